This design comes from an exercise in tuning for small area and a short achievable clock period on the open sky130 flow, not from production work. At most, simulation tests tie the RTL to the original design; equivalence was not proved. The runs stand in the order in which they began. Some may have run side by side, so a run need not build on the results above it, and the first need not be the original design. The series may have gaps, and a smaller design here may also do less where the tests do not look. The RTL of runs 2 and 3 was laid out without a check of its function. Power is estimated from default activity; no workload was simulated.

<file path="run.sh">
#!/bin/bash
# synth_recipe.tcl (not shown) runs the flow's synth.tcl, then flattens the netlist and writes it again
# the make line also repeats each setting of config.mk as NAME=value (left out here)
make -C /OpenROAD-flow-scripts/flow DESIGN_CONFIG=/design/flow/config.mk WORK_HOME=/design/flow/orfs CLKGATE_MAP_FILE= SYNTH_SCRIPT=/design/flow/synth_recipe.tcl finish
</file>
<file path="constraint.sdc">
create_clock -name core_clock -period 9.0 [get_ports {clk}]
set_input_delay 1.8000 -clock core_clock [delete_from_list [all_inputs] [get_ports {clk}]]
set_output_delay 1.8000 -clock core_clock [all_outputs]
set_load 0.01 [all_outputs]
</file>
<file path="design.v">
module P_MUL(
	clk,
    rst_n,
    in_1,
    in_2,
    in_3,
    in_4,
    in_valid,
	out_valid,
	out
);
input clk, rst_n, in_valid;
input [46:0] in_1, in_2, in_3, in_4;
output logic out_valid;
output logic [95:0] out;
logic [95:0] next_out;
logic next_out_valid;
logic [47:0] sum_A, sum_B;
logic [47:0] next_sum_A, next_sum_B;
logic stage1_valid, next_stage1_valid; 
logic [31:0] mul_A, mul_B, mul_C, mul_D, mul_E, mul_F, mul_G, mul_H, mul_I;
logic [31:0] next_mul_A, next_mul_B, next_mul_C, next_mul_D, next_mul_E, next_mul_F, next_mul_G, next_mul_H, next_mul_I;
logic stage2_valid, next_stage2_valid;
logic [95:0] sum_C, next_sum_C;
logic stage3_valid, next_stage3_valid;
always_ff @(posedge clk or negedge rst_n) begin
    if(!rst_n) begin
        sum_A        <= 48'd0;
        sum_B        <= 48'd0;
        stage1_valid <= 1'b0;
    end
    else begin
        sum_A        <= next_sum_A;
        sum_B        <= next_sum_B;
        stage1_valid <= next_stage1_valid;
    end
end
always_comb begin
    if(in_valid) begin
        next_sum_A        = in_1 + in_2;
        next_sum_B        = in_3 + in_4;
        next_stage1_valid = 1'b1;
    end
    else begin
        next_sum_A        = 48'd0;
        next_sum_B        = 48'd0;
        next_stage1_valid = 1'b0;
    end
end
always_ff @(posedge clk or negedge rst_n) begin
    if(!rst_n) begin
        mul_A        <= 32'd0;
        mul_B        <= 32'd0;
        mul_C        <= 32'd0;
        mul_D        <= 32'd0;
        mul_E        <= 32'd0;
        mul_F        <= 32'd0;
        mul_G        <= 32'd0;
        mul_H        <= 32'd0;
        mul_I        <= 32'd0;
        stage2_valid <= 1'b0;
    end
    else begin
        mul_A        <= next_mul_A;
        mul_B        <= next_mul_B;
        mul_C        <= next_mul_C;
        mul_D        <= next_mul_D;
        mul_E        <= next_mul_E;
        mul_F        <= next_mul_F;
        mul_G        <= next_mul_G;
        mul_H        <= next_mul_H;
        mul_I        <= next_mul_I;
        stage2_valid <= next_stage2_valid;
    end
end
always_comb begin
    if(stage1_valid) begin
        next_mul_A = sum_A[15:0]  * sum_B[15:0];
        next_mul_B = sum_A[31:16] * sum_B[15:0];
        next_mul_C = sum_A[47:32] * sum_B[15:0];
        next_mul_D = sum_A[15:0]  * sum_B[31:16];
        next_mul_E = sum_A[31:16] * sum_B[31:16];
        next_mul_F = sum_A[47:32] * sum_B[31:16];      
        next_mul_G = sum_A[15:0]  * sum_B[47:32];
        next_mul_H = sum_A[31:16] * sum_B[47:32];
        next_mul_I = sum_A[47:32] * sum_B[47:32];
        next_stage2_valid = 1'b1;
    end
    else begin
        next_mul_A = 32'd0;
        next_mul_B = 32'd0;
        next_mul_C = 32'd0;
        next_mul_D = 32'd0;
        next_mul_E = 32'd0;
        next_mul_F = 32'd0;      
        next_mul_G = 32'd0;
        next_mul_H = 32'd0;
        next_mul_I = 32'd0;
        next_stage2_valid = 1'b0;
    end
end
always_ff @(posedge clk or negedge rst_n) begin
    if(!rst_n) begin
        sum_C        <= 96'd0;
        stage3_valid <= 1'b0;
    end
    else begin
        sum_C        <= next_sum_C;
        stage3_valid <= next_stage3_valid;
    end
end
always_comb begin
    if(stage2_valid) begin
        next_sum_C        = {mul_C, 32'b0} + {mul_B, 16'b0} + mul_A + {mul_F, 48'b0} + {mul_E, 32'b0} + {mul_D, 16'b0} + {mul_I, 64'b0} + {mul_H, 48'b0} + {mul_G, 32'b0};
        next_stage3_valid = 1'b1;
    end
    else begin
        next_sum_C        = 96'd0;
        next_stage3_valid = 1'b0;
    end
end
always_ff @(posedge clk or negedge rst_n) begin
    if(!rst_n) begin
        out       <= 96'd0;
        out_valid <= 1'b0;
    end
    else begin
        out       <= next_out;
        out_valid <= next_out_valid;
    end
end
always_comb begin
    if(stage3_valid) begin
        next_out       = sum_C;
        next_out_valid = 1'b1;
    end
    else begin
        next_out       = 96'd0;
        next_out_valid = 1'b0;
    end
end
endmodule
</file>
<file path="config.mk">
export PLATFORM = sky130hd
export DESIGN_NAME = P_MUL
export DESIGN_NICKNAME = P_MUL
export VERILOG_FILES = /design/flow/design.v
export SDC_FILE = /design/flow/constraint.sdc
export NUM_CORES = 4
export LEC_CHECK = 0
export CAP_MARGIN = 20
export CORE_MARGIN = 2
export CORE_UTILIZATION = 40
export SLEW_MARGIN = 20
</file>
==> impl_metrics.toml, run 1 <==
[setup_path]
crit_path_max_fanout = 22
cp-start-kind = "register"
cp.arrival_ps = 8410
critPathRequiredTime_ps = 9580
worstSetupPathType = "reg -> reg"
end_kind = "register"

[logic_synthesis]
syn_area_sq_mm = 0.105
yosys_register_bits = 580
syn_avg_cell_area_sq_um = 9.15
ys_async_sr_fraction_pct = 100
synth_common_cells = "inv_1 (2,146), fa_1 (1,877), nand2_1 (1,469)"
synth_fp_nets = 14700
synthMostInstantiatedCell = "inv_1"
synth.largest_area_cell = "fa_1"
synth-seq-area-share_pct = 13.8
yosys-top-cells-area = "fa_1 (36%), dfrtp_1 (14%), ha_1 (14%)"
synth_top_area_share_pct = 35.8
synth_cells = 11500
synth_warnings = 1
ys.flop_type = "dfrtp_1"
ys_types = 83
synth-edff-count = 0

[run_status]
status = "complete, no violations"

[cts]
root_buffer = "clkbuf_16"
cts_max_level = 3
hold_buffers = 0
cts_buffers = 77
worstSkewPairLatency_ps = 750
clock-sinks = 580
clk_pin_slew_ps = 70
postCtsSetupRepairBufs = 0
postCtsResizedCells = 0
cts.path.max_buffers = 3
cts_tree = "built"

[detailed_routing]
drtAntennaViolNets = 0
vias_per_cell = 5.24
vias = 78900
routed_wl_um = 326000
wl_per_cell_um = 21.6
drc = 0
drt-initial-drc-count = 6085
drt-pass1-iter-count = 6

[timing]
rsz0062_at_grt = "false"
slew_viol_final = 0
hold_violations = 0
tns_ps = 0
skew_ps = 41.5
post-route-period-util_pct = 87.0
fmax_ghz = 0.128
relSlewSlack_pct = 18.4
finalCriticalPeriod_ps = 7830
worst_pin_slew_ps = 1220
final-setup-viol-count = 0
fin_ws_ps = 1170

[cells_and_area]
fin_util_pct = 43.8
syn2layout_area_growth_pct = 9.11
layout-drive-gt1-share_pct = 3.77
finish.instance_area_sq_mm = 0.115
final_nets = 14700

[pwr]
ir_drop_v = 0.000236
power_density_mw_per_mm2 = 267
cellLeakagePower_nw = 58.7
p_clk_share_pct = 11.2
switchingPower_mw = 16.8
pwr-share-comb_pct = 75.2
pwr-share-seq_pct = 13.6
switching_share_pct = 55.0
intPower_mw = 13.7

[floorplanning]
ios = 288
die_area_sq_mm = 0.267
rows = 188
die_w_um = 516
core_sq_mm = 0.262
initial_core_util_pct = 40.1
die_h_um = 516

[placement]
gp_congestion = 0.944
place_area_sq_mm = 0.112
preCtsSetupSlack_ps = 1290
place.port_buffers = 287
dpl.hpwl_um = 257000

[grt]
grt_max_degree = 134
grt_pass1_wl_um = 507000
gr-total-overflow = 0
antenna_found_initial = 28
grt_util_all_layers_pct = 24.8
grt_pass1_vias = 84800

[flow_run]
drv_cap = 0

[hold_path]
hold_path.class = "reg -> reg"
==> cell usage in the layout, fill, tap and decap left out, types with 47 or more instances in the layout <==
master / count
o21ai_0: 217
nor2b_1: 63
and3_1: 48
nand3_1: 84
a21o_1: 192
and2_1: 1220
fa_1: 1877
xnor2_1: 184
buf_4: 186
xor2_1: 148
a211oi_1: 47
inv_1: 2145
clkbuf_16: 77
o21bai_1: 63
nor3_1: 77
dfrtp_2: 56
nand2b_1: 73
clkdlybuf4s50_1: 285
dfrtp_1: 524
nor2_1: 486
a21oi_1: 339
a31oi_1: 48
nand2_1: 1469
ha_1: 1158
==> state kept, by name (all words and copies together) (netlist names), 32 cells and up <==
signal	flops
sum_A	48
mul_D	32
mul_A	32
mul_B	32
out	96
mul_I	32
sum_C	96
mul_G	32
sum_B	48
mul_H	32
mul_C	32
mul_F	32
mul_E	32
==> power by group through the flow <==
stage	registers, mW	clock network (mW)	logic (mW)
3_5_place_dp	4.19	0	22.5
3_3_place_gp	4.18	0	22.2
2_1_floorplan	3.62	0	15.3
6_report	4.16	3.41	23.0
4_1_cts	4.15	3.52	22.7
5_1_grt	4.22	3.61	25.7
==> stage by stage <==
step | power (mW) | instances | hold slack [ps]
4_1_cts | 30.4 | 15000 | 450
2_1_floorplan | 18.9 | 11500 | 352
3_5_place_dp | 26.7 | 14900 | 441
5_1_grt | 33.5 | 15000 | 458
3_3_place_gp | 26.4 | 14900 | 436
6_report | 30.5 | 15000 | 443
==> cells by family after synthesis <==
kind of cell	after synthesis	synth area share [%]
buf+inv	2729	9.76
xor+xnor	332	2.77
simple gates	3638	16.9
mux	10	0.0953
flops	580	13.8
fa+ha+maj	3035	49.6
compound gates	1149	7.11
==> path summary, 6_finish.rpt <==
path,startpoint,to,slack [ps],cells after the start
hold reg to reg,sum_C[50]$_DFF_PN0_,out[50]$_DFF_PN0_,440,1
min in group asynchronous,rst_n,out[81]$_DFF_PN0_,1070,1
setup reg to reg,sum_A[36]$_DFF_PN0_,mul_F[25]$_DFF_PN0_,1170,23
setup / recovery,sum_A[36]$_DFF_PN0_,mul_F[25]$_DFF_PN0_,1170,23
max in group asynchronous,rst_n,sum_A[0]$_DFF_PN0_,6450,2
hold / removal,sum_C[50]$_DFF_PN0_,out[50]$_DFF_PN0_,440,1
==> worst max-delay path, cell delays in order (launching register included) <==
cell       delay [ps]
dfrtp_1           850
buf_4             390
buf_4             380
nand2_1           120
fa_1              500
inv_1              60
fa_1              550
fa_1              430
fa_1              480
fa_1              500
inv_1              60
fa_1              550
inv_1              60
ha_1              330
and3_1            270
nand3_1           120
a211oi_1          470
o2111ai_1         270
a31oi_1           310
o21ai_0           220
a21oi_1           260
a21oi_1           110
xor2_1            280
nor2_1             80
==> metal layers <==
| layer | track usage [%] | vias up | part of all wire [%] |
|---|---|---|---|
| met5 | 0 | - | 0.0040 |
| met4 | 5.56 | 2 | 2.3 |
| met3 | 5.09 | 433 | 8.8 |
| met2 | 37.5 | 3107 | 43 |
| met1 | 36.5 | 40300 | 46 |
| li1 | - | 35000 | - |
==> cell type report <==
type                       count  area, sq um
sequential                   580        14600
clock buffer                  99         2080
inverter                    2148         8070
fill                       25300       147000
tap                         3515         4400
timing repair buffer         484         4490
clock inverter                43          702
antenna                        7         17.5
multi-input combinational   8164        80300
==> run 2: too many edits to list; what changed since run 1 <==
design.v: 142 -> 7604 lines; modules unchanged: 0
  P_MUL: edited, 142 -> 7579 lines, shown in part
  pm_fa: new, 4 lines
  pm_ha: new, 4 lines
  pm_pgn: new, 4 lines
  pm_pgp: new, 4 lines
  pm_gn: new, 3 lines
  pm_gp: new, 3 lines
  pm_inv: new, 3 lines
==> module P_MUL, changes in run 2, first 98 of 7705 lines <==
@@ -1,4 +1,4 @@
 module P_MUL(
-	clk,
+    clk,
     rst_n,
     in_1,
@@ -7,6 +7,6 @@
     in_4,
     in_valid,
-	out_valid,
-	out
+    out_valid,
+    out
 );
 input clk, rst_n, in_valid;
@@ -14,129 +14,7566 @@
 output logic out_valid;
 output logic [95:0] out;
-logic [95:0] next_out;
-logic next_out_valid;
-logic [47:0] sum_A, sum_B;
-logic [47:0] next_sum_A, next_sum_B;
-logic stage1_valid, next_stage1_valid; 
-logic [31:0] mul_A, mul_B, mul_C, mul_D, mul_E, mul_F, mul_G, mul_H, mul_I;
-logic [31:0] next_mul_A, next_mul_B, next_mul_C, next_mul_D, next_mul_E, next_mul_F, next_mul_G, next_mul_H, next_mul_I;
-logic stage2_valid, next_stage2_valid;
-logic [95:0] sum_C, next_sum_C;
-logic stage3_valid, next_stage3_valid;
+logic [47:0] sa;
+logic [23:0] one;
+logic [23:0] two;
+logic [23:0] neg;
+logic b47;
+logic [257:0] r1;
+logic [47:0] sa_d;
+logic [47:0] sb_d;
+logic pa_p1;
+logic pa_g2;
+logic pa_p3;
+logic pa_g4;
+logic pa_p5;
+logic pa_g6;
+logic pa_p7;
+logic pa_g8;
+logic pa_p9;
+logic pa_g10;
+logic pa_p11;
+logic pa_g12;
+logic pa_p13;
+logic pa_g14;
+logic pa_p15;
+logic pa_g16;
+logic pa_p17;
+logic pa_g18;
+logic pa_p19;
+logic pa_g20;
+logic pa_p21;
+logic pa_g22;
+logic pa_p23;
+logic pa_g24;
+logic pa_p25;
+logic pa_g26;
+logic pa_p27;
+logic pa_g28;
+logic pa_p29;
+logic pa_g30;
+logic pa_p31;
+logic pa_g32;
+logic pa_p33;
+logic pa_g34;
+logic pa_p35;
+logic pa_g36;
+logic pa_p37;
+logic pa_g38;
+logic pa_p39;
+logic pa_g40;
+logic pa_p41;
+logic pa_g42;
+logic pa_p43;
+logic pa_g44;
+logic pa_p45;
+logic pa_g46;
+logic pa_p47;
+logic pa_g48;
+logic pa_p49;
+logic pa_g50;
+logic pa_p51;
+logic pa_g52;
+logic pa_p53;
+logic pa_g54;
+logic pa_p55;
+logic pa_g56;
+logic pa_p57;
+logic pa_g58;
+logic pa_p59;
+logic pa_g60;
+logic pa_p61;
+logic pa_g62;
==> module pm_fa as of run 2 <==
module pm_fa(input a, input b, input c, output s, output co);
assign s = a ^ b ^ c;
assign co = (a & b) | (a & c) | (b & c);
endmodule
==> module pm_ha as of run 2 <==
module pm_ha(input a, input b, output s, output co);
assign s = a ^ b;
assign co = a & b;
endmodule
==> module pm_pgn as of run 2 <==
module pm_pgn(input gh, input ph, input gl, input pl, output gn, output pn);
assign gn = ~(gh | (ph & gl));
assign pn = ~(ph & pl);
endmodule
==> module pm_pgp as of run 2 <==
module pm_pgp(input ghn, input phn, input gln, input pln, output g, output p);
assign g = ~(ghn & (phn | gln));
assign p = ~(phn | pln);
endmodule
==> module pm_gn as of run 2 <==
module pm_gn(input gh, input ph, input gl, output gn);
assign gn = ~(gh | (ph & gl));
endmodule
==> module pm_gp as of run 2 <==
module pm_gp(input ghn, input phn, input gln, output g);
assign g = ~(ghn & (phn | gln));
endmodule
==> module pm_inv as of run 2 <==
module pm_inv(input a, output y);
assign y = ~a;
endmodule
removed: run.sh
==> flow/run.sh (new file) <==
#!/bin/bash
# Own layout flow: the standard layout (standard.sh: the standard synthesis
# and ORFS steps, unchanged) with two settings passed through the environment:
#  - the port buffers inserted before global placement are buf_2 cells
#    (every input and output port still gets its own buffer);
set -euo pipefail
export BUFFER_PORTS_ARGS="-buffer_cell sky130_fd_sc_hd__buf_2"
export SETUP_SLACK_MARGIN=5.5
bash standard.sh finish > standard.log 2>&1
==> standard.sh (new file) <==
#!/bin/bash
# synth_recipe.tcl (not shown) runs the flow's synth.tcl, then flattens the netlist and writes it again
# the make line also repeats each setting of config.mk as NAME=value (left out here)
make -C /OpenROAD-flow-scripts/flow DESIGN_CONFIG=/design/flow/config.mk WORK_HOME=/design/flow/orfs CLKGATE_MAP_FILE= SYNTH_SCRIPT=/design/flow/synth_recipe.tcl "${@:-finish}"
--- a/config.mk
+++ b/config.mk
@@ -10,2 +10,3 @@
 export CORE_UTILIZATION = 40
 export SLEW_MARGIN = 20
+export SYNTH_HIERARCHICAL = 1
==> impl_metrics.toml, run 2 <==
[logic_synthesis]
yosys_register_bits = 477
ys_types = 28
synth_fp_nets = 7800
yosys-top-cells-area = "fa_1 (32%), xnor2_1 (17%), dfxtp_1 (14%)"
synth.largest_area_cell = "fa_1"
synth-seq-area-share_pct = 14.2
synth_cells = 6251
syn_avg_cell_area_sq_um = 10.8
synth_warnings = 7
synthMostInstantiatedCell = "xnor2_1"
synth_top_area_share_pct = 32.4
ys.flop_type = "dfxtp_1"
ys_async_sr_fraction_pct = 0.629
synth-edff-count = 0
synth_common_cells = "xnor2_1 (1,325), fa_1 (1,090), a22oi_1 (1,027)"
syn_area_sq_mm = 0.0673

[placement]
dpl.hpwl_um = 173000
gp_congestion = 0.931
dp.cells = 8165
place.port_buffers = 287

[run_status]
error = "[ERROR GRT-0232] Routing congestion too high. Check the congestion heatmap in the GUI."
status = "did not finish"
lastStage = "5_1_grt"

[grt]
grt_max_degree = 50

[cts]
cts_max_level = 3
root_buffer = "clkbuf_16"
cts_buffers = 68
cts.path.max_buffers = 3
clock-sinks = 477

[floorplanning]
ios = 288
rows = 150
initial_core_util_pct = 40.3
die_h_um = 414
die_w_um = 414
## run 2: cell types whose count changed after synthesis, moves of 342 or more
| cell | delta |
|---|---|
| xnor2_1 | +1141 |
| buf_2 | +367 |
| dfrtp_1 | -577 |
| fa_1 | -787 |
| ha_1 | -890 |
| nand2_1 | -1157 |
| dfxtp_1 | +474 |
| inv_1 | -1979 |
| a22oi_1 | +1027 |
| clkbuf_1 | -523 |
| a21oi_2 | +342 |
| and2_1 | -1191 |
## run 2: worst max path at each step
stage,start,depth (start not counted),slack (ps),to
2_1_floorplan,in_3[1],12,5380,two[16]$_DFF_P_
3_3_place_gp,neg[10]$_DFF_P_,7,4510,r1[151]$_DFF_P_
3_5_place_dp,neg[10]$_DFF_P_,7,4460,r1[170]$_DFF_P_
4_1_cts,sa[15]$_DFF_P_,8,5410,r1[151]$_DFF_P_
## run 2: modules after synthesis (local to each module, per instance), a selection
module / area, sq um / times used
P_MUL: 38300 / 1
pm_gn: 8.76 / 132
pm_gp: 5.00 / 45
pm_ha: 12.5 / 60
pm_inv: 3.75 / 81
pm_pgp: 12.5 / 167
## run 2: per-stage QoR
| stage | setup slack (ps) | area (sq um) |
|---|---|---|
| after floorplan | 5380 | 68200 |
| after global placement | 4510 | 69200 |
| after detailed placement | 4460 | 69200 |
| after CTS | 5410 | 81200 |
## run 2: what timing repair did
| action | 4_1_cts |
|---|---|
| gates resized for setup | 467 |
| setup endpoints to repair | 296 |
| hold buffers | 0 |
| gates cloned | 49 |
| buffers inserted | 377 |
| pin swaps | 76 |
## run 2: logic make-up after synthesis
family / after synthesis / synth area share, %
AND/OR/NAND/NOR: 534 / 3.15
buffers and inverters: 796 / 6.74
adder cells (fa/ha/maj): 1358 / 37.4
AO/OA/AOI/OAI: 1705 / 20.5
XOR/XNOR: 1381 / 18.0
flip-flops: 477 / 14.2
## Run 3: large edit since run 2, in outline
design.v: 7604 -> 8467 lines; modules unchanged: 7
  P_MUL: edited, 7579 -> 8442 lines, shown in part
==> module P_MUL, changes in run 3, first 115 of 5810 lines <==
@@ -19,5 +19,6 @@
 logic [23:0] neg;
 logic b47;
-logic [257:0] r1;
+logic [452:0] r1;
+logic [164:0] r2;
 logic [47:0] sa_d;
 logic [47:0] sb_d;
@@ -2419,4 +2420,5 @@
 logic s1683;
 logic c1684;
+logic [452:0] r1_d;
 logic s1685;
 logic c1686;
@@ -2809,5 +2811,4 @@
 logic s2073;
 logic c2074;
-logic [257:0] r1_d;
 logic s2075;
 logic c2076;
@@ -2996,4 +2997,5 @@
 logic s2259;
 logic c2260;
+logic [164:0] r2_d;
 logic s2261;
 logic c2262;
@@ -3090,91 +3092,91 @@
 logic pf_p8;
 logic pf_p9;
-logic pf_g10;
+logic pf_p10;
 logic pf_p11;
-logic pf_g12;
-logic pf_p13;
-logic pf_g14;
-logic pf_p15;
-logic pf_g16;
-logic pf_p17;
-logic pf_g18;
-logic pf_p19;
-logic pf_g20;
-logic pf_p21;
-logic pf_g22;
-logic pf_p23;
-logic pf_g24;
-logic pf_p25;
-logic pf_g26;
-logic pf_p27;
-logic pf_g28;
-logic pf_p29;
-logic pf_g30;
-logic pf_p31;
-logic pf_g32;
-logic pf_p33;
-logic pf_g34;
-logic pf_p35;
-logic pf_g36;
-logic pf_p37;
-logic pf_g38;
-logic pf_p39;
-logic pf_g40;
-logic pf_p41;
-logic pf_g42;
-logic pf_p43;
-logic pf_g44;
-logic pf_p45;
-logic pf_g46;
-logic pf_p47;
-logic pf_g48;
-logic pf_p49;
-logic pf_g50;
-logic pf_p51;
-logic pf_g52;
-logic pf_p53;
-logic pf_g54;
-logic pf_p55;
-logic pf_g56;
-logic pf_p57;
-logic pf_g58;
-logic pf_p59;
-logic pf_g60;
-logic pf_p61;
-logic pf_g62;
-logic pf_p63;
-logic pf_g64;
-logic pf_p65;
-logic pf_g66;
-logic pf_p67;
-logic pf_g68;
-logic pf_p69;
-logic pf_g70;
-logic pf_p71;
-logic pf_g72;
-logic pf_p73;
-logic pf_g74;
-logic pf_p75;
-logic pf_g76;
-logic pf_p77;
-logic pf_g78;
-logic pf_p79;
-logic pf_g80;
-logic pf_p81;
-logic pf_g82;
-logic pf_p83;
-logic pf_g84;
-logic pf_p85;
-logic pf_g86;
-logic pf_p87;
-logic pf_g88;
-logic pf_p89;
-logic pf_g90;
-logic pf_p91;
-logic pf_g92;
-logic pf_p93;
-logic pf_g94;
--- a/flow/run.sh
+++ b/flow/run.sh
@@ -6,4 +6,4 @@
 set -euo pipefail
 export BUFFER_PORTS_ARGS="-buffer_cell sky130_fd_sc_hd__buf_2"
-export SETUP_SLACK_MARGIN=5.5
+export SETUP_SLACK_MARGIN=5.7
 bash standard.sh finish > standard.log 2>&1
--- a/config.mk
+++ b/config.mk
@@ -8,5 +8,6 @@
 export CAP_MARGIN = 20
 export CORE_MARGIN = 2
-export CORE_UTILIZATION = 40
+export CORE_UTILIZATION = 30
+export PLACE_DENSITY = 0.5
 export SLEW_MARGIN = 20
 export SYNTH_HIERARCHICAL = 1
==> impl_metrics.toml, run 3 <==
[run_status]
status = "complete, no violations"

[logic_synthesis]
synth-edff-count = 0
synth_cells = 7146
synth_warnings = 7
synth_fp_nets = 8672
synth_top_area_share_pct = 29.2
synth-seq-area-share_pct = 22.1
yosys-top-cells-area = "fa_1 (29%), dfxtp_1 (22%), xnor2_1 (15%)"
synth.largest_area_cell = "fa_1"
synth_common_cells = "xnor2_1 (1,275), a22oi_1 (1,128), fa_1 (1,108)"
syn_avg_cell_area_sq_um = 10.6
yosys_register_bits = 838
ys_types = 30
ys.flop_type = "dfxtp_1"
synthMostInstantiatedCell = "xnor2_1"
ys_async_sr_fraction_pct = 0.477
syn_area_sq_mm = 0.0759

[detailed_routing]
wl_per_cell_um = 34.6
vias_per_cell = 5.88
drt-pass1-iter-count = 8
routed_wl_um = 362000
drc = 0
vias = 61500
drt-initial-drc-count = 9025
drtAntennaViolNets = 0

[grt]
grt_pass1_wl_um = 481000
grt_util_all_layers_pct = 26.0
antenna_found_initial = 20
grt_pass1_vias = 64400
gr-total-overflow = 0
grt_max_degree = 63

[cts]
clock-sinks = 838
cts_buffers = 98
cts_max_level = 3
worstSkewPairLatency_ps = 770
clk_pin_slew_ps = 60
cts_tree = "built"
cts.path.max_buffers = 3
root_buffer = "clkbuf_16"

[placement]
dpl.hpwl_um = 211000
place_area_sq_mm = 0.0804
gp_congestion = 0.923
place.port_buffers = 287

[cells_and_area]
top_regs = "r1: 453 flops, r2: 165 flops, out: 96 flops"
fin_util_pct = 34.0
layout_commonest_cell = "xnor2_1"
finish.instance_area_sq_mm = 0.0854
syn2layout_area_growth_pct = 12.5
final_nets = 8552
largest_reg_flops = 453
top_register = "r1"
most-common-layout-cells = "xnor2_1 (1,273), a22oi_1 (1,128), fa_1 (1,108)"
layout-drive-gt1-share_pct = 21.4

[setup_path]
critPathRequiredTime_ps = 9620
cp_common_cell = "fa_1"
crit_path_max_fanout = 48
cp-start-kind = "register"
end_kind = "register"
slowest_stage = "dfxtp_4"
path_cells = "a22oi_1 > xnor2_1 > fa_1 > fa_1 > fa_1"
worstSetupPathType = "reg -> reg"
cp.arrival_ps = 4060
cpPeakStageDelay_ps = 1010

[floorplanning]
core_sq_mm = 0.251
rows = 184
die_w_um = 507
initial_core_util_pct = 30.2
ios = 288
die_h_um = 507
die_area_sq_mm = 0.257

[timing]
finalCriticalPeriod_ps = 3430
skew_ps = 49.8
post-route-period-util_pct = 38.1
tns_ps = 0
fmax_ghz = 0.291
final-setup-viol-count = 0
worst_pin_slew_ps = 1230
relSlewSlack_pct = 18.0
hold_violations = 0
slew_viol_final = 0
rsz0062_at_grt = "true"

[hold_path]
hold_path.class = "reg -> reg"

[flow_run]
drv_cap = 0
## run 3: through the flow
stage | cells | hold slack (ps) | setup WS [ps]
after floorplan | 7146 | 310 | 5410
after global placement | 10200 | 316 | 4570
after detailed placement | 10200 | 314 | 4590
after CTS | 10400 | 328 | 5700
after global routing | 10500 | 330 | 5630
final | 10500 | 328 | 5570
## run 3: per-module statistics from Yosys, one instance, submodules excluded
module  cells  copies in the design  area (sq um)  flops+latches
P_MUL    4510                     1         44300            838
pm_gn       1                    92          8.76              0
pm_gp       1                    85          5.00              0
pm_pgn      2                   320          12.5              0
pm_fa       1                  1108          20.0              0
pm_ha       1                    42          12.5              0
pm_pgp      2                   232          12.5              0
pm_inv      1                   205          3.75              0
## run 3: kinds of logic (layout without fill, tap and decap cells)
family / count (synthesis) / count (layout) / synth area share [%]
compound gates: 1879 / 1879 / 19.3
xor+xnor: 1386 / 1386 / 16.0
fa+ha+maj: 1335 / 1335 / 33.0
buf+inv: 932 / 893 / 5.36
flops: 838 / 838 / 22.1
simple gates: 776 / 776 / 4.23
other cells: 0 / 11 / 0
## run 3: cell type report
cell class,instances,area [sq um]
repair buffers,409,3200
inverters,303,1140
flip-flops and latches,838,17200
diodes,11,27.5
well taps,3348,4190
clock inverters,59,659
clock buffers,122,2630
multi-input cells,5376,56300
fillers,25400,166000
## run 3: metal layers
layer / track usage [%] / wire, um / vias up
met5: 0.222 / 337 / -
met4: 10.4 / 19500 / 34
met3: 9.33 / 50900 / 1335
met2: 37.6 / 148000 / 5317
met1: 35.0 / 143000 / 31000
li1: - / - / 23800
## run 3: path summary, 6_finish.rpt
path | startpoint | endpoint | slack, ps | cells past startpoint
max | two[2]$_DFF_P_ | r1[240]$_DFF_P_ | 5570 | 5
min | r1[18]$_DFF_P_ | r2[12]$_DFF_P_ | 330 | 0
max reg2reg | two[2]$_DFF_P_ | r1[240]$_DFF_P_ | 5570 | 5
min reg2reg | r1[18]$_DFF_P_ | r2[12]$_DFF_P_ | 330 | 0
max in group asynchronous | rst_n | vld[2]$_DFF_PN0_ | 8030 | 1
min in group asynchronous | rst_n | vld[0]$_DFF_PN0_ | 850 | 1
## run 3: timing repair
item	CTS	global route
gates resized for setup	49	114
gates cloned	0	0
endpoints found under the setup margin	181	185
hold buffers	0	0
pin swaps	6	34
setup buffers	11	51
## run 3: worst max-delay path, delay by kind of cell, from the launching register on
kind            cells  cell delay (ps)
flops               1             1010
compound gates      1              250
xor+xnor            1              220
fa+ha+maj           3             1660
Power of run 3 is not shown: default switching activity piles up to over one toggle a cycle in this logic, so the estimate is an artifact.
==> run 4: too many edits to list; what changed since run 3 <==
design.v: 8467 -> 7576 lines; modules unchanged: 7
  P_MUL: edited, 8442 -> 7551 lines, shown in part
==> module P_MUL, changes in run 4, first 116 of 3591 lines <==
@@ -20,5 +20,5 @@
 logic b47;
 logic [452:0] r1;
-logic [164:0] r2;
+logic [187:0] r2;
 logic [47:0] sa_d;
 logic [47:0] sb_d;
@@ -2997,5 +2997,4 @@
 logic s2259;
 logic c2260;
-logic [164:0] r2_d;
 logic s2261;
 logic c2262;
@@ -3082,4 +3081,5 @@
 logic s2343;
 logic c2344;
+logic [187:0] r2_d;
 logic [95:0] prod;
 logic pf_p1;
@@ -3090,93 +3090,93 @@
 logic pf_p6;
 logic pf_p7;
-logic pf_p8;
+logic pf_g8;
 logic pf_p9;
-logic pf_p10;
+logic pf_g10;
 logic pf_p11;
-logic pf_p12;
-logic pf_g13;
-logic pf_p14;
-logic pf_g15;
-logic pf_p16;
-logic pf_g17;
-logic pf_p18;
-logic pf_g19;
-logic pf_p20;
-logic pf_g21;
-logic pf_p22;
-logic pf_g23;
-logic pf_p24;
-logic pf_g25;
-logic pf_p26;
-logic pf_g27;
-logic pf_p28;
-logic pf_g29;
-logic pf_p30;
-logic pf_g31;
-logic pf_p32;
-logic pf_g33;
-logic pf_p34;
-logic pf_g35;
-logic pf_p36;
-logic pf_g37;
-logic pf_p38;
-logic pf_g39;
-logic pf_p40;
-logic pf_g41;
-logic pf_p42;
-logic pf_g43;
-logic pf_p44;
-logic pf_g45;
-logic pf_p46;
-logic pf_g47;
-logic pf_p48;
-logic pf_g49;
-logic pf_p50;
-logic pf_g51;
-logic pf_p52;
-logic pf_g53;
-logic pf_p54;
-logic pf_g55;
-logic pf_p56;
-logic pf_g57;
-logic pf_p58;
-logic pf_g59;
-logic pf_p60;
-logic pf_g61;
-logic pf_p62;
-logic pf_g63;
-logic pf_p64;
-logic pf_g65;
-logic pf_p66;
-logic pf_g67;
-logic pf_p68;
-logic pf_g69;
-logic pf_p70;
-logic pf_g71;
-logic pf_p72;
-logic pf_g73;
-logic pf_p74;
-logic pf_g75;
-logic pf_p76;
-logic pf_g77;
-logic pf_p78;
-logic pf_g79;
-logic pf_p80;
-logic pf_g81;
-logic pf_p82;
-logic pf_g83;
-logic pf_p84;
-logic pf_g85;
-logic pf_p86;
-logic pf_g87;
-logic pf_p88;
-logic pf_g89;
-logic pf_p90;
-logic pf_g91;
-logic pf_p92;
-logic pf_g93;
-logic pf_p94;
-logic pf_g95;
-logic pf_p96;
+logic pf_g12;
+logic pf_p13;
+logic pf_g14;
--- a/flow/run.sh
+++ b/flow/run.sh
@@ -6,4 +6,4 @@
 set -euo pipefail
 export BUFFER_PORTS_ARGS="-buffer_cell sky130_fd_sc_hd__buf_2"
-export SETUP_SLACK_MARGIN=5.7
+export SETUP_SLACK_MARGIN=5.8
 bash standard.sh finish > standard.log 2>&1
==> impl_metrics.toml, run 4 <==
[detailed_routing]
routed_wl_um = 354000
vias = 57300
drtAntennaViolNets = 0
wl_per_cell_um = 35.1
drc = 0
drt-pass1-iter-count = 7
vias_per_cell = 5.69
drt-initial-drc-count = 7282

[cells_and_area]
syn2layout_area_growth_pct = 13.6
most-common-layout-cells = "xnor2_1 (1,320), fa_1 (1,085), dfxtp_1 (736)"
nFillCells = 25400
largest_reg_flops = 453
layout_commonest_cell = "xnor2_1"
layout-drive-gt1-share_pct = 30.5
top_register = "r1"
top_regs = "r1: 453 flops, r2: 188 flops, out: 96 flops"
final_nets = 8139

[logic_synthesis]
synth-seq-area-share_pct = 22.3
yosys_register_bits = 861
synth_fp_nets = 8178
synth-edff-count = 0
synth_warnings = 7
yosys-top-cells-area = "fa_1 (28%), dfxtp_1 (22%), xnor2_1 (15%)"
ys_async_sr_fraction_pct = 0.465
synth_top_area_share_pct = 28.0
ys_types = 27
synth_cells = 6627
syn_area_sq_mm = 0.0775
syn_avg_cell_area_sq_um = 11.7
synth.largest_area_cell = "fa_1"
ys.flop_type = "dfxtp_1"
synth_common_cells = "xnor2_1 (1,330), fa_1 (1,085), dfxtp_1 (857)"
synthMostInstantiatedCell = "xnor2_1"

[cts]
worstSkewPairLatency_ps = 810
cts.path.max_buffers = 3
hold_buffers = 0
clk_pin_slew_ps = 60
cts_tree = "built"
cts_max_level = 3
root_buffer = "clkbuf_16"
cts_buffers = 110
clock-sinks = 861

[timing]
worst_pin_slew_ps = 999
post-route-period-util_pct = 36.0
skew_ps = 65.4
rsz0062_at_grt = "true"
tns_ps = 0
finalCriticalPeriod_ps = 3240
fmax_ghz = 0.309
hold_violations = 0
relSlewSlack_pct = 33.4
slew_viol_final = 0
final-setup-viol-count = 0

[grt]
grt_util_all_layers_pct = 25.6
grt_pass1_wl_um = 477000
grt_max_degree = 55
gr-total-overflow = 0
antenna_found_initial = 14
grt_pass1_vias = 61100

[placement]
gp_congestion = 0.908
dpl.hpwl_um = 212000
place.port_buffers = 287

[flow_run]
drv_cap = 0

[setup_path]
critPathRequiredTime_ps = 9640
crit_path_max_fanout = 28
worstSetupPathType = "reg -> reg"
r2r_slack_ps = 5760
end_kind = "register"
cp-start-kind = "register"
cp.arrival_ps = 3870

[floorplanning]
rows = 186
die_area_sq_mm = 0.262
initial_core_util_pct = 30.2
die_h_um = 512
die_w_um = 512
core_sq_mm = 0.257
ios = 288

[run_status]
status = "complete, no violations"

[hold_path]
hold_path.class = "reg -> reg"
[run 4: changes by cell type after synthesis, sizes merged, moves of 62 or more]
cell,before,now
buf,379,614
clkbuf,250,15
inv,303,146
nand2,419,313
nor2,238,171
o21ai,337,223
xor2,111,49
[run 4: metal layers]
layer	GRT usage, %	wire length [um]
met1	33.6	141000
met2	37.7	147000
met3	8.75	44400
met4	11.4	20600
met5	0.274	502
[run 4: per-module statistics from Yosys, one instance, submodules excluded]
module	flops+latches	area, sq um
P_MUL	861	48500
pm_fa	0	20.0
pm_ha	0	12.5
pm_pgn	0	12.5
pm_pgp	0	12.5
pm_gn	0	8.76
pm_gp	0	5.00
pm_inv	0	3.75
[run 4: cell families (layout without fill, tap and decap cells)]
family                     after synthesis  in the layout  synth area share, %
AOI/OAI and AO/OA                     1715           1715                 20.6
xor gates and xnor gates              1384           1384                 15.7
adders and majority gates             1360           1360                 32.5
buffers and inverters                  775            830                 6.20
DFF                                    861            861                 22.3
other                                    0             13                    0
and+or+nand+nor                        532            532                 2.72
[run 4: metrics by stage]
step	instances	worst slack [ps]	hold WS [ps]	utilization, %	instance area, sq um
floorplan	6627	5380	310	-	78800
global placement	9776	4710	313	31.7	81300
detailed placement	9777	4730	312	31.7	81300
CTS	10000	5770	322	33.7	86600
global route	10100	5720	328	34.3	88000
finish	10100	5760	320	34.3	88000
[run 4: worst max-delay path, stage by stage, from the launching register on]
cell and delay, ps:
dfxtp_4 680, buf_8 470, a22oi_1 150, xnor2_1 210, fa_1 500, fa_1 550, fa_1 470
[run 4: area by class of cell]
cell class | instances | area [sq um] | share of cell area (%)
Multi-Input combinational cell | 4991 | 57100 | 64.9
Sequential cell | 861 | 17600 | 20.0
Timing Repair Buffer | 478 | 4430 | 5.04
Clock buffer | 143 | 3010 | 3.42
Clock inverter | 63 | 956 | 1.09
Antenna cell | 13 | 32.5 | 0.0370
Inverter | 146 | 548 | 0.623
Tap cell | 3384 | 4230 | 4.81
[run 4: path summary, 6_finish.rpt]
path,from,to,depth (start not counted)
min in group asynchronous,rst_n,vld[3]$_DFF_PN0_,1
setup / recovery,sa[6]$_DFF_P_,r1[209]$_DFF_P_,6
max in group asynchronous,rst_n,vld[2]$_DFF_PN0_,1
hold / removal,r1[8]$_DFF_P_,r2[7]$_DFF_P_,0
hold reg to reg,r1[8]$_DFF_P_,r2[7]$_DFF_P_,0
setup reg to reg,sa[6]$_DFF_P_,r1[209]$_DFF_P_,6
[run 4: repair_timing]
action	in CTS	in global routing
pin swaps	7	37
gates resized for setup	202	148
buffers inserted	28	53
cloned	0	2
endpoints found under the setup margin	415	160
Power of run 4 is left out for the same reason.
## Run 5: large edit since run 4, in outline
design.v: 7576 -> 7668 lines; modules unchanged: 7
  P_MUL: edited, 7551 -> 7643 lines, shown in part
==> module P_MUL, changes in run 5, first 127 of 2146 lines <==
@@ -3081,8 +3081,192 @@
 logic s2343;
 logic c2344;
+logic p2345;
+logic g2346;
+logic p2347;
+logic g2348;
+logic p2349;
+logic g2350;
+logic p2351;
+logic g2352;
+logic p2353;
+logic g2354;
+logic p2355;
+logic g2356;
+logic p2357;
+logic g2358;
+logic p2359;
+logic g2360;
+logic p2361;
+logic g2362;
+logic p2363;
+logic g2364;
+logic p2365;
+logic g2366;
+logic p2367;
+logic g2368;
+logic p2369;
+logic g2370;
+logic p2371;
+logic g2372;
+logic p2373;
+logic g2374;
+logic p2375;
+logic g2376;
+logic p2377;
+logic g2378;
+logic p2379;
+logic g2380;
+logic p2381;
+logic g2382;
+logic p2383;
+logic g2384;
+logic p2385;
+logic g2386;
+logic p2387;
+logic g2388;
+logic p2389;
+logic g2390;
+logic p2391;
+logic g2392;
+logic p2393;
+logic g2394;
+logic p2395;
+logic g2396;
+logic p2397;
+logic g2398;
+logic p2399;
+logic g2400;
+logic p2401;
+logic g2402;
+logic p2403;
+logic g2404;
+logic p2405;
+logic g2406;
+logic p2407;
+logic g2408;
+logic p2409;
+logic g2410;
+logic p2411;
+logic g2412;
+logic p2413;
+logic g2414;
+logic p2415;
+logic g2416;
+logic p2417;
+logic g2418;
+logic p2419;
+logic g2420;
+logic p2421;
+logic g2422;
+logic p2423;
+logic g2424;
+logic p2425;
+logic g2426;
+logic p2427;
+logic g2428;
+logic p2429;
+logic g2430;
+logic p2431;
+logic g2432;
+logic p2433;
+logic g2434;
+logic p2435;
+logic g2436;
+logic p2437;
+logic g2438;
+logic p2439;
+logic g2440;
+logic p2441;
+logic g2442;
+logic p2443;
+logic g2444;
+logic p2445;
+logic g2446;
+logic p2447;
+logic g2448;
+logic p2449;
+logic g2450;
+logic p2451;
+logic g2452;
+logic p2453;
+logic g2454;
+logic p2455;
+logic g2456;
+logic p2457;
+logic g2458;
+logic p2459;
+logic g2460;
+logic p2461;
+logic g2462;
+logic p2463;
+logic g2464;
+logic p2465;
+logic g2466;
+logic p2467;
+logic g2468;
==> impl_metrics.toml, run 5 <==
[run_status]
status = "complete, no violations"

[logic_synthesis]
synthMostInstantiatedCell = "xnor2_1"
synth.largest_area_cell = "fa_1"
ys_async_sr_fraction_pct = 0.465
synth-edff-count = 0
synth_fp_nets = 8177
yosys_register_bits = 860
synth_cells = 6625
syn_area_sq_mm = 0.0787
synth_common_cells = "xnor2_1 (1,326), fa_1 (1,085), dfxtp_1 (856)"
synth_warnings = 7
synth-seq-area-share_pct = 21.9
yosys-top-cells-area = "fa_1 (28%), dfxtp_1 (22%), xnor2_1 (15%)"
ys_types = 28
ys.flop_type = "dfxtp_1"
synth_top_area_share_pct = 27.6
syn_avg_cell_area_sq_um = 11.9

[timing]
fmax_ghz = 0.310
tns_ps = 0
hold_violations = 0
post-route-period-util_pct = 35.8
rsz0062_at_grt = "true"
finalCriticalPeriod_ps = 3230
worst_pin_slew_ps = 995
final-setup-viol-count = 0
skew_ps = 55.8
relSlewSlack_pct = 33.2
slew_viol_final = 0

[setup_path]
cp.arrival_ps = 3870
critPathRequiredTime_ps = 9650
setup.worst_path.start = "one[8]$_DFF_P_"
crit_path_max_fanout = 32
cp-start-kind = "register"
end_kind = "register"
worstSetupPathType = "reg -> reg"
r2r-start = "one[8]$_DFF_P_"

[cts]
clk_pin_slew_ps = 60
cts_buffers = 106
cts_max_level = 3
cts_tree = "built"
root_buffer = "clkbuf_16"
clock-sinks = 860
worstSkewPairLatency_ps = 790
cts.path.max_buffers = 3

[grt]
gr-total-overflow = 0
grt_max_degree = 50
grt_util_all_layers_pct = 24.7
antenna_found_initial = 12
grt_pass1_wl_um = 468000
grt_pass1_vias = 60600

[placement]
place_area_sq_mm = 0.0828
gp_congestion = 0.927
place.port_buffers = 287
dpl.hpwl_um = 219000

[cells_and_area]
final_nets = 8168
top_regs = "r1: 453 flops, r2: 187 flops, out: 96 flops"
largest_reg_flops = 453
top_register = "r1"
finish.instance_area_sq_mm = 0.0892
syn2layout_area_growth_pct = 13.4
layout_commonest_cell = "xnor2_1"
most-common-layout-cells = "xnor2_1 (1,325), fa_1 (1,085), a22oi_2 (760)"
layout-drive-gt1-share_pct = 34.6

[floorplanning]
initial_core_util_pct = 30.1
core_sq_mm = 0.262
ios = 288
die_area_sq_mm = 0.266
rows = 188
die_w_um = 516
die_h_um = 516

[detailed_routing]
vias = 56600
routed_wl_um = 340000
drt-initial-drc-count = 6452
drt-pass1-iter-count = 6
drc = 0
vias_per_cell = 5.53
drtAntennaViolNets = 0
wl_per_cell_um = 33.3

[flow_run]
drv_cap = 0

[hold_path]
hold_start = "r1[3]$_DFF_P_"
hold_path.class = "reg -> reg"
==> run 5: cell count changes after synthesis, moves of 3 or more <==
cell,previous run,this run
a22oi_2,517,760
buf_6,132,127
nand2b_1,6,9
buf_4,120,133
buf_2,362,354
xnor2_2,5,11
a22oi_1,611,368
xnor2_1,1330,1326
xor2_1,49,46
nand2_1,313,310
==> run 5: layer usage <==
metal / part of all wire (%) / up-vias / track usage [%]
li1: - / 22400 / -
met1: 42 / 29300 / 33.2
met2: 42 / 3898 / 36.9
met3: 11 / 941 / 7.44
met4: 4.6 / 10 / 10.1
met5: 0.037 / - / 0
==> run 5: final cells by class <==
cell class                 instances  area, sq um
sequential                       860        17600
tap                             3515         4400
timing repair buffer             512         4480
antenna                            3         7.51
clock buffer                     121         2830
fill                           26200       172000
multi-input combinational       4991        58300
clock inverter                    79         1030
inverter                         145          544
==> run 5: per-stage QoR <==
step	util, %	setup WS, ps	hold WS, ps	std cells
global placement	31.6	4810	312	9929
finish	34.1	5770	327	10200
CTS	33.6	5780	327	10100
floorplan	-	5390	310	6625
detailed placement	31.6	4810	312	9929
global route	34.1	5710	329	10200
==> run 5: modules after synthesis (local to each module, per instance) <==
module	copies in the design	cell area (sq um)	cells inside	flops+latches
pm_gn	138	8.76	1	0
pm_pgn	214	12.5	2	0
pm_ha	157	12.5	1	0
pm_fa	1085	20.0	1	0
pm_inv	63	3.75	1	0
pm_gp	44	5.00	1	0
pm_pgp	170	12.5	2	0
P_MUL	1	48600	4370	860
==> run 5: timing repair <==
action	in CTS	in global routing
resized for setup	263	141
endpoints found under the setup margin	428	128
gates cloned	0	0
setup buffers	20	74
hold buffers	0	0
pin swaps	6	61
==> run 5: worst paths after layout <==
path / endpoint / slack (ps) / depth (start not counted)
worst max-delay path: r1[224]$_DFF_P_ / 5770 / 6
min in group asynchronous: vld[2]$_DFF_PN0_ / 850 / 1
max in group asynchronous: vld[1]$_DFF_PN0_ / 8040 / 1
worst min-delay path: r2[3]$_DFF_P_ / 330 / 0
worst max register to register: r1[224]$_DFF_P_ / 5770 / 6
worst min register to register: r2[3]$_DFF_P_ / 330 / 0
==> run 5: cell families after synthesis <==
family | after synthesis | share of synthesized area (%)
buf+inv | 774 | 6.10
xor+xnor | 1383 | 15.5
fa+ha+maj | 1361 | 32.0
simple gates | 531 | 2.68
flops | 860 | 21.9
compound gates | 1716 | 21.8
==> run 5: worst max-delay path, cell delays in order (launching register included) <==
cell and delay (ps):
dfxtp_4 590, buf_8 500, a22oi_2 110, xnor2_1 180
fa_1 540, fa_1 650, fa_1 440
Power of run 5 is left out for the same reason.
==> inputs of run 6 (changes only) <==
--- a/config.mk
+++ b/config.mk
@@ -9,4 +9,6 @@
 export CORE_MARGIN = 2
 export CORE_UTILIZATION = 30
+export CTS_CLUSTER_DIAMETER = 100
+export CTS_CLUSTER_SIZE = 30
 export PLACE_DENSITY = 0.5
 export SLEW_MARGIN = 20
==> impl_metrics.toml, run 6 <==
[run_status]
status = "complete, no violations"

[placement]
gp_congestion = 0.927
place.port_buffers = 287
preCtsSetupSlack_ps = 4810
dpl.hpwl_um = 219000
place_area_sq_mm = 0.0828

[setup_path]
worstRegToRegCells = 6
critPathRequiredTime_ps = 9690
path_cells = "buf_2 > ha_4 > nand2_4 > o21ai_4 > a21oi_4 > o21ai_2 > a21oi_2 > buf_4 > xnor2_1 > nand3b_1 > o21ai_1"
crit_path_max_fanout = 4
r2r_slack_ps = 5770
setup.worst_path.start = "in_4[3]"
slowest_stage = "xnor2_1"
cp-start-kind = "primary input"
endpoint = "two[16]$_DFF_P_"
r2r-start = "sa[34]$_DFF_P_"
cpPeakStageDelay_ps = 440
cp.arrival_ps = 3950
end_kind = "register"
r2r-end = "r1[215]$_DFF_P_"
worstSetupPathType = "in -> reg"

[flow_run]
drv_cap = 0

[logic_synthesis]
synth-seq-area-share_pct = 21.9
synth_top_area_share_pct = 27.6
synth_common_cells = "xnor2_1 (1,326), fa_1 (1,085), dfxtp_1 (856)"
synth-xor-area-share_pct = 15.5
synth_warnings = 7
ys_async_sr_fraction_pct = 0.465
synthAdderAreaFrac_pct = 32.0
synth_compound_area_share_pct = 21.8
synth_cells = 6625
ys.flop_type = "dfxtp_1"
synthMuxAreaShare_pct = 0
synth-simple-area-share_pct = 2.68
synth.largest_area_cell = "fa_1"
syn_avg_cell_area_sq_um = 11.9
synth_fp_nets = 8177
yosys_register_bits = 860
synth-edff-count = 0
synthMostInstantiatedCell = "xnor2_1"
yosys-top-cells-area = "fa_1 (28%), dfxtp_1 (22%), xnor2_1 (15%)"
ys_types = 28
syn_area_sq_mm = 0.0787
synth_top_family_by_area = "adder cells"

[detailed_routing]
wl_per_cell_um = 33.5
drtAntennaViolNets = 0
drt-initial-drc-count = 6297
routed_wl_um = 339000
vias = 56300
vias_per_cell = 5.56
drt-pass1-iter-count = 6
drc = 0

[timing]
slew_viol_final = 0
hold_violations = 0
relSlewSlack_pct = 31.0
fmax_ghz = 0.307
fin_ws_ps = 5740
tns_ps = 0
skew_ps = 47.7
final-setup-viol-count = 0
post-route-period-util_pct = 36.2
holdWs_ps = 338
rsz0062_at_grt = "true"
finalCriticalPeriod_ps = 3260
worst_pin_slew_ps = 1030

[cts]
clock-sinks = 860
hold_buffers = 0
cts_max_level = 2
root_buffer = "clkbuf_16"
worstSkewPairLatency_ps = 770
cts.path.max_buffers = 3
clk_pin_slew_ps = 100
cts_tree = "built"
cts_buffers = 54

[grt]
grt_pass1_vias = 60000
antenna_found_initial = 8
grt_pass1_wl_um = 467000
gr-total-overflow = 0
grt_util_all_layers_pct = 24.7
grt_max_degree = 50

[floorplanning]
die_h_um = 516
ios = 288
die_area_sq_mm = 0.266
initial_core_util_pct = 30.1
rows = 188
core_sq_mm = 0.262
die_w_um = 516

[cells_and_area]
layout-drive-gt1-share_pct = 33.7
layout_commonest_cell = "xnor2_1"
syn2layout_area_growth_pct = 11.2
top_register = "r1"
most-common-layout-cells = "xnor2_1 (1,325), fa_1 (1,085), a22oi_2 (760)"
top_regs = "r1: 453 flops, r2: 187 flops, out: 96 flops"
finish.instance_area_sq_mm = 0.0875
largest_reg_flops = 453
final_nets = 8114

[hold_path]
hold_path.class = "reg -> reg"
## run 6: changes by cell type in the layout (fill, tap and decap cells not counted), sizes merged
| cell | previous run | this run |
|---|---|---|
| buf | 508 | 504 |
| bufinv | 18 | 2 |
| clkbuf | 125 | 65 |
| clkinv | 33 | 17 |
| clkinvlp | 13 | 2 |
| diode | 3 | 2 |
| inv | 160 | 165 |
## run 6: area by class of cell
class                      count  area, sq um
tap                         3515         4400
multi-input combinational   4991        58200
antenna                        2         5.00
inverter                     145          544
timing repair buffer         510         4490
fill                       26300       174000
sequential                   860        17600
clock inverter                41          777
clock buffer                  59         1420
## run 6: per-layer routing
metal / vias to the layer above / track usage (%) / routed length, um / part of all wire, %
met5: - / 0 / 13 / 0.0038
met4: 2 / 9.56 / 15800 / 4.7
met3: 923 / 7.13 / 38300 / 11
met2: 3928 / 36.8 / 143000 / 42
met1: 29200 / 33.4 / 142000 / 42
li1: 22300 / - / - / -
## run 6: per-module statistics from Yosys (local to each module, per instance)
module,cells,cell area (sq um),flops+latches,copies in the design
pm_gp,1,5.00,0,44
pm_pgp,2,12.5,0,170
pm_inv,1,3.75,0,63
pm_pgn,2,12.5,0,214
P_MUL,4370,48600,860,1
pm_gn,1,8.76,0,138
pm_fa,1,20.0,0,1085
pm_ha,1,12.5,0,157
## run 6: repair_timing
action	in CTS	in global routing
pin swaps	10	35
resized for setup	256	148
setup buffers	26	66
cloned	0	0
setup endpoints to repair	430	155
## run 6: kinds of logic (layout without fill, tap and decap cells)
| kind of cell | Yosys count | after routing |
|---|---|---|
| AND/OR/NAND/NOR | 531 | 531 |
| other | 0 | 2 |
| flip-flops | 860 | 860 |
| AO/OA/AOI/OAI | 1716 | 1716 |
| buffers and inverters | 774 | 755 |
| XOR/XNOR | 1383 | 1383 |
| adder cells (fa/ha/maj) | 1361 | 1361 |
## run 6: worst min-delay path by stage
stage / slack [ps] / depth (start not counted) / start / end
2_1_floorplan: 310 / 0 / r2[0]$_DFF_P_ / out[0]$_DFF_P_
3_3_place_gp: 310 / 0 / r1[2]$_DFF_P_ / r2[2]$_DFF_P_
3_5_place_dp: 310 / 0 / r1[3]$_DFF_P_ / r2[3]$_DFF_P_
4_1_cts: 340 / 0 / r1[3]$_DFF_P_ / r2[3]$_DFF_P_
5_1_grt: 340 / 0 / r1[3]$_DFF_P_ / r2[3]$_DFF_P_
6_report: 340 / 0 / r1[3]$_DFF_P_ / r2[3]$_DFF_P_
## run 6: per-stage QoR
step           cells  utilization (%)
6_report       10100             33.4
5_1_grt        10100             33.4
3_3_place_gp    9929             31.6
3_5_place_dp    9929             31.6
4_1_cts        10100             33.0
2_1_floorplan   6625                -
## run 6: worst max-delay path: cells and delay by family
kind,cells,cell delay (ps)
AOI/OAI and AO/OA,5,930
xor gates and xnor gates,1,440
adders and majority gates,1,300
buffers and inverters,2,280
and+or+nand+nor,2,200
Power of run 6 is left out for the same reason.
==> inputs of run 7 (changes only) <==
==> design.v: back to that of run 4 <==
==> flow/run.sh (replaced) <==
#!/bin/bash
set -euo pipefail
export BUFFER_PORTS_ARGS="-buffer_cell sky130_fd_sc_hd__buf_2"
export SETUP_SLACK_MARGIN=5.8
bash standard.sh synth > synth.log 2>&1
R=orfs/results/${FLOW_PLATFORM}/P_MUL/base
LIB=${FLOW_HOME}/platforms/${FLOW_PLATFORM}/lib/sky130_fd_sc_hd__tt_025C_1v80.lib \
ODB_IN=$R/1_synth.odb ODB_OUT=$R/1_synth.odb \
  openroad -no_init -exit flow/downsize.tcl > downsize.log 2>&1
touch $R/1_synth.sdc
bash standard.sh finish > standard.log 2>&1
==> flow/downsize.tcl (new file) <==
# Downsize the combinational cells that synthesis (ABC) upsized to their
# smallest (_1) variant; timing repair later upsizes only where needed.
read_liberty $::env(LIB)
read_db $::env(ODB_IN)
set n 0
foreach inst [[ord::get_db_block] getInsts] {
  set m [[$inst getMaster] getName]
  if {[regexp {^(sky130_fd_sc_hd__(a22oi|a21oi|o21ai|o22ai|a21o|o21a|xnor2|xor2|nand2|nor2|nand3|nor3|inv|and2|or2|a211oi|o211ai|a31oi|o31ai|nand2b|nor2b|mux2i|a2bb2oi|o2bb2ai|xnor3|xor3|ha|fa))_([0-9]+)$} $m -> base kind size]} {
    if {$size > 1} {
      set new [[ord::get_db] findMaster ${base}_1]
      if {$new != "NULL"} { $inst swapMaster $new; incr n }
    }
  }
}
puts "downsized $n instances"
write_db $::env(ODB_OUT)
--- a/config.mk
+++ b/config.mk
@@ -9,6 +9,4 @@
 export CORE_MARGIN = 2
 export CORE_UTILIZATION = 30
-export CTS_CLUSTER_DIAMETER = 100
-export CTS_CLUSTER_SIZE = 30
 export PLACE_DENSITY = 0.5
 export SLEW_MARGIN = 20
==> impl_metrics.toml, run 7 <==
[run_status]
status = "complete, no violations"

[detailed_routing]
vias = 60200
drt-pass1-iter-count = 8
vias_per_cell = 6.10
routed_wl_um = 376000
wl_per_cell_um = 38.0
drc = 0
drt-initial-drc-count = 9682
drtAntennaViolNets = 0

[hold_path]
holdPathStages = 0
hold_path.class = "reg -> reg"

[grt]
antenna_found_initial = 28
gr-total-overflow = 0
grt_pass1_vias = 61400
grt_util_all_layers_pct = 26.9
grt_max_degree = 57
grt_pass1_wl_um = 474000

[cells_and_area]
top_regs = "r1: 453 flops, r2: 188 flops, out: 96 flops"
largest_reg_flops = 453
most-common-layout-cells = "xnor2_1 (1,323), a22oi_1 (1,128), fa_1 (1,085)"
nFillCells = 24000
syn2layout_area_growth_pct = 14.0
layout_commonest_cell = "xnor2_1"
final_nets = 8121
layout-drive-gt1-share_pct = 16.1
top_register = "r1"

[cts]
cts.path.max_buffers = 3
cts_tree = "built"
clock-sinks = 861
cts_max_level = 3
cts_buffers = 105
clk_pin_slew_ps = 60
worstSkewPairLatency_ps = 820
root_buffer = "clkbuf_16"

[timing]
post-route-period-util_pct = 36.6
skew_ps = 64.6
hold_violations = 0
slew_viol_final = 0
worst_pin_slew_ps = 1130
final-setup-viol-count = 0
relSlewSlack_pct = 24.5
rsz0062_at_grt = "true"
fmax_ghz = 0.303
tns_ps = 0
finalCriticalPeriod_ps = 3300

[setup_path]
worstSetupPathType = "reg -> reg"
worstRegToRegCells = 6
path_cells = "buf_12 > a22oi_1 > xnor2_1 > fa_1 > fa_1 > fa_1"
cp.arrival_ps = 3950
crit_path_max_fanout = 26
end_kind = "register"
cpPeakStageDelay_ps = 910
critPathRequiredTime_ps = 9650
slowest_stage = "dfxtp_4"
cp_common_cell = "fa_1"
cp-start-kind = "register"

[logic_synthesis]
synth_cells = 6627
synth_warnings = 7
synth_fp_nets = 8178
syn_area_sq_mm = 0.0729
syn_avg_cell_area_sq_um = 11.0

[floorplanning]
die_area_sq_mm = 0.247
die_w_um = 497
die_h_um = 497
rows = 180
ios = 288
initial_core_util_pct = 30.2
core_sq_mm = 0.241

[placement]
place.port_buffers = 287
dpl.hpwl_um = 198000
gp_congestion = 0.927

[flow_run]
drv_cap = 0
## run 7: layer usage
layer | track usage [%] | routed length, um | vias up
met4 | 14.6 | 29700 | 36
met3 | 10.9 | 59800 | 1809
met2 | 38.3 | 148000 | 5914
li1 | - | - | 22400
met1 | 34.5 | 137000 | 30100
met5 | 0 | 655 | -
## run 7: through the flow
| step | hold slack [ps] | instance area, sq um | worst slack (ps) | utilization, % | cells |
|---|---|---|---|---|---|
| global route | 328 | 83000 | 5690 | 34.4 | 9849 |
| global placement | 313 | 75900 | 4770 | 31.5 | 9531 |
| floorplan | 310 | 73900 | 5430 | - | 6627 |
| finish | 326 | 83100 | 5700 | 34.5 | 9873 |
| CTS | 327 | 80700 | 5710 | 33.5 | 9764 |
| detailed placement | 314 | 75900 | 4750 | 31.5 | 9531 |
## run 7: repair_timing
action                                  CTS  global route
endpoints found under the setup margin  401           169
pin swaps                                13            39
setup buffers                            37            79
hold buffers                              0             0
hold endpoints to repair                  0             0
gates resized for setup                 101           183
cloned                                    0             0
## run 7: final timing paths
path / start / endpoint / slack [ps]
max reg2reg: sa[40]$_DFF_P_ / r1[272]$_DFF_P_ / 5700
min in group asynchronous: rst_n / vld[1]$_DFF_PN0_ / 840
max: sa[40]$_DFF_P_ / r1[272]$_DFF_P_ / 5700
min reg2reg: r1[0]$_DFF_P_ / r2[0]$_DFF_P_ / 330
min: r1[0]$_DFF_P_ / r2[0]$_DFF_P_ / 330
max in group asynchronous: rst_n / vld[2]$_DFF_PN0_ / 8050
## run 7: critical path, delay by kind of cell, from the launching register on
| family | cells | cell delay (ps) |
|---|---|---|
| adder cells (fa/ha/maj) | 3 | 1560 |
| AO/OA/AOI/OAI | 1 | 130 |
| buffers and inverters | 1 | 300 |
| flip-flops | 1 | 910 |
| XOR/XNOR | 1 | 200 |
## run 7: final cells by class
type                    instances  area, sq um  area share, %
well taps                    3185         3990           4.80
multi-input cells            4991        52600           63.3
clock buffers                 131         2860           3.44
flip-flops and latches        861        17700           21.3
inverters                     146          548          0.660
diodes                         29         72.6         0.0874
repair buffers                465         4530           5.45
clock inverters                65          828          0.997
Power of run 7 is left out for the same reason.
==> inputs of run 8 (changes only) <==
--- a/flow/run.sh
+++ b/flow/run.sh
@@ -2,5 +2,5 @@
 set -euo pipefail
 export BUFFER_PORTS_ARGS="-buffer_cell sky130_fd_sc_hd__buf_2"
-export SETUP_SLACK_MARGIN=5.8
+export SETUP_SLACK_MARGIN=5.7
 bash standard.sh synth > synth.log 2>&1
 R=orfs/results/${FLOW_PLATFORM}/P_MUL/base
==> impl_metrics.toml, run 8 <==
[cts]
worstSkewPairLatency_ps = 820
cts_buffers = 107
cts_max_level = 3
cts.path.max_buffers = 3
hold_buffers = 0
root_buffer = "clkbuf_16"
clk_pin_slew_ps = 60
clock-sinks = 861
cts_tree = "built"

[cells_and_area]
layout_commonest_cell = "xnor2_1"
final_nets = 8079
most-common-layout-cells = "xnor2_1 (1,324), a22oi_1 (1,128), fa_1 (1,085)"
layout-drive-gt1-share_pct = 13.8
top_regs = "r1: 453 flops, r2: 188 flops, out: 96 flops"
top_register = "r1"
syn2layout_area_growth_pct = 11.6
finish.instance_area_sq_mm = 0.0813
largest_reg_flops = 453

[placement]
gp_congestion = 0.919
dpl.hpwl_um = 198000
place.port_buffers = 287
place_area_sq_mm = 0.0757

[setup_path]
cp-start-kind = "register"
r2r_slack_ps = 5610
worstSetupPathType = "reg -> reg"
r2r-start = "two[6]$_DFF_P_"
slowest_stage = "dfxtp_4"
critPathRequiredTime_ps = 9680
path_cells = "a22oi_1 > xnor2_1 > fa_1 > fa_1 > fa_1"
end_kind = "register"
cp.arrival_ps = 4080
path_buf_inv = 0
cp_common_cell = "fa_1"
crit_path_max_fanout = 48
cp_top_family = "adder cells"
cpPeakStageDelay_ps = 1080
setup.worst_path.start = "two[6]$_DFF_P_"

[grt]
gr-total-overflow = 0
antenna_found_initial = 20
grt_util_all_layers_pct = 25.8
grt_pass1_wl_um = 459000
grt_pass1_vias = 60900
grt_max_degree = 55

[timing]
slew_viol_final = 0
finalCriticalPeriod_ps = 3390
final-setup-viol-count = 0
rsz0062_at_grt = "true"
fmax_ghz = 0.295
post-route-period-util_pct = 37.7
worst_pin_slew_ps = 1190
skew_ps = 55.4
tns_ps = 0
hold_violations = 0
relSlewSlack_pct = 20.4

[floorplanning]
ios = 288
core_sq_mm = 0.241
die_h_um = 497
die_w_um = 497
die_area_sq_mm = 0.247
initial_core_util_pct = 30.2
rows = 180

[logic_synthesis]
synth_fp_nets = 8178
syn_area_sq_mm = 0.0729
synth_warnings = 7
syn_avg_cell_area_sq_um = 11.0
synth_cells = 6627

[detailed_routing]
drt-initial-drc-count = 8597
drt-pass1-iter-count = 14
vias_per_cell = 5.90
drtAntennaViolNets = 0
routed_wl_um = 348000
vias = 57900
drc = 0
wl_per_cell_um = 35.5

[flow_run]
drv_cap = 0

[run_status]
status = "complete, no violations"

[hold_path]
hold_path.class = "reg -> reg"
hold_start = "r1[0]$_DFF_P_"
## run 8: timing repair
| action | in CTS | in global routing |
|---|---|---|
| gates resized for setup | 75 | 76 |
| setup buffers | 6 | 61 |
| hold endpoints to repair | 0 | 0 |
| pin swaps | 3 | 16 |
| endpoints found under the setup margin | 362 | 155 |
## run 8: layer usage
metal,vias up,global-route usage (%),part of all wire (%)
met5,-,0.0965,0.063
met4,20,12.2,6.8
met3,1446,8.77,14
met1,29000,33.8,38
met2,5135,38.0,41
li1,22300,-,-
## run 8: cell type report
| class | instances | area (sq um) |
|---|---|---|
| diodes | 18 | 45.0 |
| inverters | 146 | 548 |
| repair buffers | 421 | 3400 |
| clock buffers | 133 | 2910 |
| clock inverters | 59 | 757 |
| multi-input cells | 4991 | 52000 |
| flip-flops and latches | 861 | 17700 |
| fillers | 24200 | 160000 |
| well taps | 3185 | 3990 |
## run 8: metrics by stage
stage	worst slack, ps	hold slack [ps]	cells	utilization (%)
after floorplan	5430	310	6627	-
after global placement	4670	312	9536	31.4
after detailed placement	4690	314	9537	31.4
after CTS	5440	325	9735	33.1
after global routing	5620	333	9797	33.7
final	5610	325	9814	33.7
## run 8: worst paths after layout
| path | cells after the start | endpoint |
|---|---|---|
| min | 0 | r2[0]$_DFF_P_ |
| max in group asynchronous | 1 | vld[0]$_DFF_PN0_ |
| min in group asynchronous | 1 | vld[3]$_DFF_PN0_ |
| max reg2reg | 5 | r1[192]$_DFF_P_ |
| max | 5 | r1[192]$_DFF_P_ |
| min reg2reg | 0 | r2[0]$_DFF_P_ |
Power of run 8 is left out for the same reason.
==> inputs of run 9 (changes only) <==
==> design.v: back to that of run 5 <==
--- a/flow/run.sh
+++ b/flow/run.sh
@@ -2,5 +2,5 @@
 set -euo pipefail
 export BUFFER_PORTS_ARGS="-buffer_cell sky130_fd_sc_hd__buf_2"
-export SETUP_SLACK_MARGIN=5.7
+export SETUP_SLACK_MARGIN=5.8
 bash standard.sh synth > synth.log 2>&1
 R=orfs/results/${FLOW_PLATFORM}/P_MUL/base
==> impl_metrics.toml, run 9 <==
[cells_and_area]
top_regs = "r1: 453 flops, r2: 187 flops, out: 96 flops"
fin_util_pct = 34.5
largest_reg_flops = 453
syn2layout_area_growth_pct = 14.0
fin_cells = 9884
layout-drive-gt1-share_pct = 16.1
most-common-layout-cells = "xnor2_1 (1,326), a22oi_1 (1,128), fa_1 (1,085)"
final_nets = 8134
layout_commonest_cell = "xnor2_1"
top_register = "r1"

[cts]
clk_pin_slew_ps = 70
cts.path.max_buffers = 3
worstSkewPairLatency_ps = 810
root_buffer = "clkbuf_16"
hold_buffers = 0
cts_max_level = 3
clock-sinks = 860
cts_buffers = 104
cts_tree = "built"

[setup_path]
cp_common_cell = "fa_1"
critPathRequiredTime_ps = 9660
end_kind = "register"
cp.arrival_ps = 3970
cp_top_family = "adder cells"
cp-start-kind = "register"
path_buf_inv = 1
crit_path_max_fanout = 25
slowest_stage = "dfxtp_4"
cpPeakStageDelay_ps = 850
path_cells = "buf_16 > a22oi_1 > xnor2_1 > fa_1 > fa_1 > fa_1"
worstSetupPathType = "reg -> reg"

[placement]
dpl.hpwl_um = 196000
dp.cells = 9540
gp_congestion = 0.900
preCtsSetupSlack_ps = 4770
place.port_buffers = 287

[detailed_routing]
drc = 0
drt-initial-drc-count = 9589
routed_wl_um = 373000
drt-pass1-iter-count = 12
vias_per_cell = 6.12
wl_per_cell_um = 37.8
drtAntennaViolNets = 0
vias = 60500

[grt]
gr-total-overflow = 0
antenna_found_initial = 28
grt_max_degree = 55
grt_pass1_wl_um = 467000
grt_util_all_layers_pct = 26.4
grt_pass1_vias = 60700

[hold_path]
hold_path.class = "reg -> reg"

[timing]
final-setup-viol-count = 0
worst_pin_slew_ps = 1130
relSlewSlack_pct = 24.9
skew_ps = 64.4
finalCriticalPeriod_ps = 3300
rsz0062_at_grt = "true"
fmax_ghz = 0.303
post-route-period-util_pct = 36.7
fin_ws_ps = 5700
slew_viol_final = 0
hold_violations = 0
tns_ps = 0

[floorplanning]
initial_core_util_pct = 30.2
die_w_um = 497
die_area_sq_mm = 0.247
core_sq_mm = 0.241
ios = 288
rows = 180
die_h_um = 497

[logic_synthesis]
synth_cells = 6625
syn_avg_cell_area_sq_um = 11.0
synth_fp_nets = 8177
syn_area_sq_mm = 0.0729
synth_warnings = 7

[run_status]
status = "complete, no violations"

[flow_run]
drv_cap = 0
==> run 9: timing repair <==
item	in CTS	in global routing
resized for setup	82	145
pin swaps	9	45
endpoints found under the setup margin	372	197
setup buffers	34	87
==> run 9: final timing paths <==
check / from / to / slack (ps) / cells after the start
max: two[11]$_DFF_P_ / r1[192]$_DFF_P_ / 5700 / 6
min: r2[0]$_DFF_P_ / out[0]$_DFF_P_ / 330 / 0
max reg2reg: two[11]$_DFF_P_ / r1[192]$_DFF_P_ / 5700 / 6
min reg2reg: r2[0]$_DFF_P_ / out[0]$_DFF_P_ / 330 / 0
max in group asynchronous: rst_n / vld[3]$_DFF_PN0_ / 8050 / 1
min in group asynchronous: rst_n / vld[0]$_DFF_PN0_ / 840 / 1
==> run 9: metal layers <==
layer | part of all wire (%) | up-vias | GRT usage, % | routed length (um)
met3 | 16 | 1804 | 10.4 | 58000
met2 | 39 | 5984 | 38.2 | 146000
met5 | 0.21 | - | 0.251 | 801
met4 | 8.0 | 38 | 13.0 | 29800
met1 | 37 | 30300 | 34.2 | 138000
li1 | - | 22400 | - | -
==> run 9: layout make-up <==
class | instances | area [sq um]
Clock buffer | 127 | 2820
Antenna cell | 29 | 72.6
Clock inverter | 67 | 832
Multi-Input combinational cell | 4991 | 52600
Fill cell | 23900 | 158000
Sequential cell | 860 | 17600
Timing Repair Buffer | 480 | 4610
Inverter | 145 | 544
Tap cell | 3185 | 3990
==> run 9: through the flow <==
step	instance area [sq um]	hold slack [ps]
CTS	80800	328
floorplan	74100	310
global route	83000	333
global placement	76100	311
finish	83100	328
detailed placement	76100	313
Power of run 9 is left out for the same reason.

re-timing with driven ports:
Ports are ideal in the flow. The routed layouts listed here were re-timed in OpenROAD.
Step 1: set_driving_cell puts a clkbuf_16 on clk and a buf_2 on each other input, an assumption about the parent block.
Step 2 also shifts input and output timing later by t, the mid clock arrival at the registers, as if the neighbouring blocks saw the same clock.
Three values: ideal, step 1, step 2; two values: the first two.
run	shift t [ns]	setup slack, ns	worst slew at a driven data input, ns	pins driven straight from the clock port
run 1	0.825	1.172 / 1.172 / 1.172	0.08	1
run 3	0.827	5.569 / 5.569 / 4.974	0.11	1
run 4	0.867	5.761 / 5.761 / 5.012	0.07	1
run 5	0.851	5.775 / 5.775 / 5.035	0.07	1
run 6	0.835	5.738 / 5.769 / 4.972	0.07	1
run 7	0.873	5.704 / 5.704 / 5.022	0.06	1
run 8	0.859	5.606 / 5.606 / 4.944	0.06	1
run 9	0.859	5.697 / 5.697 / 5.020	0.06	1
After both steps every run listed still meets setup and hold. For run 6, which loses most, drivers alone change the setup slack by +0.031 ns; drivers and shift together by -0.766 ns.
